Source: an optimization exercise on an open RTL-to-GDS flow (aim: small area). Production flows keep margins and buffers that such runs may drop.
In this exercise RTL edits were held to simulation tests only and were not proved equivalent to the original.
Order is by start time. A run may have started before the one above it ended, and the first run may already hold edits.
The series may have gaps, and a smaller design here may also do less where the tests do not look.
Power and IR drop assume default switching activity.

==> flow/config.mk <==
export PLATFORM = sky130hd
export DESIGN_NAME = MIPS
export DESIGN_NICKNAME = MIPS
export VERILOG_FILES = /design/flow/design.v
export SDC_FILE = /design/flow/constraint.sdc
export NUM_CORES = 4
export LEC_CHECK = 0
export CAP_MARGIN = 20
export CORE_MARGIN = 2
export CORE_UTILIZATION = 40
export SETUP_SLACK_MARGIN = 0.4
export SLEW_MARGIN = 20
==> flow/constraint.sdc <==
create_clock -name core_clock -period 14.0 [get_ports {i_clk}]
set_input_delay 2.8000 -clock core_clock [delete_from_list [all_inputs] [get_ports {i_clk}]]
set_output_delay 2.8000 -clock core_clock [all_outputs]
set_load 0.01 [all_outputs]
==> flow/design.v <==
module program_counter(i_clk, i_arst, i_next_addr, o_curr_addr); 
input i_clk;
input i_arst;
input [31:0] i_next_addr;
output reg [31:0] o_curr_addr;
always @(posedge i_clk, posedge i_arst) 
	if(i_arst) begin
		o_curr_addr <= 32'd0;
	end else begin
		o_curr_addr <= i_next_addr;
	end
endmodule
module sign_extender(i_input16, o_output32);
input wire [15:0] i_input16;
output reg [31:0] o_output32;
always @*	 
begin
	o_output32[15:0] = i_input16[15:0];
	o_output32[31:16] = {16{i_input16[15]}};
end 
endmodule
module main_decoder(i_opcode, o_memto_reg, o_mem_write, o_branch_beq, o_branch_bne, o_jump, o_alu_src, o_reg_dst, o_reg_write);
input [5:0] i_opcode;
output reg o_memto_reg;
output reg o_mem_write;
output reg o_branch_beq;
output reg o_branch_bne;
output reg o_jump;
output reg o_alu_src;
output reg o_reg_dst;
output reg o_reg_write;
always @(i_opcode) begin
	o_reg_write = 1'bx;
	o_reg_dst = 1'bx;
	o_alu_src = 1'bx;
	o_branch_beq = 1'bx;
	o_branch_bne = 1'bx;
	o_mem_write = 1'bx;
	o_memto_reg = 1'bx;
	o_jump = 1'bx;
	casez(i_opcode)
		6'b000000:	 
			begin
				o_reg_write = 1'b1;	
				o_reg_dst = 1'b1;
				o_alu_src = 1'b0;
				o_branch_beq = 1'b0;
				o_branch_bne = 1'b0;
				o_mem_write = 1'b0;
				o_memto_reg = 1'b0;
				o_jump = 1'b0;
			end
		6'b100011:				 
			begin
				o_reg_write = 1'b1;
				o_reg_dst = 1'b0;
				o_alu_src = 1'b1;
				o_branch_beq = 1'b0;
				o_branch_bne = 1'b0;
				o_mem_write = 1'b0;
				o_memto_reg = 1'b1;
				o_jump = 1'b0;
			end
		6'b101011:				 
			begin
				o_reg_write = 1'b0;
				o_reg_dst = 1'bx;
				o_alu_src = 1'b1;
				o_branch_beq = 1'b0;
				o_branch_bne = 1'b0;
				o_mem_write = 1'b1;
				o_memto_reg = 1'bx;
				o_jump = 1'b0;
			end
		6'b000100:				 
			begin
				o_reg_write = 1'b0;
				o_reg_dst = 1'bx;
				o_alu_src = 1'b0;
				o_branch_beq = 1'b1;
				o_branch_bne = 1'b0;
				o_mem_write = 1'b0;
				o_memto_reg = 1'bx;
				o_jump = 1'b0;
			end
		6'b000101:				 
			begin
				o_reg_write = 1'b0;
				o_reg_dst = 1'bx;
				o_alu_src = 1'b0;
				o_branch_beq = 1'b0;
				o_branch_bne = 1'b1;
				o_mem_write = 1'b0;
				o_memto_reg = 1'bx;
				o_jump = 1'b0;
			end
		6'b001000:				 
			begin
				o_reg_write = 1'b1;
				o_reg_dst = 1'b0;
				o_alu_src = 1'b1;
				o_branch_beq = 1'b0;
				o_branch_bne = 1'b0;
				o_mem_write = 1'b0;
				o_memto_reg = 1'b0;
				o_jump = 1'b0;
			end
		6'b001010:				 
			begin
				o_reg_write = 1'b1;	 
				o_reg_dst = 1'b0;	 
				o_alu_src = 1'b1;	 
				o_branch_beq = 1'b0;	 
				o_branch_bne = 1'b0;
				o_mem_write = 1'b0;	 
				o_memto_reg = 1'b0;	 
				o_jump = 1'b0;		 
			end
		6'b001100:				 
			begin
				o_reg_write = 1'b1;
				o_reg_dst = 1'b0;
				o_alu_src = 1'b1;
				o_branch_beq = 1'b0;
				o_branch_bne = 1'b0;
				o_mem_write = 1'b0;
				o_memto_reg = 1'b0;
				o_jump = 1'b0;
			end
		6'b001101:				 
			begin
				o_reg_write = 1'b1;
				o_reg_dst = 1'b0;
				o_alu_src = 1'b1;
				o_branch_beq = 1'b0;
				o_branch_bne = 1'b0;
				o_mem_write = 1'b0;
				o_memto_reg = 1'b0;
				o_jump = 1'b0;
			end
		6'b001110:				 
			begin
				o_reg_write = 1'b1;
				o_reg_dst = 1'b0;
				o_alu_src = 1'b1;
				o_branch_beq = 1'b0;
				o_branch_bne = 1'b0;
				o_mem_write = 1'b0;
				o_memto_reg = 1'b0;
				o_jump = 1'b0;
			end
		6'b000010:				 
			begin
				o_reg_write = 1'b0;
				o_reg_dst = 1'bx;
				o_alu_src = 1'bx;
				o_branch_beq = 1'bx;
				o_branch_bne = 1'bx;
				o_mem_write = 1'b0;
				o_memto_reg = 1'bx;
				o_jump = 1'b1;
			end
		default:	
			begin
				o_reg_write = 1'bx;
				o_reg_dst = 1'bx;
				o_alu_src = 1'bx;
				o_branch_beq = 1'bx;
				o_branch_bne = 1'bx;
				o_mem_write = 1'bx;
				o_memto_reg = 1'bx;
				o_jump = 1'bx;
			end
	endcase
end
endmodule
module alu_decoder(i_opcode, i_funct, o_shift, o_alu_control);
input [5:0] i_opcode;		 
input [5:0] i_funct;		 
output reg o_shift;
output reg [3:0] o_alu_control;	 
always @(*) begin 
	o_alu_control = 4'bxxxx;	 
	o_shift = 1'bx;
	casez(i_opcode)
		6'b000000:	 
			begin
				casez(i_funct)
					6'b100000:	
						begin	
							o_alu_control = 4'b0010;  
							o_shift = 1'b0;
						end 
					6'b100010:	
						begin	
							o_alu_control = 4'b0110;  
							o_shift = 1'b0;
						end
					6'b100100:	
						begin
							o_alu_control = 4'b0000;  
							o_shift = 1'b0;
						end
					6'b100101:	
						begin	
							o_alu_control = 4'b0001;  
							o_shift = 1'b0;
						end
					6'b101010:	
						begin	
							o_alu_control = 4'b0111;  
							o_shift = 1'b0;
						end
					6'b100110:	
						begin	
							o_alu_control = 4'b0011;  
							o_shift = 1'b0;
						end
					6'b100111:	
						begin	
							o_alu_control = 4'b0100;  
							o_shift = 1'b0;
						end
					6'b000000:									 
						begin
							o_alu_control = 4'b1000;  
							o_shift = 1'b1;
						end
					6'b000010:
						begin
							o_alu_control = 4'b1001;  
							o_shift = 1'b1;
						end
					6'b000011:	
						begin
							o_alu_control = 4'b1010;  
							o_shift = 1'b1;
						end
					6'b000101:	
						begin
							o_alu_control = 4'b1011;  
							o_shift = 1'b1;
						end
					6'b001001:	
						begin
							o_alu_control = 4'b1100;  
							o_shift = 1'b1;
						end
					default: 	
						begin
							o_alu_control = 4'bxxxx;  
							o_shift = 1'bx;
						end
				endcase	
			end
		6'b100011:	 
			begin
				o_alu_control = 4'b0010;	 
				o_shift = 1'b0;
			end
		6'b101011:	 
			begin
				o_alu_control = 4'b0010;	 
				o_shift = 1'b0;
			end
		6'b000100:	 
			begin
				o_alu_control = 4'b0110;	 
				o_shift = 1'b0;
			end
		6'b000101:	 
			begin
				o_alu_control = 4'b0110;	 
				o_shift = 1'b0;
			end
		6'b001000:	 
			begin
				o_alu_control = 4'b0010;	 
				o_shift = 1'b0;
			end
		6'b001010:	 
			begin
				o_alu_control = 4'b0111;	 
				o_shift = 1'b0;
			end
		6'b001100:	 
			begin
				o_alu_control = 4'b0000;	 
				o_shift = 1'b0;
			end
		6'b001101:	 
			begin
				o_alu_control = 4'b0001;	 
				o_shift = 1'b0;
			end
		6'b001110:	 
			begin
				o_alu_control = 4'b0011;	 
				o_shift = 1'b0;
			end
		6'b000010:	 
			begin
				o_alu_control = 4'bxxxx;	 
				o_shift = 1'b0;
			end
		default:	 
			begin
				o_alu_control = 4'bxxxx;	 
				o_shift = 1'bx;
			end
	endcase
end
endmodule
module barrel_shifter(i_data, i_mode, i_shift_count, o_data);
input [31:0] i_data;
input [2:0] i_mode;
input [4:0] i_shift_count;
output reg [31:0] o_data;
wire [63:0] l_shifted = {i_data, i_data} << i_shift_count;
wire [63:0] r_shifted = {i_data, i_data} >> i_shift_count;
always @(*) begin
	case (i_mode)
		3'b000:
			begin
				o_data = l_shifted[31:0];				 
			end
		3'b001:
			begin
				o_data = r_shifted[63:32];				 
			end
		3'b010:	
			begin							 
				o_data = l_shifted[63:32];
			end
		3'b011:	
			begin							 
				o_data = r_shifted[31:0];
			end
		3'b100:
			begin
				o_data = $signed(i_data) >>> i_shift_count;	 
			end
		default:
			begin
				o_data = {32{1'bx}};	 
			end
	endcase
end
endmodule
module ALU(i_data_A, i_data_B, i_alu_control, o_zero_flag, o_result);
input [31:0] i_data_A;					 
input [31:0] i_data_B;					 
output reg [31:0] o_result;				 
input [3:0] i_alu_control;				 
output wire o_zero_flag;				 
assign o_zero_flag = ~|o_result;
reg [31:0] i_shifter_data;
reg [2:0] i_shift_mode;
reg [4:0] i_shift_cnt;
wire [31:0] o_shifted_data; 
barrel_shifter bs_inst(.i_data(i_shifter_data),
			.i_mode(i_shift_mode),
			.i_shift_count(i_shift_cnt),
			.o_data(o_shifted_data));
always @(*) begin
	i_shifter_data = {32{1'bx}};
	i_shift_mode = {3{1'bx}};
	i_shift_cnt = {5{1'bx}};
	casex(i_alu_control)
		4'b0010:	 
			begin
				o_result = i_data_A + i_data_B;
			end
		4'b0110:	 
			begin
				o_result = i_data_A - i_data_B;
			end
		4'b0000:	 
			begin
				o_result = i_data_A & i_data_B;
			end
		4'b0001:	 
			begin
				o_result = i_data_A | i_data_B;
			end
		4'b0111:	 
			begin
				o_result = i_data_A < i_data_B ? 32'h00000001 : 32'h00000000;	
			end
		4'b0011:	 
			begin
				o_result = i_data_A ^ i_data_B;
			end
		4'b0100:	 
			begin
				o_result = ~(i_data_A | i_data_B);
			end
		4'b1000:	 
			begin
				i_shifter_data = i_data_B;
				i_shift_mode = 3'b000;
				i_shift_cnt = i_data_A[4:0];	 
				o_result = o_shifted_data;		
			end
		4'b1001:	 
			begin
				i_shifter_data = i_data_B;
				i_shift_mode = 3'b001;
				i_shift_cnt = i_data_A[4:0];	
				o_result = o_shifted_data;	
			end
		4'b1010:	 
			begin
				i_shifter_data = i_data_B;
				i_shift_mode = 3'b100;
				i_shift_cnt = i_data_A[4:0];	
				o_result = o_shifted_data;	
			end
		4'b1011:	 
			begin
				i_shifter_data = i_data_B;
				i_shift_mode = 3'b011;
				i_shift_cnt = i_data_A[4:0];
				o_result = o_shifted_data;	
			end
		4'b1100:	 
			begin
				i_shifter_data = i_data_B;
				i_shift_mode = 3'b010;
				i_shift_cnt = i_data_A[4:0];	
				o_result = o_shifted_data;	
			end
		default:
			begin
				o_result = {32{1'bx}};	 
			end
	endcase
end
endmodule
module register_file(i_clk, i_we, i_arst, i_addr_1, i_addr_2, i_addr_3, i_wdata, o_rdata_1, o_rdata_2);
input i_clk;				 
input i_we;				 
input i_arst;
integer i;
input [4:0] i_addr_1;			 
input [4:0] i_addr_2;			 
input [4:0] i_addr_3;			 
input [31:0] i_wdata;			 
output [31:0] o_rdata_1;		 
output [31:0] o_rdata_2;		 
reg [31:0] registers[31:0];		 
assign o_rdata_1 = (i_addr_1 == 0) ? 32'd0 : registers[i_addr_1];	 
assign o_rdata_2 = (i_addr_2 == 0) ? 32'd0 : registers[i_addr_2];	 
always @(posedge i_clk or posedge i_arst)			 
	if(i_arst) begin
		for(i = 0; i < 32; i = i + 1) 
			registers[i] <= 32'd0;
	end else if(i_we) begin
		registers[i_addr_3] <= (i_addr_3 == 0) ? 32'd0 : i_wdata;
	end else begin
		for(i = 0; i < 32; i = i + 1) 
			registers[i] <= registers[i];	 
	end
endmodule
module MIPS(i_clk, i_arst, o_pc_cur, o_pc_next, i_instr, o_mem_addr, o_mem_wdata, o_mem_we, i_mem_rdata);
input i_clk;	 
input i_arst;	 
output wire [31:0] o_pc_cur;
output wire [31:0] o_pc_next;
input [31:0] i_instr;			 
output wire [31:0] o_mem_addr;		 
output wire [31:0] o_mem_wdata;		 
output wire o_mem_we;			 
input [31:0] i_mem_rdata;		 
wire MemtoReg;
wire MemWrite;
wire Branch_beq;
wire Branch_bne;
wire [3:0] ALUControl;
wire ALUSrc;
wire RegDst;
wire RegWrite;
wire Shift;
wire Jump;
wire Zero;						 
wire PCSrc;						 
assign PCSrc = (Branch_beq & Zero) | (Branch_bne & !Zero);
reg [31:0] pc_next;					 
wire [31:0] pc_current;					 
wire [31:0] pc_plus4;					 
wire [31:0] pc_branch;					 
wire [31:0] pc_jump;					 
wire [31:0] ROM_A;					 
wire [31:0] Instr;					 
assign ROM_A = pc_current;				 
	assign o_pc_cur = pc_current;
	assign o_pc_next = pc_next;
assign Instr = i_instr;					 
wire [31:0] sign_imm;					 
wire [31:0] shifted_sign_imm;					 
assign shifted_sign_imm = {sign_imm[29:0], 2'b00};	 
assign pc_plus4 = pc_current + 32'd4;			 
assign pc_branch = pc_plus4 + shifted_sign_imm;		 
assign pc_jump = {pc_plus4[31:28], Instr[25:0], 2'b00};	 
always @(*) begin
	casex(Jump)
		1'b0:
			begin
				casex(PCSrc)
					1'b0:
						begin
							pc_next = pc_plus4;
						end
					1'b1:	
						begin
							pc_next = pc_branch;
						end
				endcase
			end
		1'b1:	
			begin
				pc_next = pc_jump;
			end
	endcase
end
program_counter pc_inst(.i_clk(i_clk),			 
			.i_arst(i_arst),
			.i_next_addr(pc_next),
			.o_curr_addr(pc_current));
sign_extender sign_ext_inst(.i_input16(Instr[15:0]),	 
				.o_output32(sign_imm));	
main_decoder main_control_inst(.i_opcode(Instr[31:26]),  
				.o_memto_reg(MemtoReg),
				.o_mem_write(MemWrite),
				.o_branch_beq(Branch_beq),
				.o_branch_bne(Branch_bne),
				.o_jump(Jump),
				.o_alu_src(ALUSrc),
				.o_reg_dst(RegDst),
				.o_reg_write(RegWrite));
alu_decoder alu_control_inst(.i_opcode(Instr[31:26]),	 
				.i_funct(Instr[5:0]),
				.o_shift(Shift),
				.o_alu_control(ALUControl));
wire [4:0] REGF_A1;	
wire [4:0] REGF_A2;
reg [4:0] REGF_A3;
wire [31:0] REGF_WD3;
wire [31:0] REGF_RD1;
wire [31:0] REGF_RD2;
reg [31:0] result;		 
assign REGF_A1 = Instr[25:21];	 
assign REGF_A2 = Instr[20:16];	 
assign REGF_WD3 = result;
always @(*) begin
	casex(RegDst)
		1'b0:
			begin
				REGF_A3 = Instr[20:16];	 
			end
		1'b1:
			begin
				REGF_A3 = Instr[15:11];	 
			end
	endcase
end
register_file reg_file_inst(.i_clk(i_clk),		 
				.i_we(RegWrite),
				.i_arst(i_arst),
				.i_addr_1(REGF_A1),
				.i_addr_2(REGF_A2),
				.i_addr_3(REGF_A3),
				.i_wdata(REGF_WD3),
				.o_rdata_1(REGF_RD1),
				.o_rdata_2(REGF_RD2));
reg [31:0] srcA;
reg [31:0] srcB;
wire [31:0] alu_result;
always @(*) begin
	casex(Shift)
		1'b0:
			begin
				srcA = REGF_RD1;
			end
		1'b1:	
			begin
				srcA = {{27{1'b0}}, Instr[10:6]};
			end
	endcase
end
always @(*) begin
	casex(ALUSrc)
		1'b0:
			begin
				srcB = REGF_RD2;
			end
		1'b1:	
			begin
				srcB = sign_imm;
			end
	endcase
end
ALU alu_inst(.i_data_A(srcA),				 
		.i_data_B(srcB),
		.i_alu_control(ALUControl),
		.o_zero_flag(Zero),
		.o_result(alu_result));
wire [31:0] RAM_A;
wire [31:0] RAM_WD;
wire [31:0] RAM_RD;
assign RAM_A = alu_result;
assign RAM_WD = REGF_RD2;
assign o_mem_addr = RAM_A;
assign o_mem_wdata = RAM_WD;
assign o_mem_we = MemWrite;
assign RAM_RD = i_mem_rdata;
always @(*) begin
	casex(MemtoReg)
		1'b0: 
			begin
				result = alu_result;
			end
		1'b1:
			begin
				result = RAM_RD;
			end
	endcase
end
endmodule
==> flow/run.sh <==
#!/bin/bash
# synth_recipe.tcl (not shown) runs the flow's synth.tcl, then flattens the netlist and writes it again
# the make line also repeats each setting of config.mk as NAME=value (left out here)
make -C /OpenROAD-flow-scripts/flow DESIGN_CONFIG=/design/flow/config.mk WORK_HOME=/design/flow/orfs CLKGATE_MAP_FILE= SYNTH_SCRIPT=/design/flow/synth_recipe.tcl finish
==> results.txt, run 1 <==
- Maximum number of pins on one net before global-route repair: 180
- Largest vdd supply drop: 0.157 mV
- Worst Tran Pin Value: 1.18 ns
- F_max: 0.0724 GHz
- Proportion of power drawn by flip-flops and latches: 33.3%
- Switching Share: 44.0%
- Overall power consumption: 15.3 mW
- Main combinational cell family by area after synthesis: compound AO/OA/AOI/OAI gates
- Clock input transition at the sequential cells of the worst setup and hold paths: 0.06 ns
- Post-synthesis xor/xnor area fraction: 1.01%
- Min-delay worst type: reg -> reg
- Amount of wire on met3 after detailed routing: 60600 microns
- Die Y-Extent: 408 microns
- Number of design-rule violations left by the first detailed-router iteration: 13400
- Clk root buf: clkbuf_16
- Initial antenna violation count: 42
- Post-synthesis to final-layout area growth: 30.6%
- Logic gate share of total power: 45.8%
- Initial Util: 40.2%
- Placed cell areas: 79200 sq um
- Start point of the worst min-delay path: reg_file_inst.registers[15][29]
- Complex-gate fraction of the synthesized area: 26.8%
- Vias after detailed routing: 77700
- Crit path launch type: primary input
- Largest fanout on the critical path: 14
- Fraction of layout cells with a size suffix above 1: 24.4%
- CP max stage delay: 0.60 ns
- Vias/cell: 6.97
- Setup Total Neg Slack: 0 ns
- Routed wire length per instance: 39.9 microns
- Post-detailed-placement half-perimeter wirelength: 321000 microns
- Required time of the worst setup path: 11.20 ns
- Final nets: 9030
- Final min period: 13.81 ns
- Post-Synthesis Cells: 7808
- Wire length of the first global-routing pass: 604000 microns
- DRC Markers: 0
- DRT Wirelength: 445000 microns
- Highest Signal Layer: met5
- Outcome: complete, no violations
- Multiplexer share of the synthesized area: 4.65%
- Non-Filler Cell Area, Final: 85200 sq um
- Final critical-path share of the clock period: 98.6%
- Total overflow reported by the global router: 0
- Die span in x: 408 microns
- Vias in the first global route: 73100
- Wire length on met2: 179000 microns
- Setup clock skew after layout: 0.0799 ns
- Final Wtd Congestion: 1.13
- Cell count of the worst reg-to-reg path: 37
- Minimum setup slack among reg-to-reg paths: 6.07 ns
- Critical path's most frequent cell: buf_4
- Core area: 162000 sq um
- Overall fraction of global-route tracks in use: 51.7%
- Most used DFF post-synth: dfrtp_1
- Endpoint of the worst hold path: reg_file_inst.registers[15][29]
- Drt pass-1 iters: 9
- Critical Path AT: 11.01 ns
- Mapped Avg Cell Area: 8.35 sq um
- Power per cell area: 179 nW/um^2
- Final antenna-violating net count: 0
- Worst path slowest cell: a2111oi_1
- Sequential share of the synthesized area: 39.3%
- Number of violations of the max-capacitance limit: 0
- Category of the critical setup timing path: in -> out
- Critical register-to-register path startpoint: reg_file_inst.registers[8][0]
- Num rows: 148
- Number of port buffers: 194
- Worst Hold Path Cells: 2
- Slew Limit Fails: 0
- Fraction of power consumed by the clock network: 20.9%
- Arithmetic-cell share of the synthesized area counting full adders, half adders and majority gates: 2.49%
- Die area: 166000 sq um
- EDFF count, synth: 0
- Clock tree sinks: 1024
- Setup ws final: 0.195 ns
- Synthesized area: 65200 sq um
- Post-synthesis share of cell area spent on and, or, nand and nor gates: 20.5%
- Count of unique library cells instantiated by Yosys: 112
- Total clock buffers created by CTS: 113
- Worst slew margin relative to its limit: 20.5%
- Proportion of synthesized flip-flops having asynchronous set or reset: 100%
- Switching pwr: 6.71 mW
- Setup repair after global routing missed its margin: false
- Flop and latch count out of synthesis: 1024
- Final setup violating endpoints: 0
- Pre-CTS worst setup slack: -1.05 ns
- CTS Buffer Depth: 3
- Static Leakage: 40.0 nW
- Sum of routed wire segments on met1: 158000 microns
- Clock latency of the later-clocked register in the worst-skew pair: 0.85 ns
- Final hold violation count: 0
- I/O pin count: 195
- Crit path capture type: primary output
- Internal power consumption: 8.55 mW
- Terminus of the critical flop-to-flop path: pc_inst.o_curr_addr[27]
- Number of H-tree levels: 3
- Ys Warns: 9
- Clock tree from TritonCTS: built
[metrics by stage]
stage | hold slack [ns] | std cells | util [%]
2_1_floorplan | 0.455 | 7808 | -
3_3_place_gp | 0.480 | 10800 | 48.8
3_5_place_dp | 0.488 | 10800 | 48.8
4_1_cts | 0.502 | 11100 | 51.7
5_1_grt | 0.529 | 11100 | 52.4
6_report | 0.501 | 11100 | 52.4
[synthesized netlist by cell type, drive strengths merged (118+ instances only)]
cell / number / area [sq um]
a22oi: 519 / 3920
mux2i: 140 / 1420
nor2: 363 / 1370
buf: 145 / 801
clkbuf: 573 / 2150
ha: 124 / 1550
mux2: 141 / 1590
o21ai: 1063 / 5320
and3: 489 / 3060
inv: 137 / 514
a2111oi: 138 / 1210
dfrtp: 1024 / 25600
nand2: 1259 / 4730
a21oi: 251 / 1310
nand3: 118 / 591
[routing by layer]
layer | track usage (%) | up-vias
met4 | 42.7 | 28
li1 | - | 31000
met2 | 72.8 | 6870
met5 | 0 | -
met3 | 20.2 | 2272
met1 | 62.1 | 37500
[critical path, delay by kind of cell]
kind                   cells  cell delay (ns)
AOI/OAI and AO/OA         10             2.76
buffers and inverters     14             2.84
muxes                      1             0.21
and+or+nand+nor            8             2.34
[layout by cell type, fill, tap and decap left out, types with 44 or more instances in the layout]
master	Yosys	final
clkdlybuf4s50_1	0	154
and3_1	488	483
dfrtp_1	1024	1024
nand3_1	118	114
xnor2_1	46	46
a22oi_1	517	508
nor2_1	361	308
buf_12	1	99
mux2i_1	135	135
buf_6	10	50
or2_2	46	44
o22ai_1	91	90
a2111oi_0	137	97
nand2_1	1257	1224
a211oi_1	76	69
a21oi_1	240	228
mux2_2	138	139
buf_4	14	1273
clkbuf_16	0	118
nor3_1	103	89
inv_1	134	130
o21ai_0	1053	1035
nand4_1	111	111
ha_1	124	116
a221oi_1	70	56
[power groups by stage]
stage	logic, mW	clock network (mW)	registers (mW)
2_1_floorplan	3.15	0	4.47
3_3_place_gp	6.51	0	5.00
3_5_place_dp	6.55	0	4.99
4_1_cts	6.63	3.16	4.95
5_1_grt	7.34	3.29	5.07
6_report	7.00	3.18	5.08
[timing repair]
item	in CTS	in global routing
resized for setup	200	224
pin swaps	39	66
setup buffers	20	20
setup endpoints to repair	30	30
gates cloned	2	5
hold buffers	0	0
[final cells by class]
class | count | area [sq um]
fillers | 15500 | 77200
multi-input cells | 5927 | 38000
flip-flops and latches | 1024 | 25600
repair buffers | 1632 | 14300
clock buffers | 156 | 3180
well taps | 2175 | 2720
clock inverters | 51 | 707
inverters | 139 | 528
diodes | 38 | 95.1
[state kept, by name (all words and copies together) (netlist names)]
signal / cells
reg_file_inst.registers: 992
pc_inst.o_curr_addr: 32
[cell families after synthesis]
| kind of cell | count (synthesis) |
|---|---|
| AO/OA/AOI/OAI | 2658 |
| XOR/XNOR | 75 |
| adder cells (fa/ha/maj) | 128 |
| buffers and inverters | 857 |
| flip-flops | 1024 |
| multiplexers | 282 |
| AND/OR/NAND/NOR | 2784 |
[worst max path at each step]
stage | startpoint | end | slack (ns)
global route | i_instr[17] | o_pc_next[27] | 0.34
detailed placement | i_instr[24] | o_pc_next[27] | -1.05
CTS | i_instr[25] | o_pc_next[12] | 0.40
finish | i_instr[19] | o_pc_next[27] | 0.19
floorplan | i_arst | pc_inst.o_curr_addr[0] | -2.91
global placement | i_instr[24] | o_pc_next[28] | -1.11
==> inputs of run 2 (changes only) <==
==> flow/design.v (replaced) <==
module program_counter(i_clk, i_arst, i_imm, i_target, i_jump, i_taken, o_pc, o_pc_next);
input i_clk;
input i_arst;
input [29:0] i_imm;		 
input [25:0] i_target;		 
input i_jump;
input i_taken;
output reg [29:0] o_pc;
output [31:0] o_pc_next;	 
wire [29:0] pc_plus4 = o_pc + 30'd1;
wire [29:0] pc_branch = o_pc + i_imm + 30'd1;
wire [29:0] pc_next = i_jump ? {pc_plus4[29:26], i_target} :
		      i_taken ? pc_branch : pc_plus4;
assign o_pc_next = {pc_next, 2'b00};
always @(posedge i_clk, posedge i_arst)
	if (i_arst)
		o_pc <= 30'd0;
	else
		o_pc <= pc_next;
endmodule
module sign_extender(i_input16, o_output32);
input [15:0] i_input16;
output [31:0] o_output32;
assign o_output32 = {{16{i_input16[15]}}, i_input16};
endmodule
module main_decoder(i_opcode, o_reg_write, o_reg_dst, o_alu_src, o_memto_reg, o_mem_write,
			o_branch, o_branch_ne, o_jump);
input [5:0] i_opcode;
output o_reg_write;	 
output o_reg_dst;	 
output o_alu_src;	 
output o_memto_reg;	 
output o_mem_write;	 
output o_branch;	 
output o_branch_ne;	 
output o_jump;		 
wire mem = i_opcode[5];
wire imm = i_opcode[3];
assign o_reg_write = mem ? ~imm : (imm | ~(i_opcode[2] | i_opcode[1]));
assign o_reg_dst = ~imm & ~mem;
assign o_alu_src = imm | mem;
assign o_memto_reg = mem;
assign o_mem_write = mem & imm;
assign o_branch = ~mem & ~imm & i_opcode[2];
assign o_branch_ne = i_opcode[0];
assign o_jump = ~mem & ~imm & i_opcode[1];
endmodule
module alu_decoder(i_opcode, i_funct, o_sub, o_slt, o_logic, o_logic_sel,
			o_shift, o_shift_left, o_shift_rot, o_shift_arith);
input [5:0] i_opcode;
input [5:0] i_funct;
output o_sub;			 
output o_slt;			 
output o_logic;			 
output [1:0] o_logic_sel;	 
output o_shift;			 
output o_shift_left;		 
output o_shift_rot;		 
output o_shift_arith;		 
wire imm = i_opcode[3];
wire [2:0] f = imm ? i_opcode[2:0] : i_funct[2:0];
assign o_sub = ~i_opcode[5] & f[1];
assign o_slt = imm ? i_opcode[1] : i_funct[3];
assign o_logic = f[2];
assign o_logic_sel = f[1:0];
assign o_shift = ~imm & ~i_funct[5];
assign o_shift_left = i_funct[3] | ~(i_funct[2] | i_funct[1]);
assign o_shift_rot = i_funct[3] | i_funct[2];
assign o_shift_arith = i_funct[0];
endmodule
module barrel_shifter(i_data, i_shift_count, i_left, i_rot, i_arith, o_data);
input [31:0] i_data;
input [4:0] i_shift_count;
input i_left;		 
input i_rot;		 
input i_arith;		 
output [31:0] o_data;
wire [4:0] n = i_left ? (5'd0 - i_shift_count) : i_shift_count;
wire [31:0] r0 = n[0] ? {i_data[0], i_data[31:1]} : i_data;
wire [31:0] r1 = n[1] ? {r0[1:0], r0[31:2]} : r0;
wire [31:0] r2 = n[2] ? {r1[3:0], r1[31:4]} : r1;
wire [31:0] r3 = n[3] ? {r2[7:0], r2[31:8]} : r2;
wire [31:0] rotated = n[4] ? {r3[15:0], r3[31:16]} : r3;
wire [31:0] low = ~(32'hffffffff << i_shift_count);
wire fill = i_arith & i_data[31];
genvar i;
generate
	for (i = 0; i < 32; i = i + 1) begin : g_bit
		wire wrapped = ~i_rot & (i_left ? low[i] : low[31 - i]);
		assign o_data[i] = wrapped ? fill : rotated[i];
	end
endgenerate
endmodule
module ALU(i_a, i_b, i_rt, i_shamt, i_sub, i_slt, i_logic, i_logic_sel, i_shift, i_shift_left,
		i_shift_rot, i_shift_arith, o_sum, o_equal, o_result);
input [31:0] i_a;
input [31:0] i_b;
input [31:0] i_rt;			 
input [4:0] i_shamt;
input i_sub;
input i_slt;
input i_logic;
input [1:0] i_logic_sel;
input i_shift;
input i_shift_left;
input i_shift_rot;
input i_shift_arith;
output [31:0] o_sum;
output o_equal;
output [31:0] o_result;
wire carry;
assign {carry, o_sum} = {1'b0, i_a} + {1'b0, i_b ^ {32{i_sub}}} + {32'd0, i_sub};
wire [31:0] x = i_a ^ i_b;
assign o_equal = i_a == i_rt;
reg [31:0] logic_res;
always @(*)
	case (i_logic_sel)
		2'b00: logic_res = i_a & i_b;
		2'b01: logic_res = i_a | i_b;
		2'b10: logic_res = x;
		default: logic_res = ~(i_a | i_b);
	endcase
wire [31:0] shifted;
barrel_shifter bs_inst(.i_data(i_rt), .i_shift_count(i_shamt), .i_left(i_shift_left),
			.i_rot(i_shift_rot), .i_arith(i_shift_arith), .o_data(shifted));
assign o_result = i_shift ? shifted :
		  i_logic ? logic_res :
		  i_slt ? {31'd0, ~carry} : o_sum;
endmodule
module register_file(i_clk, i_arst, i_we, i_addr_1, i_addr_2, i_addr_3, i_wdata, o_rdata_1, o_rdata_2);
input i_clk;
input i_arst;
input i_we;
input [4:0] i_addr_1;
input [4:0] i_addr_2;
input [4:0] i_addr_3;
input [31:0] i_wdata;
output [31:0] o_rdata_1;
output [31:0] o_rdata_2;
reg [31:0] registers [1:31];
reg [31:1] valid;
wire [31:1] we;
wire [31:1] sel_1, sel_2;
wire [32*31-1:0] data;
genvar i;
generate
	for (i = 1; i < 32; i = i + 1) begin : g_reg
		assign we[i] = i_we & (i_addr_3 == i);
		always @(posedge i_clk)
			if (we[i])
				registers[i] <= i_wdata;
		assign sel_1[i] = valid[i] & (i_addr_1 == i);
		assign sel_2[i] = valid[i] & (i_addr_2 == i);
		assign data[32*(i-1) +: 32] = registers[i];
	end
endgenerate
always @(posedge i_clk, posedge i_arst)
	if (i_arst)
		valid <= 31'd0;
	else
		valid <= valid | we;
read_port rp1_inst(.i_sel(sel_1), .i_data(data), .o_data(o_rdata_1));
read_port rp2_inst(.i_sel(sel_2), .i_data(data), .o_data(o_rdata_2));
endmodule
module read_port(i_sel, i_data, o_data);
input [31:1] i_sel;
input [32*31-1:0] i_data;
output reg [31:0] o_data;
integer j;
always @(*) begin
	o_data = 32'd0;
	for (j = 1; j < 32; j = j + 1)
		o_data = o_data | ({32{i_sel[j]}} & i_data[32*(j-1) +: 32]);
end
endmodule
module MIPS(i_clk, i_arst, o_pc_cur, o_pc_next, i_instr, o_mem_addr, o_mem_wdata, o_mem_we, i_mem_rdata);
input i_clk;
input i_arst;
output wire [31:0] o_pc_cur;
output wire [31:0] o_pc_next;
input [31:0] i_instr;
output wire [31:0] o_mem_addr;
output wire [31:0] o_mem_wdata;
output wire o_mem_we;
input [31:0] i_mem_rdata;
wire [5:0] op = i_instr[31:26];
wire reg_write, reg_dst, alu_src, mem_to_reg, mem_write, branch, branch_ne, jump;
wire sub, slt, logic_op, shift;
wire [1:0] logic_sel;
wire shift_left, shift_rot, shift_arith;
main_decoder dec_inst(.i_opcode(op),
			.o_reg_write(reg_write), .o_reg_dst(reg_dst), .o_alu_src(alu_src),
			.o_memto_reg(mem_to_reg), .o_mem_write(mem_write),
			.o_branch(branch), .o_branch_ne(branch_ne), .o_jump(jump));
alu_decoder alu_dec_inst(.i_opcode(op), .i_funct(i_instr[5:0]),
			.o_sub(sub), .o_slt(slt), .o_logic(logic_op), .o_logic_sel(logic_sel),
			.o_shift(shift), .o_shift_left(shift_left), .o_shift_rot(shift_rot),
			.o_shift_arith(shift_arith));
wire [31:0] rs_data, rt_data, wdata;
wire [4:0] waddr = reg_dst ? i_instr[15:11] : i_instr[20:16];
register_file rf_inst(.i_clk(i_clk), .i_arst(i_arst), .i_we(reg_write),
			.i_addr_1(i_instr[25:21]), .i_addr_2(i_instr[20:16]), .i_addr_3(waddr),
			.i_wdata(wdata), .o_rdata_1(rs_data), .o_rdata_2(rt_data));
wire [31:0] sign_imm;
sign_extender sx_inst(.i_input16(i_instr[15:0]), .o_output32(sign_imm));
wire [31:0] src_b = alu_src ? sign_imm : rt_data;
wire [31:0] sum, alu_result;
wire equal;
ALU alu_inst(.i_a(rs_data), .i_b(src_b), .i_rt(rt_data), .i_shamt(i_instr[10:6]),
		.i_sub(sub), .i_slt(slt), .i_logic(logic_op), .i_logic_sel(logic_sel),
		.i_shift(shift), .i_shift_left(shift_left), .i_shift_rot(shift_rot),
		.i_shift_arith(shift_arith),
		.o_sum(sum), .o_equal(equal), .o_result(alu_result));
assign wdata = mem_to_reg ? i_mem_rdata : alu_result;
assign o_mem_addr = sum;
assign o_mem_wdata = rt_data;
assign o_mem_we = mem_write;
wire [29:0] pc;
wire taken = branch & (equal ^ branch_ne);
program_counter pc_inst(.i_clk(i_clk), .i_arst(i_arst), .i_imm(sign_imm[29:0]),
			.i_target(i_instr[25:0]), .i_jump(jump), .i_taken(taken), .o_pc(pc),
			.o_pc_next(o_pc_next));
assign o_pc_cur = {pc, 2'b00};
endmodule
==> flow/flow/run.sh (new file) <==
#!/bin/bash
# Own layout flow: the standard ORFS flow, with
#  - port buffers of the smallest buffer cell;
#  - clock tree without dummy loads.
# Each tool's output goes to the ORFS logs under orfs/logs; make's own output to flow_make.log.
set -euo pipefail
WORK=$(cd "$(dirname "$0")/.." && pwd)
cd "$WORK"

sed "s|log_cmd abc {\*}\$abc_args|log_cmd abc -script $WORK/flow/abc_area.script {*}[lrange \$abc_args 2 end]|" \
	"$FLOW_HOME/scripts/synth.tcl" > "$WORK/flow_synth_core.tcl"
grep -q "flow/abc_area.script" "$WORK/flow_synth_core.tcl"
sed "s|source \$::env(SCRIPTS_DIR)/synth.tcl|source $WORK/flow_synth_core.tcl|" \
	"$WORK/synth_recipe.tcl" > "$WORK/flow_synth.tcl"
grep -q "flow_synth_core.tcl" "$WORK/flow_synth.tcl"

export BUFFER_PORTS_ARGS="-buffer_cell sky130_fd_sc_hd__buf_1"
export CTS_ARGS="-sink_clustering_enable -repair_clock_nets -dont_use_dummy_load -buf_list {sky130_fd_sc_hd__clkbuf_4 sky130_fd_sc_hd__clkbuf_8}"

bash "$WORK/standard.sh" SYNTH_SCRIPT="$WORK/flow_synth.tcl" finish > "$WORK/flow_make.log" 2>&1
test -s "$WORK/out/final.def"
==> flow/flow/abc_area.script (new file) <==
strash
&get -n
&st
&syn2
&dch
&nf -a
&st
&dch
&nf -a
&put
topo
stime -c
buffer -c
upsize -c
dnsize -c
==> flow/standard.sh (new file) <==
#!/bin/bash
# synth_recipe.tcl (not shown) runs the flow's synth.tcl, then flattens the netlist and writes it again
# the make line also repeats each setting of config.mk as NAME=value (left out here)
make -C /OpenROAD-flow-scripts/flow DESIGN_CONFIG=/design/flow/config.mk WORK_HOME=/design/flow/orfs CLKGATE_MAP_FILE= SYNTH_SCRIPT=/design/flow/synth_recipe.tcl "${@:-finish}"
--- a/flow/config.mk
+++ b/flow/config.mk
@@ -7,6 +7,9 @@
 export LEC_CHECK = 0
 export CAP_MARGIN = 20
 export CORE_MARGIN = 2
-export CORE_UTILIZATION = 40
+export CORE_UTILIZATION = 55
+export GPL_TIMING_DRIVEN = 0
 export SETUP_SLACK_MARGIN = 0.4
 export SLEW_MARGIN = 20
+export SYNTH_HIERARCHICAL = 1
+export SYNTH_MINIMUM_KEEP_SIZE = 200
removed: flow/run.sh
==> results.txt, run 2 <==
- Flop and latch count out of synthesis: 1053
- Proportion of power drawn by flip-flops and latches: 46.6%
- Num rows: 115
- Final min period: 12.97 ns
- Clock tree sinks: 1053
- Worst path slowest cell: or3_1
- Initial Util: 55.2%
- Overall power consumption: 8.07 mW
- Max FFs per register: 992
- CP bufs+invs: 6
- Wire length of the first global-routing pass: 284000 microns
- Cell types with the largest area share after synthesis: edfxtp_1 (55%), a22oi_1 (7.4%), a221oi_1 (3.3%)
- F_max: 0.0771 GHz
- Area fraction of the dominant cell type after synthesis: 55.1%
- EDFF count, synth: 992
- Critical path's most frequent cell: buf_1
- Static Leakage: 20.5 nW
- Power per cell area: 135 nW/um^2
- Vias after detailed routing: 43000
- Logic gate share of total power: 26.8%
- Die span in x: 318 microns
- Fraction of power consumed by the clock network: 26.6%
- Die Y-Extent: 318 microns
- Category of the critical setup timing path: in -> out
- Quantity of hold-fixing buffers added after cts: 0
- Clock latency of the later-clocked register in the worst-skew pair: 0.84 ns
- Mapped Avg Cell Area: 12.7 sq um
- Switching pwr: 2.72 mW
- Worst slew margin relative to its limit: 22.4%
- Count of unique library cells instantiated by Yosys: 90
- Outcome: complete, no violations
- Ys Warns: 11
- Number of H-tree levels: 4
- Overall fraction of global-route tracks in use: 38.8%
- Fraction of layout cells with a size suffix above 1: 10.3%
- Total overflow reported by the global router: 0
- Most instantiated cells after synthesis: edfxtp_1 (992), a22oi_1 (535), nand4_1 (215)
- Maximum number of pins on one net before global-route repair: 32
- Met2 usage in global routing: 59.6%
- Critical Path AT: 10.17 ns
- Core area: 98000 sq um
- Largest fanout on the critical path: 10
- Dominant cell by count in the synthesized netlist: edfxtp_1
- Post-detailed-placement half-perimeter wirelength: 151000 microns
- Post-synthesis to final-layout area growth: 10.5%
- Synthesized area: 54100 sq um
- Cell taking the most area after synthesis: edfxtp_1
- Vias in the first global route: 41200
- DRT Wirelength: 201000 microns
- Crit path capture type: primary output
- Number of design-rule violations left by the first detailed-router iteration: 6991
- CP max stage delay: 0.78 ns
- Setup clock skew after layout: 0.0671 ns
- DRC Markers: 0
- Final Wtd Congestion: 1.02
- Total clock buffers created by CTS: 169
- Critical path, cell by cell: buf_1, nor2_1, and3_1, buf_4, a221oi_1, nand4_1, or3_1, o2bb2ai_1, or4_1, nor4_1, xor2_1, and3_1, clkbuf_1, inv_1, buf_1, a21oi_1, o21ai_0, a2bb2oi_1, buf_1
- Clock input transition at the sequential cells of the worst setup and hold paths: 0.06 ns
- Number of violations of the max-capacitance limit: 0
- Setup Total Neg Slack: 0 ns
- GRT Max-Usage Layer: met2
- Number of port buffers: 187
- Sequential share of the synthesized area: 57.9%
- Post-Synthesis Cells: 4255
- CTS Buffer Depth: 3
- Internal power consumption: 5.35 mW
- Largest Register: rf_inst.registers
- Final antenna-violating net count: 0
- Post-CTS setup repair buffer count: 0
- Vias/cell: 7.24
- Final hold violation count: 0
- Worst Tran Pin Value: 1.16 ns
- Drt pass-1 iters: 12
- CP delay by family, top: simple AND/OR/NAND/NOR gates
- Initial antenna violation count: 10
- Met1 Usage GRT: 50.3%
- Min-delay worst type: reg -> reg
- Met3 GRT Util: 9.62%
- Die area: 101000 sq um
- Count of cells resized by post-cts repair: 0
- Final setup violating endpoints: 0
- I/O pin count: 195
- Required time of the worst setup path: 11.20 ns
- Switching Share: 33.7%
- Clk root buf: clkbuf_8
- Final critical-path share of the clock period: 92.7%
- Slew Limit Fails: 0
- Most used DFF post-synth: edfxtp_1
- Final nets: 4850
- Registers with the most flip-flops: rf_inst.registers (992), rf_inst.valid (31), pc_inst.o_pc (30)
- Proportion of synthesized flip-flops having asynchronous set or reset: 5.79%
- Crit path launch type: primary input
- Most frequent cells in the layout: edfxtp_1 (992), a22oi_1 (535), nand4_1 (215)
- Setup repair after global routing missed its margin: false
- Most common library cell in the layout ignoring fill and taps: edfxtp_1
- Largest vdd supply drop: 0.0948 mV
- Routed wire length per instance: 33.8 microns
- Clock tree from TritonCTS: built
==> run 2: cell types whose count changed in the layout (fill, tap and decap cells not counted), moves of 154 or more <==
cell and delta:
and3_1 -410, a22o_1 +165, buf_4 -1251, clkbuf_8 +154
clkdlybuf4s50_1 -154, o21ai_0 -917, edfxtp_1 +992, dfrtp_1 -963
nand2_1 -1055, clkbuf_1 +157, buf_1 +193, nor2_1 -225
==> run 2: per-layer routing <==
metal | up-vias | wire [microns]
met3 | 580 | 23000
met1 | 21200 | 75400
met5 | - | 13
met4 | 2 | 12500
li1 | 18200 | -
met2 | 3011 | 90100
==> run 2: modules after synthesis (local to each module, per instance) <==
module | flops+latches | copies in the design
register_file | 1023 | 1
read_port | 0 | 2
ALU | 0 | 1
program_counter | 30 | 1
barrel_shifter | 0 | 1
MIPS | 0 | 1
==> run 2: worst paths after layout <==
| kind | start | to | slack, ns | cells after the start |
|---|---|---|---|---|
| max | i_instr[17] | o_pc_next[26] | 1.03 | 19 |
| min | rf_inst.valid[1] | rf_inst.valid[1] | 0.48 | 1 |
| max reg2reg | rf_inst.valid[27] | rf_inst.registers[5][30] | 6.30 | 20 |
| min reg2reg | rf_inst.valid[1] | rf_inst.valid[1] | 0.48 | 1 |
| max in group asynchronous | i_arst | rf_inst.valid[17] | 11.28 | 2 |
| min in group asynchronous | i_arst | pc_inst.o_pc[27] | 2.22 | 2 |
==> run 2: cell families after synthesis <==
| family | Yosys count | share of synthesized area (%) |
|---|---|---|
| AO/OA/AOI/OAI | 1552 | 21.8 |
| flip-flops | 1053 | 57.9 |
| AND/OR/NAND/NOR | 766 | 7.62 |
| buffers and inverters | 439 | 3.95 |
| multiplexers | 197 | 3.80 |
| adder cells (fa/ha/maj) | 135 | 3.15 |
| XOR/XNOR | 111 | 1.81 |
| other | 2 | 0.0139 |
==> run 2: worst reg2reg max path, stage by stage (launching register included) <==
cell and delay (ns):
dfrtp_1 0.39, and3_1 0.33, buf_6 0.24, a22o_1 0.20, a221oi_1 0.55, nand4_1 0.33
or3_1 0.60, mux2_2 0.39, xor2_1 0.17, ha_1 0.42, a21o_1 0.20, a21oi_1 0.13
o21ai_2 0.33, a41oi_1 0.25, o31a_1 0.45, o31ai_1 0.50, a21oi_1 0.20, xnor2_1 0.59
a211oi_1 0.18, a21oi_1 0.26, mux2_2 0.67
==> run 2: area by class of cell <==
cell class | count | area (sq um)
Fill cell | 8034 | 38200
Sequential cell | 1053 | 31300
Multi-Input combinational cell | 2765 | 20900
Clock buffer | 169 | 2330
Buffer | 306 | 1640
Tap cell | 1287 | 1610
Timing Repair Buffer | 221 | 1470
Inverter | 133 | 499
Antenna cell | 6 | 15.0
==> run 2: metrics by stage <==
stage / util [%] / std cells / worst slack, ns / area (sq um) / hold slack, ns
floorplan: - / 4257 / 4.26 / 54100 / 0.448
global placement: 57.6 / 5731 / 1.29 / 56400 / 0.464
detailed placement: 58.6 / 5765 / 1.34 / 57400 / 0.466
CTS: 61.0 / 5934 / 1.33 / 59700 / 0.484
global route: 61.0 / 5937 / 0.905 / 59800 / 0.503
finish: 61.0 / 5940 / 1.03 / 59800 / 0.482
==> run 2: power groups by stage <==
stage | logic, mW | registers [mW] | clock network, mW
CTS | 2.10 | 3.76 | 2.17
floorplan | 1.25 | 3.80 | 0
detailed placement | 2.09 | 3.82 | 0
global route | 2.28 | 3.77 | 2.29
finish | 2.17 | 3.76 | 2.14
global placement | 2.06 | 3.82 | 0
==> inputs of run 3 (changes only) <==
==> flow/flow/run.sh (replaced) <==
#!/bin/bash
# Own layout flow: the standard ORFS flow (standard.sh), with these changes:
#  - port buffers of the smallest buffer cell (buf_1);
#  - clock tree of clkbuf_4/clkbuf_8 without dummy loads.
# Each tool writes its full output to its own log under orfs/logs/; make's output goes to
# flow_make.log in the work folder.
set -euo pipefail
WORK=$(cd "$(dirname "$0")/.." && pwd)
cd "$WORK"

CORE="$WORK/flow_synth_core.tcl"
awk -v gates="$WORK/flow/read_port_gates.v" -v abcs="$WORK/flow/abc_area.script" '
	/^read_checkpoint .*1_1_yosys_canonicalize.rtlil/ {
		print; print "delete read_port"; print "read_verilog -overwrite " gates; n1++; next }
	/^  log_cmd abc \{\*\}\$abc_args$/ {
		print "  log_cmd abc -script " abcs " {*}[lrange $abc_args 2 end]"; n2++; next }
	{ print }
	END { if (n1 != 1 || n2 != 1) exit 1 }' "$FLOW_HOME/scripts/synth.tcl" > "$CORE"
sed "s|source \$::env(SCRIPTS_DIR)/synth.tcl|source $CORE|" "$WORK/synth_recipe.tcl" > "$WORK/flow_synth.tcl"
grep -q "flow_synth_core.tcl" "$WORK/flow_synth.tcl"

export BUFFER_PORTS_ARGS="-buffer_cell sky130_fd_sc_hd__buf_1"
export CTS_ARGS="-sink_clustering_enable -repair_clock_nets -dont_use_dummy_load -buf_list {sky130_fd_sc_hd__clkbuf_4 sky130_fd_sc_hd__clkbuf_8}"

bash "$WORK/standard.sh" SYNTH_SCRIPT="$WORK/flow_synth.tcl" ${FLOW_TARGET:-finish} > "$WORK/flow_make.log" 2>&1
[[ -n "${FLOW_TARGET:-}" ]] || test -s "$WORK/out/final.def"
==> flow/flow/abc_area.script (replaced) <==
strash
&get -n
&st
&syn2
&dch
&nf -a
&st
&dch
&nf -a
&put
topo
==> flow/flow/read_port_gates.v (new file) <==
// read_port mapped onto sky130_fd_sc_hd cells (read by the flow's synthesis in place of the
// RTL read_port of register.v). Per bit: ten a222oi_1 and one nand2_1 give eleven active-low
// terms, two nand4_1 and a nand3_1 merge them, and an or3_1 gives the bit.
module read_port(i_sel, i_data, o_data);
input [31:1] i_sel;
input [32*31-1:0] i_data;
output [31:0] o_data;
genvar b, g;
generate
	for (b = 0; b < 32; b = b + 1) begin : g_bit
		wire [10:0] n;
		wire [2:0] m;
		for (g = 0; g < 10; g = g + 1) begin : g_grp
			sky130_fd_sc_hd__a222oi_1 u_a (
				.A1(i_sel[3*g+1]), .A2(i_data[32*(3*g)+b]),
				.B1(i_sel[3*g+2]), .B2(i_data[32*(3*g+1)+b]),
				.C1(i_sel[3*g+3]), .C2(i_data[32*(3*g+2)+b]), .Y(n[g]));
		end
		sky130_fd_sc_hd__nand2_1 u_n (.A(i_sel[31]), .B(i_data[32*30+b]), .Y(n[10]));
		sky130_fd_sc_hd__nand4_1 u_m0 (.A(n[0]), .B(n[1]), .C(n[2]), .D(n[3]), .Y(m[0]));
		sky130_fd_sc_hd__nand4_1 u_m1 (.A(n[4]), .B(n[5]), .C(n[6]), .D(n[7]), .Y(m[1]));
		sky130_fd_sc_hd__nand3_1 u_m2 (.A(n[8]), .B(n[9]), .C(n[10]), .Y(m[2]));
		sky130_fd_sc_hd__or3_1 u_o (.A(m[0]), .B(m[1]), .C(m[2]), .X(o_data[b]));
	end
endgenerate
endmodule
--- a/flow/config.mk
+++ b/flow/config.mk
@@ -7,9 +7,7 @@
 export LEC_CHECK = 0
 export CAP_MARGIN = 20
 export CORE_MARGIN = 2
-export CORE_UTILIZATION = 55
+export CORE_UTILIZATION = 60
 export GPL_TIMING_DRIVEN = 0
 export SETUP_SLACK_MARGIN = 0.4
 export SLEW_MARGIN = 20
-export SYNTH_HIERARCHICAL = 1
-export SYNTH_MINIMUM_KEEP_SIZE = 200
==> results.txt, run 3 <==
- Number of design-rule violations left by the first detailed-router iteration: 11600
- Clk root buf: clkbuf_8
- CTS Buffer Depth: 3
- Crit path capture type: primary output
- Largest vdd supply drop: 0.119 mV
- DRC Markers: 0
- Complex-gate fraction of the synthesized area: 20.4%
- Area fraction of the dominant cell type after synthesis: 59.3%
- Initial antenna violation count: 11
- Static Leakage: 19.8 nW
- Wire length of the first global-routing pass: 292000 microns
- Placed cell areas: 56700 sq um
- Core area: 83300 sq um
- Post-synthesis to final-layout area growth: 17.6%
- Worst Hold Path Cells: 1
- Vias in the first global route: 42700
- Registers with the most flip-flops: rf_inst.registers (992), rf_inst.valid (31), pc_inst.o_pc (30)
- Most used DFF post-synth: edfxtp_1
- Critical Path AT: 10.18 ns
- Worst Tran Pin Value: 1.18 ns
- Setup repair after global routing missed its margin: false
- Initial Util: 60.3%
- Routed wire length per instance: 39.0 microns
- Cell count of the worst reg-to-reg path: 20
- Number of H-tree levels: 4
- Outcome: complete, no violations
- DRT Wirelength: 209000 microns
- Max FFs per register: 992
- Fraction of layout cells with a size suffix above 1: 11.4%
- Cell taking the most area after synthesis: edfxtp_1
- Die span in x: 293 microns
- Main combinational cell family by area after synthesis: compound AO/OA/AOI/OAI gates
- Final instance count without filler cells: 5353
- Die area: 86000 sq um
- Worst slew margin relative to its limit: 21.6%
- Min-delay worst type: reg -> reg
- Final hold violation count: 0
- Most common library cell in the layout ignoring fill and taps: edfxtp_1
- Total clock buffers created by CTS: 162
- Synthesized area: 50200 sq um
- Num rows: 106
- Category of the critical setup timing path: in -> out
- Total overflow reported by the global router: 0
- Cell types with the largest area share after synthesis: edfxtp_1 (59%), a222oi_1 (13%), ha_1 (3.3%)
- Mapped Avg Cell Area: 13.4 sq um
- Crit path launch type: primary input
- Post-detailed-placement half-perimeter wirelength: 141000 microns
- Clock tree sinks: 1053
- Dominant cell by count in the synthesized netlist: edfxtp_1
- F_max: 0.0770 GHz
- Slew Limit Fails: 0
- Proportion of synthesized flip-flops having asynchronous set or reset: 5.79%
- Non-Filler Cell Area, Final: 59000 sq um
- Final antenna-violating net count: 0
- Die Y-Extent: 293 microns
- Power per cell area: 133 nW/um^2
- Ys Warns: 5
- Setup clock skew after layout: 0.0957 ns
- Largest fanout on the critical path: 16
- Post-synthesis xor/xnor area fraction: 2.22%
- Post-Synthesis Cells: 3736
- Final Wtd Congestion: 1.02
- Final nets: 4465
- Quantity of hold-fixing buffers added after cts: 0
- Sequential share of the synthesized area: 62.4%
- Final setup violating endpoints: 0
- Overall fraction of global-route tracks in use: 47.6%
- Final critical-path share of the clock period: 92.7%
- Drt pass-1 iters: 17
- Number of violations of the max-capacitance limit: 0
- Largest Register: rf_inst.registers
- Vias after detailed routing: 44500
- Most frequent cells in the layout: edfxtp_1 (992), a222oi_1 (640), nand2_1 (304)
- I/O pin count: 195
- Flop and latch count out of synthesis: 1053
- Clock input transition at the sequential cells of the worst setup and hold paths: 0.06 ns
- Number of instances in the placed design: 5180
- Vias/cell: 8.31
- Arithmetic-cell share of the synthesized area counting full adders, half adders and majority gates: 3.35%
- Most instantiated cells after synthesis: edfxtp_1 (992), a222oi_1 (640), nand2_1 (304)
- Maximum number of pins on one net before global-route repair: 39
- EDFF count, synth: 992
- Count of unique library cells instantiated by Yosys: 56
- Post-CTS setup repair buffer count: 0
- Required time of the worst setup path: 11.20 ns
- Count of cells resized by post-cts repair: 0
- Clock tree from TritonCTS: built
- Clock latency of the later-clocked register in the worst-skew pair: 0.85 ns
- Multiplexer share of the synthesized area: 1.32%
- Filler cells: 5539
- Final min period: 12.98 ns
- Number of port buffers: 189
- Post-synthesis share of cell area spent on and, or, nand and nor gates: 9.63%
## run 3: changes by cell type in the layout (fill, tap and decap cells not counted), sizes merged, moves of 64 or more
cell    change
nand2     +135
a222oi    +576
clkinv     +90
inv       -133
a21oi      +64
a22oi     -533
a22o      -187
nand3      +76
mux2i      -77
clkbuf    -200
a221oi    -184
## run 3: through the flow
stage                     worst slack, ns   TNS, ns  hold slack, ns  utilization [%]  total power, mW
after floorplan                     0.993         0           0.449                -             4.87
after global placement              -4.90  -2940.71           0.466             62.8             5.55
after detailed placement             1.55         0           0.482             68.1             5.70
after CTS                            1.53         0           0.498             70.8             7.73
after global routing                0.978         0           0.521             70.8             8.05
final                                1.02         0           0.506             70.8             7.84
## run 3: cell type report
| class | instances | area [sq um] | share of cell area (%) |
|---|---|---|---|
| Antenna cell | 9 | 22.5 | 0.0382 |
| Buffer | 4 | 30.0 | 0.0509 |
| Clock buffer | 162 | 2230 | 3.78 |
| Inverter | 90 | 339 | 0.575 |
| Multi-Input combinational cell | 2592 | 19300 | 32.7 |
| Sequential cell | 1053 | 31300 | 53.1 |
| Tap cell | 1080 | 1350 | 2.29 |
| Timing Repair Buffer | 363 | 4430 | 7.51 |
## run 3: cell families after synthesis
family | Yosys count
AO/OA/AOI/OAI | 1279
flip-flops | 1053
AND/OR/NAND/NOR | 984
adder cells (fa/ha/maj) | 133
XOR/XNOR | 127
buffers and inverters | 94
multiplexers | 65
other | 1
## run 3: metal layers
metal  track usage (%)  vias up  wire [microns]
met1              58.4    21000           66100
li1                  -    17400               -
met5             0.510        -              79
met2              67.9     4856           86500
met3              20.1     1127           37400
met4              34.0       10           18700
## run 3: final timing paths
check,startpoint,end,slack (ns)
min,rf_inst.valid[27],rf_inst.valid[27],0.51
min in group asynchronous,i_arst,pc_inst.o_pc[14],2.01
max,i_instr[16],o_mem_addr[26],1.02
max reg2reg,rf_inst.valid[13],rf_inst.registers[16][0],5.91
max in group asynchronous,i_arst,rf_inst.valid[15],11.41
min reg2reg,rf_inst.valid[27],rf_inst.valid[27],0.51
## run 3: critical path, cell delays in order
cell and delay (ns):
buf_1 0.39, nor2b_1 0.50, nor2b_1 0.43, and3_2 0.67, a222oi_1 0.17, nand4_1 0.44, or3_1 0.51, mux2i_1 0.27
xnor2_1 0.30, clkinv_1 0.13, fa_1 0.48, nor2b_1 0.13, nor3_1 0.07, o31a_1 0.31, o21ai_0 0.33, a31oi_1 0.29
o31a_1 0.42, o31a_1 0.36, o31a_1 0.37, o31a_1 0.34, xnor2_1 0.27, buf_1 0.20
## run 3: where the power goes
part	switching (mW)	internal (mW)
sequential	0.0967	3.63
combinational	1.39	0.626
clock	1.08	1.02
total	2.56	5.27
==> inputs of run 4 (changes only) <==
--- a/flow/design.v
+++ b/flow/design.v
@@ -59,7 +59,7 @@
 output o_shift_arith;		 
 wire imm = i_opcode[3];
 wire [2:0] f = imm ? i_opcode[2:0] : i_funct[2:0];
-assign o_sub = ~i_opcode[5] & f[1];
+assign o_sub = ~i_opcode[5] & f[1] & ~f[2];	 
 assign o_slt = imm ? i_opcode[1] : i_funct[3];
 assign o_logic = f[2];
 assign o_logic_sel = f[1:0];
@@ -91,11 +91,13 @@
 	end
 endgenerate
 endmodule
-module ALU(i_a, i_b, i_rt, i_shamt, i_sub, i_slt, i_logic, i_logic_sel, i_shift, i_shift_left,
+module ALU(i_a, i_b, i_rt, i_rdata, i_load, i_shamt, i_sub, i_slt, i_logic, i_logic_sel, i_shift, i_shift_left,
 		i_shift_rot, i_shift_arith, o_sum, o_equal, o_result);
 input [31:0] i_a;
 input [31:0] i_b;
 input [31:0] i_rt;			 
+input [31:0] i_rdata;			 
+input i_load;				 
 input [4:0] i_shamt;
 input i_sub;
 input i_slt;
@@ -110,22 +112,23 @@
 output [31:0] o_result;
 wire carry;
 assign {carry, o_sum} = {1'b0, i_a} + {1'b0, i_b ^ {32{i_sub}}} + {32'd0, i_sub};
-wire [31:0] x = i_a ^ i_b;
 assign o_equal = i_a == i_rt;
-reg [31:0] logic_res;
-always @(*)
-	case (i_logic_sel)
-		2'b00: logic_res = i_a & i_b;
-		2'b01: logic_res = i_a | i_b;
-		2'b10: logic_res = x;
-		default: logic_res = ~(i_a | i_b);
-	endcase
+wire [31:0] p = i_a ^ i_b;
+wire [31:0] g = i_a & i_b;
 wire [31:0] shifted;
 barrel_shifter bs_inst(.i_data(i_rt), .i_shift_count(i_shamt), .i_left(i_shift_left),
 			.i_rot(i_shift_rot), .i_arith(i_shift_arith), .o_data(shifted));
-assign o_result = i_shift ? shifted :
-		  i_logic ? logic_res :
-		  i_slt ? {31'd0, ~carry} : o_sum;
+wire alu = ~i_load & ~i_shift;
+wire s_sh = ~i_load & i_shift;
+wire s_lg = alu & i_logic;
+wire s_sum = alu & ~i_logic & ~i_slt;
+wire s_slt = alu & ~i_logic & i_slt;
+wire t_g = s_lg & ~i_logic_sel[1];			 
+wire t_p = s_lg & (i_logic_sel[1] ^ i_logic_sel[0]);	 
+wire t_0 = s_lg & i_logic_sel[1] & i_logic_sel[0];	 
+assign o_result = ({32{i_load}} & i_rdata) | ({32{s_sh}} & shifted) |
+		  ({32{s_sum}} & o_sum) | {31'd0, s_slt & ~carry} |
+		  ({32{t_g}} & g) | ({32{t_p}} & p) | ({32{t_0}} & ~(p | g));
 endmodule
 module register_file(i_clk, i_arst, i_we, i_addr_1, i_addr_2, i_addr_3, i_wdata, o_rdata_1, o_rdata_2);
 input i_clk;
@@ -204,14 +207,13 @@
 wire [31:0] sign_imm;
 sign_extender sx_inst(.i_input16(i_instr[15:0]), .o_output32(sign_imm));
 wire [31:0] src_b = alu_src ? sign_imm : rt_data;
-wire [31:0] sum, alu_result;
+wire [31:0] sum;
 wire equal;
-ALU alu_inst(.i_a(rs_data), .i_b(src_b), .i_rt(rt_data), .i_shamt(i_instr[10:6]),
+ALU alu_inst(.i_a(rs_data), .i_b(src_b), .i_rt(rt_data), .i_rdata(i_mem_rdata), .i_load(mem_to_reg), .i_shamt(i_instr[10:6]),
 		.i_sub(sub), .i_slt(slt), .i_logic(logic_op), .i_logic_sel(logic_sel),
 		.i_shift(shift), .i_shift_left(shift_left), .i_shift_rot(shift_rot),
 		.i_shift_arith(shift_arith),
-		.o_sum(sum), .o_equal(equal), .o_result(alu_result));
-assign wdata = mem_to_reg ? i_mem_rdata : alu_result;
+		.o_sum(sum), .o_equal(equal), .o_result(wdata));
 assign o_mem_addr = sum;
 assign o_mem_wdata = rt_data;
 assign o_mem_we = mem_write;
--- a/flow/flow/run.sh
+++ b/flow/flow/run.sh
@@ -1,7 +1,8 @@
 #!/bin/bash
 # Own layout flow: the standard ORFS flow (standard.sh), with these changes:
 #  - port buffers of the smallest buffer cell (buf_1);
-#  - clock tree of clkbuf_4/clkbuf_8 without dummy loads.
+#  - the repair of slew and capacitance after placement uses small cells (flow/resize_pre.tcl);
+#  - clock tree of clkbuf_4 in clusters of up to 10 sinks, without dummy loads.
 # Each tool writes its full output to its own log under orfs/logs/; make's output goes to
 # flow_make.log in the work folder.
 set -euo pipefail
@@ -19,8 +20,10 @@
 sed "s|source \$::env(SCRIPTS_DIR)/synth.tcl|source $CORE|" "$WORK/synth_recipe.tcl" > "$WORK/flow_synth.tcl"
 grep -q "flow_synth_core.tcl" "$WORK/flow_synth.tcl"
 
+export PRE_RESIZE_TCL="$WORK/flow/resize_pre.tcl"
 export BUFFER_PORTS_ARGS="-buffer_cell sky130_fd_sc_hd__buf_1"
-export CTS_ARGS="-sink_clustering_enable -repair_clock_nets -dont_use_dummy_load -buf_list {sky130_fd_sc_hd__clkbuf_4 sky130_fd_sc_hd__clkbuf_8}"
+export CTS_ARGS="-sink_clustering_enable -repair_clock_nets -dont_use_dummy_load -buf_list {sky130_fd_sc_hd__clkbuf_4} -sink_clustering_size 10 -sink_clustering_max_diameter 50"
 
-bash "$WORK/standard.sh" SYNTH_SCRIPT="$WORK/flow_synth.tcl" ${FLOW_TARGET:-finish} > "$WORK/flow_make.log" 2>&1
+bash "$WORK/standard.sh" SYNTH_SCRIPT="$WORK/flow_synth.tcl" SYNTH_OPERATIONS_ARGS=-noshare ADDER_MAP_FILE= \
+	${FLOW_TARGET:-finish} > "$WORK/flow_make.log" 2>&1
 [[ -n "${FLOW_TARGET:-}" ]] || test -s "$WORK/out/final.def"
==> flow/flow/abc_area.script (replaced) <==
strash
&get -n
&st
&syn2
&dch -f
&nf -a -R 1000
&st
&syn2
&dch -f
&nf -a -R 1000
&st
&dch -f
&nf -a -R 1000
&put
topo
==> flow/flow/resize_pre.tcl (new file) <==
# Sourced by ORFS's resize step (PRE_RESIZE_TCL) before repair_design: fix slew and
# capacitance with small buffers and gates rather than the big buffers the repair
# otherwise picks. Later steps (timing repair after CTS and global route) may still
# use every cell.
set_dont_use {sky130_fd_sc_hd__buf_6 sky130_fd_sc_hd__buf_8 sky130_fd_sc_hd__buf_12
	sky130_fd_sc_hd__buf_16 sky130_fd_sc_hd__clkbuf_* sky130_fd_sc_hd__dlygate*
	sky130_fd_sc_hd__clkdly* sky130_fd_sc_hd__dlymetal* sky130_fd_sc_hd__bufbuf*
	sky130_fd_sc_hd__bufinv* sky130_fd_sc_hd__*_4 sky130_fd_sc_hd__*_8}
--- a/flow/config.mk
+++ b/flow/config.mk
@@ -7,7 +7,7 @@
 export LEC_CHECK = 0
 export CAP_MARGIN = 20
 export CORE_MARGIN = 2
-export CORE_UTILIZATION = 60
+export CORE_UTILIZATION = 50
 export GPL_TIMING_DRIVEN = 0
-export SETUP_SLACK_MARGIN = 0.4
+export SETUP_SLACK_MARGIN = 0.3
 export SLEW_MARGIN = 20
==> results.txt, run 4 <==
- Core area: 96400 sq um
- CP max stage delay: 0.76 ns
- Clock input transition at the sequential cells of the worst setup and hold paths: 0.09 ns
- Largest fanout on the critical path: 19
- Die area: 99600 sq um
- CP bufs+invs: 5
- Number of H-tree levels: 4
- Die Y-Extent: 316 microns
- Post-detailed-placement half-perimeter wirelength: 145000 microns
- Logic gate share of total power: 25.1%
- Maximum number of pins on one net before global-route repair: 40
- Most used DFF post-synth: edfxtp_1
- Fraction of power consumed by the clock network: 20.0%
- Final min period: 13.50 ns
- Worst Tran Pin Value: 1.08 ns
- Mapped Avg Cell Area: 13.7 sq um
- Overall fraction of global-route tracks in use: 40.2%
- Final antenna-violating net count: 0
- Vias/cell: 7.84
- Number of port buffers: 189
- Total clock buffers created by CTS: 131
- Total overflow reported by the global router: 0
- Clock latency of the later-clocked register in the worst-skew pair: 1.09 ns
- Ys Warns: 4
- Number of violations of the max-capacitance limit: 0
- Min-delay worst type: reg -> reg
- Drt pass-1 iters: 14
- Worst path slowest cell: or3_1
- Crit path capture type: primary output
- Max FFs per register: 992
- Initial Util: 50.4%
- Clock tree sinks: 1053
- I/O pin count: 195
- Largest Register: rf_inst.registers
- Outcome: complete, no violations
- Die span in x: 316 microns
- Proportion of synthesized flip-flops having asynchronous set or reset: 5.79%
- F_max: 0.0741 GHz
- Required time of the worst setup path: 11.20 ns
- Proportion of power drawn by flip-flops and latches: 54.8%
- Critical Path AT: 10.70 ns
- CP delay by family, top: compound AO/OA/AOI/OAI gates
- Post-Synthesis Cells: 3532
- Vias in the first global route: 39900
- Final setup violating endpoints: 0
- Fraction of layout cells with a size suffix above 1: 12.0%
- EDFF count, synth: 992
- Slew Limit Fails: 0
- Registers with the most flip-flops: rf_inst.registers (992), rf_inst.valid (31), pc_inst.o_pc (30)
- Switching Share: 33.8%
- Num rows: 114
- DRT Wirelength: 205000 microns
- Count of unique library cells instantiated by Yosys: 58
- Most instantiated cells after synthesis: edfxtp_1 (992), a222oi_1 (643), nand2_1 (277)
- Worst Hold Slack: 0.487 ns
- Area fraction of the dominant cell type after synthesis: 61.3%
- Post-synthesis to final-layout area growth: 9.77%
- Final Wtd Congestion: 0.985
- Category of the critical setup timing path: in -> out
- Routed wire length per instance: 38.4 microns
- Number of design-rule violations left by the first detailed-router iteration: 9922
- Worst slew margin relative to its limit: 27.5%
- Largest vdd supply drop: 0.0813 mV
- Power per cell area: 132 nW/um^2
- Most frequent cells in the layout: edfxtp_1 (992), a222oi_1 (643), nand2_1 (272)
- Switching pwr: 2.38 mW
- Wire length of the first global-routing pass: 284000 microns
- Final nets: 4120
- Final hold violation count: 0
- Clock tree from TritonCTS: built
- Setup ws final: 0.497 ns
- Static Leakage: 17.5 nW
- Flop and latch count out of synthesis: 1053
- Initial antenna violation count: 8
- Internal power consumption: 4.67 mW
- Crit path launch type: primary input
- CTS Buffer Depth: 3
- Cell taking the most area after synthesis: edfxtp_1
- Most common library cell in the layout ignoring fill and taps: edfxtp_1
- Dominant cell by count in the synthesized netlist: edfxtp_1
- Sequential share of the synthesized area: 64.5%
- Setup repair after global routing missed its margin: true
- Vias after detailed routing: 41800
- Clk root buf: clkbuf_4
- Synthesized area: 48600 sq um
- Cell types with the largest area share after synthesis: edfxtp_1 (61%), a222oi_1 (13%), dfrtp_1 (3.1%)
- DRC Markers: 0
- Setup clock skew after layout: 0.177 ns
- Final critical-path share of the clock period: 96.5%
- Pre-CTS worst setup slack: -1.36 ns
==> run 4: cell types whose count changed after synthesis, moves of 24 or more <==
cell      before  now
mux2i_1       55   96
nand2_1      304  277
ha_1         131    0
nand3_1       93  121
a21oi_1      255  174
clkinv_1      90   32
nand2b_1       7   31
==> run 4: power by group through the flow <==
| stage | Clock (mW) | Combinational [mW] | Sequential [mW] |
|---|---|---|---|
| after floorplan | 0 | 0.970 | 3.92 |
| after global placement | 0 | 1.64 | 3.94 |
| after detailed placement | 0 | 1.69 | 3.93 |
| after CTS | 1.42 | 1.70 | 3.86 |
| after global routing | 1.54 | 1.87 | 3.88 |
| final | 1.41 | 1.77 | 3.86 |
==> run 4: cells by family (layout without fill, tap and decap cells) <==
kind of cell    count (synthesis)  after routing  share of synthesized area (%)
simple gates                 1044           1044                           10.9
compound gates               1167           1167                           19.8
flops                        1053           1053                           64.5
mux                           109            109                           2.35
xor+xnor                      119            119                           2.15
buf+inv                        36            553                          0.309
other cells                     1              8                        0.00772
fa+ha+maj                       3              3                         0.0618
==> run 4: path summary, 6_finish.rpt <==
check                            startpoint                       to  slack (ns)  cells after the start
min in group asynchronous            i_arst         pc_inst.o_pc[27]        1.71                      2
max in group asynchronous            i_arst         pc_inst.o_pc[14]       11.09                      3
hold / removal             pc_inst.o_pc[29]         pc_inst.o_pc[29]        0.49                      1
setup reg to reg           rf_inst.valid[8]  rf_inst.registers[4][0]        5.44                     27
hold reg to reg            pc_inst.o_pc[29]         pc_inst.o_pc[29]        0.49                      1
setup / recovery                i_instr[20]           o_mem_addr[31]        0.50                     28
==> run 4: area by class of cell <==
cell class	count	area, sq um
multi-input combinational	2446	17500
timing repair buffer	386	1770
fill	8033	43100
inverter	32	121
tap	1276	1600
sequential	1053	31300
buffer	4	30.0
antenna	4	10.0
clock buffer	131	983
==> run 4: metrics by stage <==
stage | instance area [sq um] | setup TNS (ns) | util, % | power [mW] | std cells
after floorplan | 48600 | 0 | - | 4.89 | 3535
after global placement | 50900 | -2556.20 | 52.8 | 5.58 | 5000
after detailed placement | 52100 | -8.51 | 54.0 | 5.63 | 5194
after CTS | 53200 | 0 | 55.1 | 6.99 | 5325
after global routing | 53300 | 0 | 55.3 | 7.29 | 5331
final | 53300 | 0 | 55.3 | 7.05 | 5332
==> run 4: worst register-to-register path: stages, from the launching register on <==
cell	delay, ns
dfrtp_1	0.41
and3_2	0.38
clkbuf_4	0.41
a222oi_1	0.40
nand4_1	0.38
or3_1	0.76
mux2i_1	0.38
a22oi_1	0.10
o21ai_0	0.17
nand2_1	0.12
clkinv_1	0.09
a221oi_1	0.08
a211oi_1	0.34
a31oi_2	0.18
a21o_1	0.29
o21ai_4	0.30
a21oi_2	0.21
a21oi_1	0.27
a31oi_2	0.25
nor4_1	0.42
a211oi_2	0.08
buf_4	0.18
nor3_2	0.29
a41oi_1	0.29
or3_1	0.44
nand2_1	0.13
nand4_1	0.51
buf_2	0.46
==> run 4: routing by layer <==
| metal | global-route usage [%] | share of wire (%) | up-vias | wire [microns] |
|---|---|---|---|---|
| li1 | - | - | 16800 | - |
| met1 | 50.5 | 34 | 20400 | 69100 |
| met2 | 60.0 | 43 | 3831 | 89000 |
| met3 | 12.4 | 15 | 742 | 30600 |
| met4 | 27.2 | 7.8 | 6 | 16000 |
| met5 | 0 | 0.018 | - | 37 |
==> run 4: timing repair <==
item,4_1_cts,5_1_grt
buffers inserted,0,2
gates resized for setup,24,20
setup endpoints to repair,11,7
gates cloned,0,0
hold buffers,0,0
endpoints found under the hold margin,0,0
pin swaps,1,2
==> inputs of run 5 (changes only) <==
--- a/flow/design.v
+++ b/flow/design.v
@@ -7,8 +7,15 @@
 input i_taken;
 output reg [29:0] o_pc;
 output [31:0] o_pc_next;	 
-wire [29:0] pc_plus4 = o_pc + 30'd1;
-wire [29:0] pc_branch = o_pc + i_imm + 30'd1;
+wire [16:0] lo_plus4 = {1'b0, o_pc[15:0]} + 17'd1;
+wire [16:0] lo_branch = {1'b0, o_pc[15:0]} + {1'b0, i_imm[15:0]} + 17'd1;
+wire [13:0] hi = o_pc[29:16];
+wire [13:0] hi_inc = hi + 14'd1;
+wire [13:0] hi_dec = hi - 14'd1;
+wire [13:0] hi_plus4 = lo_plus4[16] ? hi_inc : hi;
+wire [13:0] hi_branch = (lo_branch[16] == i_imm[15]) ? hi : lo_branch[16] ? hi_inc : hi_dec;
+wire [29:0] pc_plus4 = {hi_plus4, lo_plus4[15:0]};
+wire [29:0] pc_branch = {hi_branch, lo_branch[15:0]};
 wire [29:0] pc_next = i_jump ? {pc_plus4[29:26], i_target} :
 		      i_taken ? pc_branch : pc_plus4;
 assign o_pc_next = {pc_next, 2'b00};
@@ -112,9 +119,9 @@
 output [31:0] o_result;
 wire carry;
 assign {carry, o_sum} = {1'b0, i_a} + {1'b0, i_b ^ {32{i_sub}}} + {32'd0, i_sub};
-assign o_equal = i_a == i_rt;
 wire [31:0] p = i_a ^ i_b;
 wire [31:0] g = i_a & i_b;
+assign o_equal = ~|p;
 wire [31:0] shifted;
 barrel_shifter bs_inst(.i_data(i_rt), .i_shift_count(i_shamt), .i_left(i_shift_left),
 			.i_rot(i_shift_rot), .i_arith(i_shift_arith), .o_data(shifted));
--- a/flow/flow/run.sh
+++ b/flow/flow/run.sh
@@ -2,7 +2,7 @@
 # Own layout flow: the standard ORFS flow (standard.sh), with these changes:
 #  - port buffers of the smallest buffer cell (buf_1);
 #  - the repair of slew and capacitance after placement uses small cells (flow/resize_pre.tcl);
-#  - clock tree of clkbuf_4 in clusters of up to 10 sinks, without dummy loads.
+#  - clock tree of clkbuf_4 in clusters of up to 8 sinks, without dummy loads.
 # Each tool writes its full output to its own log under orfs/logs/; make's output goes to
 # flow_make.log in the work folder.
 set -euo pipefail
@@ -22,7 +22,7 @@
 
 export PRE_RESIZE_TCL="$WORK/flow/resize_pre.tcl"
 export BUFFER_PORTS_ARGS="-buffer_cell sky130_fd_sc_hd__buf_1"
-export CTS_ARGS="-sink_clustering_enable -repair_clock_nets -dont_use_dummy_load -buf_list {sky130_fd_sc_hd__clkbuf_4} -sink_clustering_size 10 -sink_clustering_max_diameter 50"
+export CTS_ARGS="-sink_clustering_enable -repair_clock_nets -dont_use_dummy_load -buf_list {sky130_fd_sc_hd__clkbuf_4} -sink_clustering_size 8 -sink_clustering_max_diameter 40"
 
 bash "$WORK/standard.sh" SYNTH_SCRIPT="$WORK/flow_synth.tcl" SYNTH_OPERATIONS_ARGS=-noshare ADDER_MAP_FILE= \
 	${FLOW_TARGET:-finish} > "$WORK/flow_make.log" 2>&1
==> results.txt, run 5 <==
- Outcome: complete, no violations
- Most instantiated cells after synthesis: edfxtp_1 (992), a222oi_1 (640), nand2_1 (266)
- Ys Warns: 4
- Clock input transition at the sequential cells of the worst setup and hold paths: 0.08 ns
- CP bufs+invs: 3
- Post-synthesis to final-layout area growth: 10.5%
- Cell taking the most area after synthesis: edfxtp_1
- Most common library cell in the layout ignoring fill and taps: edfxtp_1
- Synthesized area: 48200 sq um
- Critical Path AT: 10.96 ns
- Final hold violation count: 0
- Crit path launch type: primary input
- DRC Markers: 0
- Final critical-path share of the clock period: 98.3%
- Switching pwr: 2.36 mW
- Total overflow reported by the global router: 0
- Most used DFF post-synth: edfxtp_1
- Initial Util: 50.6%
- Overall fraction of global-route tracks in use: 40.3%
- Largest vdd supply drop: 0.0815 mV
- GRT Max-Usage Layer: met2
- Mapped Avg Cell Area: 14.0 sq um
- Worst slew margin relative to its limit: 21.6%
- Area fraction of the dominant cell type after synthesis: 61.8%
- Total clock buffers created by CTS: 165
- Die span in x: 315 microns
- I/O pin count: 195
- Power per cell area: 134 nW/um^2
- Post-Synthesis Cells: 3442
- Post-detailed-placement half-perimeter wirelength: 142000 microns
- Proportion of synthesized flip-flops having asynchronous set or reset: 5.79%
- Worst Tran Pin Value: 1.18 ns
- F_max: 0.0726 GHz
- Clk root buf: clkbuf_4
- Category of the critical setup timing path: in -> out
- Vias/cell: 7.89
- Non-Filler Cell Area, Final: 53300 sq um
- Most frequent cells in the layout: edfxtp_1 (992), a222oi_1 (640), nand2_1 (263)
- Proportion of power drawn by flip-flops and latches: 54.1%
- CP delay by family, top: simple AND/OR/NAND/NOR gates
- Final Wtd Congestion: 0.978
- Setup repair after global routing missed its margin: true
- Dominant cell by count in the synthesized netlist: edfxtp_1
- DRT Wirelength: 204000 microns
- Worst path slowest cell: buf_2
- Initial antenna violation count: 3
- Met2 usage in global routing: 60.6%
- Flop and latch count out of synthesis: 1053
- Number of design-rule violations left by the first detailed-router iteration: 9862
- Registers with the most flip-flops: rf_inst.registers (992), rf_inst.valid (31), pc_inst.o_pc (30)
- Placed cell areas: 51800 sq um
- Core area: 95300 sq um
- Final min period: 13.76 ns
- Met1 Usage GRT: 51.2%
- Fraction of layout cells with a size suffix above 1: 13.4%
- Required time of the worst setup path: 11.20 ns
- Routed wire length per instance: 38.7 microns
- Wire length of the first global-routing pass: 283000 microns
- Num rows: 113
- Largest fanout on the critical path: 18
- Internal power consumption: 4.77 mW
- Count of unique library cells instantiated by Yosys: 59
- Clock latency of the later-clocked register in the worst-skew pair: 1.17 ns
- Number of violations of the max-capacitance limit: 0
- Maximum number of pins on one net before global-route repair: 44
- Static Leakage: 17.5 nW
- Vias after detailed routing: 41600
- Max FFs per register: 992
- Final nets: 4071
- Final antenna-violating net count: 0
- Clock tree sinks: 1053
- Switching Share: 33.1%
- Sequential share of the synthesized area: 64.9%
- Met3 GRT Util: 12.1%
- CTS Buffer Depth: 3
- Drt pass-1 iters: 15
- Number of H-tree levels: 4
- Setup clock skew after layout: 0.160 ns
- Die Y-Extent: 315 microns
- Clock tree from TritonCTS: built
- Crit path capture type: primary output
- Number of port buffers: 189
- EDFF count, synth: 992
- Setup Total Neg Slack: 0 ns
- Filler cells: 7834
- CP max stage delay: 0.66 ns
- Cell types with the largest area share after synthesis: edfxtp_1 (62%), a222oi_1 (13%), dfrtp_1 (3.2%)
- Vias in the first global route: 39400
- Fraction of power consumed by the clock network: 21.9%
- Logic gate share of total power: 24.0%
- Final setup violating endpoints: 0
- Largest Register: rf_inst.registers
- Min-delay worst type: reg -> reg
- Die area: 98900 sq um
- Slew Limit Fails: 0
-- run 5: worst paths after layout --
path / startpoint / end / slack [ns] / cells past startpoint
max: i_instr[22] / o_mem_addr[31] / 0.24 / 29
min: pc_inst.o_pc[29] / pc_inst.o_pc[29] / 0.50 / 1
max reg2reg: rf_inst.valid[8] / rf_inst.registers[22][31] / 5.43 / 27
min reg2reg: pc_inst.o_pc[29] / pc_inst.o_pc[29] / 0.50 / 1
max in group asynchronous: i_arst / pc_inst.o_pc[18] / 11.10 / 3
min in group asynchronous: i_arst / rf_inst.valid[27] / 1.68 / 2
-- run 5: power by group through the flow --
| stage | Combinational [mW] | Clock [mW] | Sequential (mW) |
|---|---|---|---|
| 6_report | 1.71 | 1.56 | 3.86 |
| 5_1_grt | 1.80 | 1.70 | 3.87 |
| 4_1_cts | 1.66 | 1.56 | 3.86 |
| 2_1_floorplan | 0.949 | 0 | 3.91 |
| 3_5_place_dp | 1.65 | 0 | 3.93 |
| 3_3_place_gp | 1.59 | 0 | 3.93 |
-- run 5: cell type report --
type / instances / area (sq um) / area share (%)
multi-input cells: 2368 / 17200 / 32.2
inverters: 20 / 76.3 / 0.143
repair buffers: 393 / 1860 / 3.48
well taps: 1265 / 1580 / 2.97
plain buffers: 4 / 30.0 / 0.0563
clock buffers: 165 / 1240 / 2.32
diodes: 6 / 15.0 / 0.0282
flip-flops and latches: 1053 / 31300 / 58.8
-- run 5: per-stage QoR --
stage / util (%) / std cells / power [mW] / hold slack (ns) / worst slack [ns]
floorplan: - / 3445 / 4.86 / 0.449 / 0.578
CTS: 55.8 / 5263 / 7.08 / 0.492 / 0.341
detailed placement: 54.3 / 5097 / 5.57 / 0.473 / -0.689
global placement: 53.0 / 4899 / 5.51 / 0.464 / -5.30
global route: 55.9 / 5271 / 7.37 / 0.512 / -0.0120
finish: 55.9 / 5274 / 7.13 / 0.496 / 0.235
-- run 5: cell families after synthesis --
| family | after synthesis | share of synthesized area (%) |
|---|---|---|
| AOI/OAI and AO/OA | 1077 | 18.8 |
| DFF | 1053 | 64.9 |
| and+or+nand+nor | 1050 | 11.0 |
| xor gates and xnor gates | 118 | 2.14 |
| muxes | 115 | 2.81 |
| buffers and inverters | 24 | 0.218 |
| adders and majority gates | 4 | 0.0830 |
| other | 1 | 0.00778 |
-- run 5: what timing repair did --
item	4_1_cts	5_1_grt
buffers inserted	1	5
pin swaps	1	0
endpoints found under the setup margin	11	12
hold buffers	0	0
gates resized for setup	51	11
-- run 5: metal layers --
layer	part of all wire, %	vias up
met4	7.5	0
met2	44	4098
met1	33	20200
li1	-	16600
met3	16	773
met5	0	-
==> inputs of run 6 (changes only) <==
==> flow/flow/abc_area.script (replaced) <==
strash
&get -n
&st
&dc2
&syn2
&dch -f
&nf -a -R 1000
&st
&dc2
&dch -f
&nf -a -R 1000
&st
&dch -f
&nf -a -R 1000
&put
topo
==> results.txt, run 6 <==
- Met3 GRT Util: 14.6%
- Post-Synthesis Cells: 3346
- Worst slew margin relative to its limit: 21.2%
- Proportion of synthesized flip-flops having asynchronous set or reset: 5.79%
- Final Wtd Congestion: 0.962
- Initial antenna violation count: 9
- Area fraction of the dominant cell type after synthesis: 62.4%
- Die Y-Extent: 313 microns
- Number of design-rule violations left by the first detailed-router iteration: 10700
- Vias after detailed routing: 41100
- Max FFs per register: 992
- Die span in x: 313 microns
- Worst path slowest cell: buf_2
- Largest fanout on the critical path: 21
- Most frequent cells in the layout: edfxtp_1 (992), a222oi_1 (640), nand2_1 (292)
- Quantity of hold-fixing buffers added after cts: 0
- Fraction of layout cells with a size suffix above 1: 16.0%
- I/O pin count: 195
- Static Leakage: 17.9 nW
- CP bufs+invs: 4
- Power per cell area: 133 nW/um^2
- Dominant cell by count in the synthesized netlist: edfxtp_1
- Overall power consumption: 7.16 mW
- GRT Max-Usage Layer: met2
- Drt pass-1 iters: 14
- Number of port buffers: 189
- Final min period: 13.67 ns
- CTS Buffer Depth: 3
- Outcome: complete, no violations
- Most common library cell in the layout ignoring fill and taps: edfxtp_1
- CP max stage delay: 0.72 ns
- Core area: 94900 sq um
- Final hold violation count: 0
- Min-delay worst type: reg -> reg
- Setup repair after global routing missed its margin: true
- Crit path capture type: primary output
- Count of unique library cells instantiated by Yosys: 52
- Clock tree from TritonCTS: built
- F_max: 0.0731 GHz
- Final antenna-violating net count: 0
- Setup Total Neg Slack: 0 ns
- Setup clock skew after layout: 0.110 ns
- Routed wire length per instance: 39.6 microns
- Met2 usage in global routing: 59.2%
- Post-detailed-placement half-perimeter wirelength: 145000 microns
- Critical path's most frequent cell: o21ai_2
- DRT Wirelength: 207000 microns
- Final critical-path share of the clock period: 97.7%
- Number of violations of the max-capacitance limit: 0
- DRC Markers: 0
- Vias/cell: 7.86
- Critical Path AT: 10.87 ns
- Cell taking the most area after synthesis: edfxtp_1
- Total clock buffers created by CTS: 170
- Slew Limit Fails: 0
- Ys Warns: 4
- CP delay by family, top: simple AND/OR/NAND/NOR gates
- Mapped Avg Cell Area: 14.3 sq um
- Registers with the most flip-flops: rf_inst.registers (992), rf_inst.valid (31), pc_inst.o_pc (30)
- Crit path launch type: primary input
- Total overflow reported by the global router: 0
- Met1 Usage GRT: 53.1%
- Clk root buf: clkbuf_4
- Post-synthesis to final-layout area growth: 13.1%
- Maximum number of pins on one net before global-route repair: 43
- Initial Util: 50.3%
- Die area: 98000 sq um
- Sequential share of the synthesized area: 65.6%
- EDFF count, synth: 992
- Overall fraction of global-route tracks in use: 41.2%
- Clock tree sinks: 1053
- Synthesized area: 47800 sq um
- Largest Register: rf_inst.registers
- Largest vdd supply drop: 0.0876 mV
- Final nets: 4025
- Number of H-tree levels: 4
- Num rows: 113
- Vias in the first global route: 39000
- Cell types with the largest area share after synthesis: edfxtp_1 (62%), a222oi_1 (13%), dfrtp_1 (3.2%)
- Most instantiated cells after synthesis: edfxtp_1 (992), a222oi_1 (640), nand2_1 (295)
- Final setup violating endpoints: 0
- Most used DFF post-synth: edfxtp_1
- Worst Tran Pin Value: 1.18 ns
- Clock input transition at the sequential cells of the worst setup and hold paths: 0.09 ns
- Category of the critical setup timing path: in -> out
- Clock latency of the later-clocked register in the worst-skew pair: 1.18 ns
- Required time of the worst setup path: 11.20 ns
- Flop and latch count out of synthesis: 1053
- Wire length of the first global-routing pass: 285000 microns
[run 6: cell types whose count changed after synthesis, moves of 12 or more]
cell	previous run	this run
nor2_1	165	125
nand2_1	266	295
a21oi_1	150	124
xor2_1	27	50
nor2b_1	36	14
o21ai_0	124	104
o22ai_1	25	6
nand2b_1	36	24
[run 6: cell type report]
class | count | area [sq um]
Antenna cell | 13 | 32.5
Buffer | 4 | 30.0
Clock buffer | 170 | 1280
Fill cell | 7753 | 40900
Inverter | 19 | 72.6
Multi-Input combinational cell | 2273 | 17200
Sequential cell | 1053 | 31300
Tap cell | 1265 | 1580
Timing Repair Buffer | 438 | 2530
[run 6: cell families (layout without fill, tap and decap cells)]
family          after synthesis  in the layout  share of synthesized area, %
buf+inv                      23            631                         0.212
fa+ha+maj                    10             10                         0.210
xor+xnor                    143            143                          2.62
flops                      1053           1053                          65.6
mux                         116            116                          2.72
compound gates              999            999                          18.0
simple gates               1001           1001                          10.6
other cells                   1             17                       0.00785
[run 6: through the flow]
step | hold slack (ns) | setup slack [ns] | cells | cell area, sq um | util (%)
6_report | 0.510 | 0.328 | 5235 | 54000 | 56.9
5_1_grt | 0.525 | 0.165 | 5232 | 54000 | 56.9
4_1_cts | 0.501 | 0.303 | 5209 | 53700 | 56.6
3_5_place_dp | 0.477 | -3.03 | 4998 | 51300 | 54.1
3_3_place_gp | 0.466 | -5.28 | 4803 | 50100 | 52.8
2_1_floorplan | 0.449 | 0.762 | 3349 | 47800 | -
[run 6: power breakdown]
group	internal, mW	switching [mW]
Combinational	0.483	1.23
Clock	0.553	1.03
Sequential	3.77	0.0931
Total	4.80	2.36
[run 6: path summary, 6_finish.rpt]
check | slack [ns] | from | cells after the start | to
hold / removal | 0.51 | rf_inst.valid[31] | 1 | rf_inst.valid[31]
max in group asynchronous | 11.08 | i_arst | 3 | pc_inst.o_pc[26]
setup / recovery | 0.33 | i_instr[25] | 39 | o_mem_addr[31]
min in group asynchronous | 1.68 | i_arst | 2 | rf_inst.valid[16]
setup reg to reg | 5.01 | rf_inst.valid[10] | 43 | rf_inst.registers[19][31]
hold reg to reg | 0.51 | rf_inst.valid[31] | 1 | rf_inst.valid[31]
[run 6: per-layer routing]
| metal | share of wire [%] | vias up |
|---|---|---|
| met4 | 7.3 | 12 |
| met3 | 17 | 741 |
| met5 | 0.077 | - |
| li1 | - | 16300 |
| met1 | 34 | 20000 |
| met2 | 42 | 4119 |
[run 6: worst register-to-register path, delay by kind of cell (launching register included)]
kind / cells / cell delay, ns
AOI/OAI and AO/OA: 14 / 2.56
and+or+nand+nor: 19 / 3.20
DFF: 1 / 0.41
xor gates and xnor gates: 2 / 0.28
adders and majority gates: 4 / 1.33
muxes: 1 / 0.20
buffers and inverters: 3 / 0.49
[run 6: repair_timing]
item | 4_1_cts | 5_1_grt
pin swaps | 38 | 32
resized for setup | 227 | 31
buffers inserted | 41 | 12
endpoints found under the setup margin | 69 | 8
==> inputs of run 7 (changes only) <==
==> flow/flow/abc_area.script (replaced) <==
strash
&get -n
&st
&syn2
&dch -f
&nf -a -R 1000
&st
&syn2
&dch -f
&nf -a -R 1000
&st
&dch -f
&nf -a -R 1000
&put
topo
--- a/flow/config.mk
+++ b/flow/config.mk
@@ -9,5 +9,5 @@
 export CORE_MARGIN = 2
 export CORE_UTILIZATION = 50
 export GPL_TIMING_DRIVEN = 0
-export SETUP_SLACK_MARGIN = 0.3
+export SETUP_SLACK_MARGIN = 0.6
 export SLEW_MARGIN = 20
==> results.txt, run 7 <==
- Final antenna-violating net count: 0
- Most instantiated cells after synthesis: edfxtp_1 (992), a222oi_1 (640), nand2_1 (266)
- Crit path capture type: primary output
- Final nets: 4071
- Number of H-tree levels: 4
- Proportion of power drawn by flip-flops and latches: 54.0%
- Logic gate share of total power: 24.3%
- Initial antenna violation count: 10
- F_max: 0.0755 GHz
- DRT Wirelength: 202000 microns
- Max FFs per register: 992
- Setup repair after global routing missed its margin: false
- CP max stage delay: 0.55 ns
- Fraction of power consumed by the clock network: 21.8%
- Worst Tran Pin Value: 1.22 ns
- Overall power consumption: 7.14 mW
- Routed wire length per instance: 38.3 microns
- Vias/cell: 7.82
- Flop and latch count out of synthesis: 1053
- Outcome: complete, no violations
- Cell types with the largest area share after synthesis: edfxtp_1 (62%), a222oi_1 (13%), dfrtp_1 (3.2%)
- Met1 Usage GRT: 50.2%
- Largest Register: rf_inst.registers
- Final min period: 13.25 ns
- Switching Share: 33.1%
- Die area: 98900 sq um
- DRC Markers: 0
- Post-detailed-placement half-perimeter wirelength: 141000 microns
- Static Leakage: 17.5 nW
- Start point of the worst min-delay path: rf_inst.valid[20]
- I/O pin count: 195
- Met2 usage in global routing: 59.7%
- Worst path slowest cell: and3_2
- Met3 GRT Util: 13.6%
- Clock input transition at the sequential cells of the worst setup and hold paths: 0.06 ns
- Internal power consumption: 4.78 mW
- Final critical-path share of the clock period: 94.6%
- Final Wtd Congestion: 0.972
- Number of design-rule violations left by the first detailed-router iteration: 10100
- Required time of the worst setup path: 11.20 ns
- Category of the critical setup timing path: in -> out
- Registers with the most flip-flops: rf_inst.registers (992), rf_inst.valid (31), pc_inst.o_pc (30)
- Terminus of the critical flop-to-flop path: rf_inst.registers[21][29]
- Number of instances in the placed design: 5088
- Synthesized area: 48200 sq um
- Final instance count without filler cells: 5278
- Fraction of layout cells with a size suffix above 1: 13.9%
- Largest vdd supply drop: 0.0880 mV
- Most common library cell in the layout ignoring fill and taps: edfxtp_1
- Sequential share of the synthesized area: 64.9%
- Switching pwr: 2.36 mW
- Vias after detailed routing: 41300
- Endpoint of the worst hold path: rf_inst.valid[20]
- Count of unique library cells instantiated by Yosys: 59
- Crit path launch type: primary input
- CTS Buffer Depth: 3
- Initial Util: 50.6%
- Minimum setup slack among reg-to-reg paths: 5.80 ns
- Core area: 95300 sq um
- Final hold violation count: 0
- Largest fanout on the critical path: 21
- Overall fraction of global-route tracks in use: 39.7%
- Clock tree sinks: 1053
- Post-synthesis to final-layout area growth: 10.9%
- Total overflow reported by the global router: 0
- Die Y-Extent: 315 microns
- Placed cell areas: 51700 sq um
- Ys Warns: 4
- Final setup violating endpoints: 0
- Clock latency of the later-clocked register in the worst-skew pair: 1.21 ns
- Maximum number of pins on one net before global-route repair: 42
- Area fraction of the dominant cell type after synthesis: 61.8%
- Most used DFF post-synth: edfxtp_1
- Clock tree from TritonCTS: built
- Total clock buffers created by CTS: 163
- Post-Synthesis Cells: 3442
- Cell taking the most area after synthesis: edfxtp_1
- Vias in the first global route: 38800
- Critical Path AT: 10.45 ns
- Dominant cell by count in the synthesized netlist: edfxtp_1
- Wire length of the first global-routing pass: 278000 microns
- Number of violations of the max-capacitance limit: 0
- Quantity of hold-fixing buffers added after cts: 0
- Most frequent cells in the layout: edfxtp_1 (992), a222oi_1 (640), nand2_1 (264)
- Num rows: 113
- GRT Max-Usage Layer: met2
- Setup clock skew after layout: 0.152 ns
- Mapped Avg Cell Area: 14.0 sq um
- Worst Hold Slack: 0.490 ns
- Critical register-to-register path startpoint: rf_inst.valid[4]
- Worst Hold Path Cells: 1
- Clk root buf: clkbuf_4
- EDFF count, synth: 992
- Worst slew margin relative to its limit: 18.3%
- Min-delay worst type: reg -> reg
- Cell count of the worst reg-to-reg path: 26
- Slew Limit Fails: 0
- Die span in x: 315 microns
- Non-Filler Cell Area, Final: 53500 sq um
- Proportion of synthesized flip-flops having asynchronous set or reset: 5.79%
- Power per cell area: 134 nW/um^2
- Number of port buffers: 189
- Drt pass-1 iters: 14
- Setup Total Neg Slack: 0 ns
[run 7: how the worst max path moves through the flow]
stage | start | slack [ns] | end | depth (start not counted)
final | i_instr[18] | 0.75 | o_mem_addr[31] | 31
after floorplan | i_instr[31] | 1.52 | o_mem_addr[31] | 23
after CTS | i_instr[23] | 0.37 | o_mem_addr[31] | 29
after global placement | i_instr[31] | -4.10 | o_mem_addr[31] | 23
after detailed placement | i_instr[16] | -0.55 | o_mem_addr[31] | 30
after global routing | i_instr[18] | 0.60 | o_mem_addr[31] | 30
[run 7: routing by layer]
metal	vias to the layer above	wire length (microns)
li1	16600	-
met1	20000	68000
met2	3946	88100
met3	737	31900
met4	6	14100
met5	-	38
[run 7: area by class of cell]
class                      instances  area, sq um
fill                            7873        41800
sequential                      1053        31300
multi-input combinational       2368        17300
timing repair buffer             395         1940
tap                             1265         1580
clock buffer                     163         1220
inverter                          20         76.3
buffer                             4         30.0
antenna                           10         25.0
[run 7: cells by family after synthesis]
kind of cell	share of synthesized area, %
adders and majority gates	0.0830
xor gates and xnor gates	2.14
other	0.00778
AOI/OAI and AO/OA	18.8
DFF	64.9
and+or+nand+nor	11.0
buffers and inverters	0.218
muxes	2.81
[run 7: critical path, delay by kind of cell]
kind,cells,cell delay (ns)
AND/OR/NAND/NOR,14,3.91
AO/OA/AOI/OAI,10,1.98
buffers and inverters,4,1.12
multiplexers,2,0.33
XOR/XNOR,1,0.25
[run 7: timing repair]
| action | 4_1_cts | 5_1_grt |
|---|---|---|
| pin swaps | 2 | 13 |
| setup buffers | 1 | 15 |
| gates cloned | 0 | 0 |
| resized for setup | 41 | 66 |
| setup endpoints to repair | 23 | 34 |
[run 7: stage by stage]
stage	util [%]	setup WS, ns
after CTS	55.7	0.366
after global placement	53.0	-4.10
after detailed placement	54.3	-0.552
final	56.1	0.752
after floorplan	-	1.52
after global routing	56.1	0.604
[run 7: power groups by stage]
stage	registers (mW)	logic (mW)	clock network [mW]
4_1_cts	3.86	1.65	1.56
5_1_grt	3.87	1.83	1.68
2_1_floorplan	3.91	0.949	0
3_3_place_gp	3.92	1.59	0
3_5_place_dp	3.93	1.64	0
6_report	3.86	1.73	1.56
==> inputs of run 8 (changes only) <==
--- a/flow/flow/run.sh
+++ b/flow/flow/run.sh
@@ -2,7 +2,7 @@
 # Own layout flow: the standard ORFS flow (standard.sh), with these changes:
 #  - port buffers of the smallest buffer cell (buf_1);
 #  - the repair of slew and capacitance after placement uses small cells (flow/resize_pre.tcl);
-#  - clock tree of clkbuf_4 in clusters of up to 8 sinks, without dummy loads.
+#  - clock tree of clkbuf_4 in clusters of up to 9 sinks, without dummy loads.
 # Each tool writes its full output to its own log under orfs/logs/; make's output goes to
 # flow_make.log in the work folder.
 set -euo pipefail
@@ -22,7 +22,7 @@
 
 export PRE_RESIZE_TCL="$WORK/flow/resize_pre.tcl"
 export BUFFER_PORTS_ARGS="-buffer_cell sky130_fd_sc_hd__buf_1"
-export CTS_ARGS="-sink_clustering_enable -repair_clock_nets -dont_use_dummy_load -buf_list {sky130_fd_sc_hd__clkbuf_4} -sink_clustering_size 8 -sink_clustering_max_diameter 40"
+export CTS_ARGS="-sink_clustering_enable -repair_clock_nets -dont_use_dummy_load -buf_list {sky130_fd_sc_hd__clkbuf_4} -sink_clustering_size 9 -sink_clustering_max_diameter 40"
 
 bash "$WORK/standard.sh" SYNTH_SCRIPT="$WORK/flow_synth.tcl" SYNTH_OPERATIONS_ARGS=-noshare ADDER_MAP_FILE= \
 	${FLOW_TARGET:-finish} > "$WORK/flow_make.log" 2>&1
--- a/flow/config.mk
+++ b/flow/config.mk
@@ -5,9 +5,9 @@
 export SDC_FILE = /design/flow/constraint.sdc
 export NUM_CORES = 4
 export LEC_CHECK = 0
-export CAP_MARGIN = 20
+export CAP_MARGIN = 10
 export CORE_MARGIN = 2
 export CORE_UTILIZATION = 50
 export GPL_TIMING_DRIVEN = 0
 export SETUP_SLACK_MARGIN = 0.6
-export SLEW_MARGIN = 20
+export SLEW_MARGIN = 10
==> results.txt, run 8 <==
- Ys Warns: 4
- Fraction of layout cells with a size suffix above 1: 12.9%
- Cell types with the largest area share after synthesis: edfxtp_1 (62%), a222oi_1 (13%), dfrtp_1 (3.2%)
- CP bufs+invs: 4
- Pre-CTS worst setup slack: -0.608 ns
- Largest Register: rf_inst.registers
- Total clock buffers created by CTS: 155
- Registers with the most flip-flops: rf_inst.registers (992), rf_inst.valid (31), pc_inst.o_pc (30)
- Overall fraction of global-route tracks in use: 39.8%
- Crit path launch type: primary input
- Highest Signal Layer: met5
- Area fraction of the dominant cell type after synthesis: 61.8%
- Clock tree from TritonCTS: built
- Maximum number of pins on one net before global-route repair: 42
- Post-detailed-placement half-perimeter wirelength: 140000 microns
- F_max: 0.0749 GHz
- Sequential share of the synthesized area: 64.9%
- Most frequent cells in the layout: edfxtp_1 (992), a222oi_1 (640), nand2_1 (266)
- Largest vdd supply drop: 0.0920 mV
- Dominant cell by count in the synthesized netlist: edfxtp_1
- Slew Limit Fails: 0
- Final setup violating endpoints: 0
- Routed wire length per instance: 38.4 microns
- Static Leakage: 17.4 nW
- CP max stage delay: 0.53 ns
- Number of design-rule violations left by the first detailed-router iteration: 9526
- Setup ws final: 0.646 ns
- Total overflow reported by the global router: 0
- Worst slew margin relative to its limit: 14.0%
- Synthesized area: 48200 sq um
- Final instance count without filler cells: 5257
- Final critical-path share of the clock period: 95.4%
- EDFF count, synth: 992
- Initial antenna violation count: 9
- Vias after detailed routing: 41300
- Largest fanout on the critical path: 23
- Flop and latch count out of synthesis: 1053
- Die Y-Extent: 315 microns
- Setup clock skew after layout: 0.147 ns
- Die area: 98900 sq um
- Final nets: 4046
- Critical Path AT: 10.55 ns
- Post-synthesis to final-layout area growth: 10.6%
- Count of unique library cells instantiated by Yosys: 59
- Clock tree sinks: 1053
- Filler cells: 7873
- Num rows: 113
- Post-Route Utilization: 56.0%
- Number of violations of the max-capacitance limit: 0
- Min-delay worst type: reg -> reg
- Worst path slowest cell: or3_1
- Vias in the first global route: 38700
- Crit path capture type: primary output
- Overall power consumption: 7.10 mW
- Final antenna-violating net count: 0
- I/O pin count: 195
- Amount of wire on met3 after detailed routing: 31500 microns
- Mapped Avg Cell Area: 14.0 sq um
- Max FFs per register: 992
- Drt pass-1 iters: 13
- Number of H-tree levels: 4
- DRC Markers: 0
- Power per cell area: 133 nW/um^2
- Proportion of synthesized flip-flops having asynchronous set or reset: 5.79%
- Wire length on met2: 88600 microns
- Most common library cell in the layout ignoring fill and taps: edfxtp_1
- Final Wtd Congestion: 0.972
- Final hold violation count: 0
- Setup repair after global routing missed its margin: false
- Vias/cell: 7.86
- Most instantiated cells after synthesis: edfxtp_1 (992), a222oi_1 (640), nand2_1 (266)
- Quantity of hold-fixing buffers added after cts: 0
- Final min period: 13.35 ns
- Initial Util: 50.6%
- Number of port buffers: 189
- Clock latency of the later-clocked register in the worst-skew pair: 1.16 ns
- Core area: 95300 sq um
- Number of instances in the placed design: 5074
- CP delay by family, top: simple AND/OR/NAND/NOR gates
- Sum of routed wire segments on met1: 67600 microns
- DRT Wirelength: 202000 microns
- Wire length of the first global-routing pass: 279000 microns
- CTS Buffer Depth: 3
- Required time of the worst setup path: 11.20 ns
- Outcome: complete, no violations
- Cell taking the most area after synthesis: edfxtp_1
- Worst Tran Pin Value: 1.29 ns
- Most used DFF post-synth: edfxtp_1
- Die span in x: 315 microns
- Clk root buf: clkbuf_4
- Clock input transition at the sequential cells of the worst setup and hold paths: 0.07 ns
- Category of the critical setup timing path: in -> out
- Post-Synthesis Cells: 3442
[run 8: cell counts after synthesis]
Identical to the previous run, type by type.
[run 8: metal layers]
layer	vias to the layer above	GRT usage, %
li1	16500	-
met1	20200	49.7
met2	3922	59.7
met3	715	14.4
met4	6	23.7
met5	-	0.338
[run 8: kinds of logic after synthesis]
| kind of cell | count (synthesis) | synth area share [%] |
|---|---|---|
| other | 1 | 0.00778 |
| and+or+nand+nor | 1050 | 11.0 |
| adders and majority gates | 4 | 0.0830 |
| buffers and inverters | 24 | 0.218 |
| xor gates and xnor gates | 118 | 2.14 |
| muxes | 115 | 2.81 |
| DFF | 1053 | 64.9 |
| AOI/OAI and AO/OA | 1077 | 18.8 |
[run 8: report_power, final]
| part | internal, mW | switching (mW) | total [mW] |
|---|---|---|---|
| Clock | 0.507 | 1.01 | 1.51 |
| Sequential | 3.76 | 0.0951 | 3.86 |
| Combinational | 0.480 | 1.25 | 1.73 |
[run 8: area by class of cell]
type	instances	area (sq um)	area share, %
multi-input cells	2368	17200	32.3
clock buffers	155	1160	2.18
repair buffers	378	1870	3.51
flip-flops and latches	1053	31300	58.7
inverters	20	76.3	0.143
plain buffers	4	30.0	0.0563
diodes	14	35.0	0.0657
well taps	1265	1580	2.97
[run 8: path summary, 6_finish.rpt]
kind / startpoint / endpoint / slack [ns] / cells after the start
max: i_instr[18] / o_mem_addr[31] / 0.65 / 31
min: rf_inst.valid[12] / rf_inst.valid[12] / 0.49 / 1
max reg2reg: rf_inst.valid[8] / rf_inst.registers[20][31] / 5.34 / 27
min reg2reg: rf_inst.valid[12] / rf_inst.valid[12] / 0.49 / 1
max in group asynchronous: i_arst / pc_inst.o_pc[1] / 11.01 / 3
min in group asynchronous: i_arst / rf_inst.valid[6] / 1.68 / 2
[run 8: repair_timing]
item / CTS / global route
gates resized for setup: 62 / 47
setup buffers: 4 / 8
pin swaps: 4 / 8
endpoints found under the setup margin: 24 / 12
hold endpoints to repair: 0 / 0
cloned: 0 / 0
[run 8: through the flow]
stage	TNS [ns]	hold WS [ns]	instance area [sq um]
5_1_grt	0	0.510	53300
2_1_floorplan	0	0.449	48200
3_5_place_dp	-1.30	0.474	51600
3_3_place_gp	-1020.71	0.463	50500
4_1_cts	0	0.489	53000
6_report	0	0.490	53300
[run 8: worst reg2reg max path, stage by stage, from the launching register on]
cell	delay, ns
dfrtp_1	0.42
and3_2	0.39
buf_4	0.37
a222oi_1	0.34
nand4_1	0.42
or3_1	0.66
mux2i_2	0.36
xnor2_1	0.20
nor2_1	0.08
o21ai_2	0.28
and3_1	0.23
a211oi_2	0.06
or3_1	0.53
nor2_4	0.25
a21oi_2	0.12
or2_0	0.30
o21a_1	0.30
a21oi_1	0.21
o21ai_2	0.07
buf_4	0.17
a211oi_2	0.28
nor3_4	0.11
or3_1	0.38
o211ai_1	0.17
nor2b_1	0.21
nor2_1	0.07
xnor2_1	0.24
a221o_1	0.99
==> inputs of run 9 (changes only) <==
--- a/flow/config.mk
+++ b/flow/config.mk
@@ -9,5 +9,5 @@
 export CORE_MARGIN = 2
 export CORE_UTILIZATION = 50
 export GPL_TIMING_DRIVEN = 0
-export SETUP_SLACK_MARGIN = 0.6
+export SETUP_SLACK_MARGIN = 0.45
 export SLEW_MARGIN = 10
==> results.txt, run 9 <==
- Registers with the most flip-flops: rf_inst.registers (992), rf_inst.valid (31), pc_inst.o_pc (30)
- Die span in x: 315 microns
- Number of H-tree levels: 4
- Ys Warns: 4
- Sequential share of the synthesized area: 64.9%
- I/O pin count: 195
- Crit path depth: 30
- Dominant cell by count in the synthesized netlist: edfxtp_1
- Cell types with the largest area share after synthesis: edfxtp_1 (62%), a222oi_1 (13%), dfrtp_1 (3.2%)
- CP delay by family, top: simple AND/OR/NAND/NOR gates
- Cell taking the most area after synthesis: edfxtp_1
- Number of violations of the max-capacitance limit: 0
- Main combinational cell family by area after synthesis: compound AO/OA/AOI/OAI gates
- Slew Limit Fails: 0
- Most instantiated cells after synthesis: edfxtp_1 (992), a222oi_1 (640), nand2_1 (266)
- Post-Route Utilization: 55.9%
- Initial antenna violation count: 7
- Power per cell area: 133 nW/um^2
- Cell count of the worst reg-to-reg path: 27
- Crit path launch type: primary input
- Most frequent cells in the layout: edfxtp_1 (992), a222oi_1 (640), nand2_1 (266)
- Synthesized area: 48200 sq um
- Die Y-Extent: 315 microns
- Final min period: 13.42 ns
- Final antenna-violating net count: 0
- Worst setup startpoint: i_instr[18]
- Vias in the first global route: 39100
- Largest Register: rf_inst.registers
- Vias/cell: 7.90
- CTS Buffer Depth: 3
- Count of unique library cells instantiated by Yosys: 59
- Most used DFF post-synth: edfxtp_1
- Number of design-rule violations left by the first detailed-router iteration: 10300
- Arithmetic-cell share of the synthesized area counting full adders, half adders and majority gates: 0.0830%
- Core area: 95300 sq um
- Placed cell areas: 51700 sq um
- Non-Filler Cell Area, Final: 53300 sq um
- Worst path slowest cell: buf_4
- Routed wire length per instance: 39.1 microns
- Minimum setup slack among reg-to-reg paths: 5.21 ns
- Crit path capture type: primary output
- Post-Synthesis Cells: 3442
- Critical register-to-register path startpoint: rf_inst.valid[8]
- Required time of the worst setup path: 11.20 ns
- Drt pass-1 iters: 11
- Fraction of layout cells with a size suffix above 1: 12.7%
- Post-synthesis xor/xnor area fraction: 2.14%
- Clk root buf: clkbuf_4
- Overall fraction of global-route tracks in use: 40.4%
- Final setup violating endpoints: 0
- Number of port buffers: 189
- Terminus of the critical flop-to-flop path: rf_inst.registers[19][31]
- Max FFs per register: 992
- Clock tree from TritonCTS: built
- Num rows: 113
- Final nets: 4047
- Post-detailed-placement half-perimeter wirelength: 141000 microns
- Overall power consumption: 7.09 mW
- Maximum number of pins on one net before global-route repair: 45
- Multiplexer share of the synthesized area: 2.81%
- Initial Util: 50.6%
- Most common library cell in the layout ignoring fill and taps: edfxtp_1
- Largest fanout on the critical path: 23
- Category of the critical setup timing path: in -> out
- DRC Markers: 0
- Area fraction of the dominant cell type after synthesis: 61.8%
- Total clock buffers created by CTS: 155
- Mapped Avg Cell Area: 14.0 sq um
- Worst Hold Slack: 0.491 ns
- Proportion of synthesized flip-flops having asynchronous set or reset: 5.79%
- CP max stage delay: 0.52 ns
- Post-synthesis share of cell area spent on and, or, nand and nor gates: 11.0%
- Largest vdd supply drop: 0.0830 mV
- Complex-gate fraction of the synthesized area: 18.8%
- Clock input transition at the sequential cells of the worst setup and hold paths: 0.08 ns
- Clock latency of the later-clocked register in the worst-skew pair: 1.14 ns
- Worst Tran Pin Value: 1.30 ns
- Wire length of the first global-routing pass: 283000 microns
- Die area: 98900 sq um
- DRT Wirelength: 206000 microns
- Last element of the critical path: o_mem_addr[31]
- Static Leakage: 17.4 nW
- Worst slew margin relative to its limit: 13.2%
- Quantity of hold-fixing buffers added after cts: 0
- Setup repair after global routing missed its margin: false
- Vias after detailed routing: 41500
- Outcome: complete, no violations
- Final hold violation count: 0
- Setup clock skew after layout: 0.134 ns
- EDFF count, synth: 992
- Critical Path AT: 10.62 ns
- Final Wtd Congestion: 0.978
- Total overflow reported by the global router: 0
- Min-delay worst type: reg -> reg
- Clock tree sinks: 1053
- CP bufs+invs: 3
- F_max: 0.0745 GHz
- Flop and latch count out of synthesis: 1053
- Final critical-path share of the clock period: 95.9%
- Post-synthesis to final-layout area growth: 10.5%
==> run 9: changes by cell type in the layout (fill, tap and decap cells not counted), sizes merged <==
cell    before  now
buf        375  373
clkbuf     162  165
diode       14   12
==> run 9: final cells by class <==
cell class | count | area [sq um]
buffer | 4 | 30.0
tap | 1265 | 1580
fill | 7926 | 42000
antenna | 12 | 30.0
clock buffer | 155 | 1160
timing repair buffer | 379 | 1890
multi-input combinational | 2368 | 17200
sequential | 1053 | 31300
inverter | 20 | 76.3
==> run 9: report_power, final <==
part | leakage [nW] | switching [mW] | internal (mW) | total [mW]
Sequential | 9.64 | 0.0957 | 3.76 | 3.86
Clock | 0.713 | 1.00 | 0.507 | 1.51
Combinational | 7.06 | 1.24 | 0.473 | 1.72
Total | 17.4 | 2.34 | 4.74 | 7.09
==> run 9: logic make-up (layout without fill, tap and decap cells) <==
logic type                 count (synthesis)  in the layout
xor gates and xnor gates                 118            118
and+or+nand+nor                         1050           1050
buffers and inverters                     24            558
AOI/OAI and AO/OA                       1077           1077
DFF                                     1053           1053
other                                      1             16
muxes                                    115            115
adders and majority gates                  4              4
==> run 9: repair_timing <==
action | 4_1_cts | 5_1_grt
buffers inserted | 1 | 9
gates resized for setup | 51 | 45
endpoints found under the setup margin | 16 | 21
pin swaps | 1 | 5
==> run 9: per-stage QoR <==
stage / instances / setup WS, ns / setup TNS [ns]
floorplan: 3445 / 0.578 / 0
global placement: 4899 / -5.30 / -2101.57
detailed placement: 5077 / -0.708 / -1.34
CTS: 5233 / 0.501 / 0
global route: 5251 / 0.458 / 0
finish: 5256 / 0.577 / 0
==> run 9: worst reg2reg max path, stage by stage (launching register included) <==
cell	delay [ns]
dfrtp_1	0.42
and3_2	0.41
buf_2	0.43
a222oi_1	0.39
nand4_1	0.49
or3_1	0.64
nand2b_1	0.16
nand2_1	0.06
a21oi_1	0.14
a31oi_1	0.10
maj3_1	0.41
maj3_1	0.37
a211oi_2	0.39
or3_1	0.29
nor2_1	0.14
a21oi_2	0.27
or2_0	0.24
o21a_1	0.27
a21oi_1	0.10
o21ai_2	0.31
a211oi_1	0.11
nor3_2	0.42
or3_1	0.19
o211ai_1	0.14
nor2b_1	0.18
nor2_1	0.13
xnor2_1	0.16
a221o_1	0.99
==> run 9: routing by layer <==
metal	routed length [microns]	track usage, %	vias to the layer above
li1	-	-	16500
met1	69500	51.3	20200
met2	89000	59.9	4046
met3	31700	12.6	765
met4	15400	26.1	8
met5	92	0.338	-
==> run 9: worst min path at each step <==
stage / start / end / slack (ns) / cells past startpoint
after CTS: rf_inst.valid[23] / rf_inst.valid[23] / 0.49 / 1
after floorplan: rf_inst.valid[10] / rf_inst.valid[10] / 0.45 / 1
after global routing: rf_inst.valid[21] / rf_inst.valid[21] / 0.51 / 1
final: pc_inst.o_pc[29] / pc_inst.o_pc[29] / 0.49 / 1
after global placement: rf_inst.valid[12] / rf_inst.valid[12] / 0.46 / 1
after detailed placement: rf_inst.valid[23] / rf_inst.valid[23] / 0.47 / 1
==> inputs of run 10 (changes only) <==
--- a/flow/config.mk
+++ b/flow/config.mk
@@ -5,9 +5,9 @@
 export SDC_FILE = /design/flow/constraint.sdc
 export NUM_CORES = 4
 export LEC_CHECK = 0
-export CAP_MARGIN = 10
+export CAP_MARGIN = 0
 export CORE_MARGIN = 2
 export CORE_UTILIZATION = 50
 export GPL_TIMING_DRIVEN = 0
 export SETUP_SLACK_MARGIN = 0.45
-export SLEW_MARGIN = 10
+export SLEW_MARGIN = 0
==> results.txt, run 10 <==
- Worst path slowest cell: or3_4
- Required time of the worst setup path: 11.20 ns
- Wire length of the first global-routing pass: 282000 microns
- Ys Warns: 4
- I/O pin count: 195
- Post-Synthesis Cells: 3442
- Number of H-tree levels: 4
- Total overflow reported by the global router: 0
- Drt pass-1 iters: 14
- Initial Util: 50.6%
- Worst slew margin relative to its limit: 8.79%
- Pre-CTS worst setup slack: -0.725 ns
- Number of port buffers: 189
- Most used DFF post-synth: edfxtp_1
- Most instantiated cells after synthesis: edfxtp_1 (992), a222oi_1 (640), nand2_1 (266)
- Initial antenna violation count: 6
- Die Y-Extent: 315 microns
- Cell taking the most area after synthesis: edfxtp_1
- Mapped Avg Cell Area: 14.0 sq um
- Cell count of the worst reg-to-reg path: 28
- Post-synthesis to final-layout area growth: 10.2%
- Core area: 95300 sq um
- Filler cells: 7893
- Cell types with the largest area share after synthesis: edfxtp_1 (62%), a222oi_1 (13%), dfrtp_1 (3.2%)
- Area fraction of the dominant cell type after synthesis: 61.8%
- Largest fanout on the critical path: 17
- EDFF count, synth: 992
- Count of unique library cells instantiated by Yosys: 59
- Clock input transition at the sequential cells of the worst setup and hold paths: 0.07 ns
- CTS Buffer Depth: 3
- Clock latency of the later-clocked register in the worst-skew pair: 1.14 ns
- Final hold violation count: 0
- Vias/cell: 7.88
- Crit path capture type: primary output
- Most common library cell in the layout ignoring fill and taps: edfxtp_1
- Outcome: complete, no violations
- Setup ws final: 0.518 ns
- Worst Tran Pin Value: 1.37 ns
- Registers with the most flip-flops: rf_inst.registers (992), rf_inst.valid (31), pc_inst.o_pc (30)
- Final nets: 4017
- Quantity of hold-fixing buffers added after cts: 0
- Sequential share of the synthesized area: 64.9%
- DRC Markers: 0
- Critical Path AT: 10.68 ns
- Number of instances in the placed design: 5051
- Largest Register: rf_inst.registers
- DRT Wirelength: 204000 microns
- Die area: 98900 sq um
- Number of violations of the max-capacitance limit: 0
- Critical path's most frequent cell: a21oi_1
- Category of the critical setup timing path: in -> out
- Num rows: 113
- Routed wire length per instance: 39.1 microns
- Number of design-rule violations left by the first detailed-router iteration: 9983
- Vias after detailed routing: 41200
- Min-delay worst type: reg -> reg
- Largest vdd supply drop: 0.0753 mV
- F_max: 0.0742 GHz
- Setup repair after global routing missed its margin: false
- Final instance count without filler cells: 5224
- Final Wtd Congestion: 0.978
- Synthesized area: 48200 sq um
- Flop and latch count out of synthesis: 1053
- Clock tree sinks: 1053
- Power per cell area: 133 nW/um^2
- CP max stage delay: 0.62 ns
- Setup clock skew after layout: 0.155 ns
- Total clock buffers created by CTS: 153
- Fraction of layout cells with a size suffix above 1: 12.1%
- Worst Hold Path Cells: 1
- Final min period: 13.48 ns
- Placed cell areas: 51500 sq um
- Final setup violating endpoints: 0
- Clock tree from TritonCTS: built
- Max FFs per register: 992
- Setup Total Neg Slack: 0 ns
- Clk root buf: clkbuf_4
- Crit path launch type: primary input
- Die span in x: 315 microns
- Final antenna-violating net count: 0
- Maximum number of pins on one net before global-route repair: 47
- Most frequent cells in the layout: edfxtp_1 (992), a222oi_1 (640), nand2_1 (266)
- Static Leakage: 17.2 nW
- Final critical-path share of the clock period: 96.3%
- Post-detailed-placement half-perimeter wirelength: 138000 microns
- Slew Limit Fails: 0
- Post-Route Utilization: 55.8%
- Vias in the first global route: 39300
- Non-Filler Cell Area, Final: 53100 sq um
- Proportion of synthesized flip-flops having asynchronous set or reset: 5.79%
- Dominant cell by count in the synthesized netlist: edfxtp_1
- Overall fraction of global-route tracks in use: 40.2%
==> run 10: cell types whose count changed in the layout (fill, tap and decap cells not counted), sizes merged <==
cell / change
diode: -2
clkbuf: -4
buf: -26
==> run 10: critical path, delay by kind of cell <==
family / cells / cell delay [ns]
adder cells (fa/ha/maj): 2 / 0.78
multiplexers: 1 / 0.32
AO/OA/AOI/OAI: 10 / 2.30
XOR/XNOR: 1 / 0.16
AND/OR/NAND/NOR: 13 / 3.43
buffers and inverters: 3 / 0.85
==> run 10: what timing repair did <==
action                     in CTS  in global routing
setup endpoints to repair      14                 21
setup buffers                   0                  9
resized for setup              49                 69
pin swaps                       0                  6
==> run 10: power breakdown <==
group	total, mW	internal, mW	switching, mW
Clock	1.50	0.500	1.00
Combinational	1.72	0.472	1.25
Sequential	3.86	3.77	0.0950
==> run 10: cell type report <==
cell class | count | area, sq um | share of cell area, %
plain buffers | 4 | 30.0 | 0.0565
diodes | 10 | 25.0 | 0.0471
repair buffers | 351 | 1740 | 3.28
flip-flops and latches | 1053 | 31300 | 58.9
clock buffers | 153 | 1150 | 2.16
well taps | 1265 | 1580 | 2.98
inverters | 20 | 76.3 | 0.144
multi-input cells | 2368 | 17200 | 32.4
==> run 10: final timing paths <==
path                              startpoint                   endpoint  slack, ns
min                        rf_inst.valid[29]          rf_inst.valid[29]       0.49
max in group asynchronous             i_arst           pc_inst.o_pc[18]      10.98
min reg2reg                rf_inst.valid[29]          rf_inst.valid[29]       0.49
max reg2reg                 rf_inst.valid[8]  rf_inst.registers[22][31]       5.05
max                              i_instr[16]             o_mem_addr[31]       0.52
min in group asynchronous             i_arst           pc_inst.o_pc[23]       1.64
==> run 10: through the flow <==
step / hold WS (ns) / total power [mW]
final: 0.487 / 7.08
after global routing: 0.519 / 7.32
after CTS: 0.489 / 7.01
after detailed placement: 0.474 / 5.57
after global placement: 0.464 / 5.51
after floorplan: 0.449 / 4.86
==> run 10: cells by family after synthesis <==
group           Yosys count  share of synthesized area (%)
compound gates         1077                           18.8
xor+xnor                118                           2.14
fa+ha+maj                 4                         0.0830
buf+inv                  24                          0.218
flops                  1053                           64.9
mux                     115                           2.81
other cells               1                        0.00778
simple gates           1050                           11.0
==> run 10: layer usage <==
metal | GRT usage (%) | wire (microns) | up-vias
li1 | - | - | 16500
met1 | 51.0 | 68600 | 20000
met2 | 59.3 | 88100 | 3992
met3 | 12.2 | 31200 | 750
met4 | 27.4 | 16100 | 4
met5 | 0.193 | 23 | -
==> inputs of run 11 (changes only) <==
==> flow/config.mk (replaced) <==
export PLATFORM = sky130hd
export DESIGN_NAME = MIPS
export DESIGN_NICKNAME = MIPS
export VERILOG_FILES = /design/flow/design.v
export SDC_FILE = /design/flow/constraint.sdc
export NUM_CORES = 4
export LEC_CHECK = 0
export CAP_MARGIN = 10
export CORE_MARGIN = 2
export CORE_UTILIZATION = 45
export GPL_TIMING_DRIVEN = 0
export SETUP_SLACK_MARGIN = 0.45
export SLEW_MARGIN = 10
==> results.txt, run 11 <==
- Synthesized area: 48200 sq um
- Total overflow reported by the global router: 0
- Critical path's most frequent cell: or3_1
- Clock tree from TritonCTS: built
- Wire length of the first global-routing pass: 277000 microns
- Vias/cell: 7.59
- Met2 usage in global routing: 50.5%
- Count of unique library cells instantiated by Yosys: 59
- Endpoint of the worst hold path: pc_inst.o_pc[29]
- I/O pin count: 195
- Main combinational cell family by area after synthesis: compound AO/OA/AOI/OAI gates
- EDFF count, synth: 992
- Final nets: 4047
- Initial antenna violation count: 10
- Multiplexer share of the synthesized area: 2.81%
- Minimum setup slack among reg-to-reg paths: 5.20 ns
- Met3 GRT Util: 10.5%
- Area fraction of the dominant cell type after synthesis: 61.8%
- Critical Path AT: 10.96 ns
- Final critical-path share of the clock period: 98.3%
- GRT Max-Usage Layer: met2
- Required time of the worst setup path: 11.20 ns
- Num rows: 120
- Drt pass-1 iters: 15
- Final min period: 13.76 ns
- Die area: 110000 sq um
- Final antenna-violating net count: 0
- Number of H-tree levels: 4
- Post-Synthesis Cells: 3442
- Most frequent cells in the layout: edfxtp_1 (992), a222oi_1 (640), nand2_1 (266)
- Worst slew margin relative to its limit: 14.6%
- Flop and latch count out of synthesis: 1053
- Final setup violating endpoints: 0
- Die Y-Extent: 331 microns
- Vias in the first global route: 37500
- Clock input transition at the sequential cells of the worst setup and hold paths: 0.07 ns
- Critical register-to-register path startpoint: rf_inst.valid[22]
- Worst Hold Path Cells: 1
- Cell taking the most area after synthesis: edfxtp_1
- Total clock buffers created by CTS: 160
- Post-detailed-placement half-perimeter wirelength: 138000 microns
- Area occupied by multi-input gates: 17200 sq um
- Core area: 107000 sq um
- Outcome: complete, no violations
- Proportion of synthesized flip-flops having asynchronous set or reset: 5.79%
- Overall fraction of global-route tracks in use: 35.1%
- CP max stage delay: 0.63 ns
- Overall power consumption: 7.12 mW
- CTS Buffer Depth: 3
- Clock tree sinks: 1053
- Number of instances in the placed design: 5214
- Met1 Usage GRT: 47.1%
- Largest fanout on the critical path: 20
- Setup clock skew after layout: 0.133 ns
- DRT Wirelength: 200000 microns
- Fraction of layout cells with a size suffix above 1: 12.9%
- Cell types with the largest area share after synthesis: edfxtp_1 (62%), a222oi_1 (13%), dfrtp_1 (3.2%)
- Slew Limit Fails: 0
- Most common library cell in the layout ignoring fill and taps: edfxtp_1
- Clk root buf: clkbuf_4
- Sequential cell area in the final layout: 31300 sq um
- Largest vdd supply drop: 0.0833 mV
- Min-delay worst type: reg -> reg
- Final hold violation count: 0
- Worst path slowest cell: or3_1
- Vias after detailed routing: 41000
- Arithmetic-cell share of the synthesized area counting full adders, half adders and majority gates: 0.0830%
- Static Leakage: 17.4 nW
- Maximum number of pins on one net before global-route repair: 38
- Category of the critical setup timing path: in -> out
- DRC Markers: 0
- Most used DFF post-synth: edfxtp_1
- Dominant cell by count in the synthesized netlist: edfxtp_1
- Number of violations of the max-capacitance limit: 0
- F_max: 0.0727 GHz
- Clock latency of the later-clocked register in the worst-skew pair: 1.16 ns
- Most instantiated cells after synthesis: edfxtp_1 (992), a222oi_1 (640), nand2_1 (266)
- Post-synthesis xor/xnor area fraction: 2.14%
- Final Wtd Congestion: 0.992
- Terminus of the critical flop-to-flop path: rf_inst.registers[25][31]
- Cell count of the worst reg-to-reg path: 26
- Worst Hold Slack: 0.490 ns
- Crit path launch type: primary input
- Max FFs per register: 992
- Die span in x: 331 microns
- Ys Warns: 4
- Final instance count without filler cells: 5393
- Post-synthesis share of cell area spent on and, or, nand and nor gates: 11.0%
- Quantity of hold-fixing buffers added after cts: 0
- Setup repair after global routing missed its margin: true
- Post-synthesis to final-layout area growth: 10.8%
- Filler cells: 9211
- Initial Util: 45.2%
- Complex-gate fraction of the synthesized area: 18.8%
- Largest Register: rf_inst.registers
- Crit path capture type: primary output
- Start point of the worst min-delay path: pc_inst.o_pc[29]
- Number of design-rule violations left by the first detailed-router iteration: 9860
- Number of port buffers: 189
- Mapped Avg Cell Area: 14.0 sq um
- Worst Tran Pin Value: 1.28 ns
- Power per cell area: 133 nW/um^2
- Registers with the most flip-flops: rf_inst.registers (992), rf_inst.valid (31), pc_inst.o_pc (30)
- Sequential share of the synthesized area: 64.9%
- Routed wire length per instance: 37.1 microns
-- run 11: timing repair --
action / 4_1_cts / 5_1_grt
setup endpoints to repair: 11 / 14
pin swaps: 1 / 1
buffers inserted: 1 / 3
resized for setup: 65 / 11
-- run 11: worst max-delay path: cells and delay by family --
kind | cells | cell delay, ns
AND/OR/NAND/NOR | 14 | 4.32
AO/OA/AOI/OAI | 9 | 2.10
buffers and inverters | 3 | 0.83
multiplexers | 1 | 0.31
XOR/XNOR | 2 | 0.55
-- run 11: where the power goes --
group          switching, mW  internal [mW]
clock                   1.02          0.522
combinational           1.25          0.482
sequential            0.0935           3.76
total                   2.36           4.77
-- run 11: worst max path at each step --
stage | start | depth (start not counted) | to | slack (ns)
floorplan | i_instr[31] | 23 | o_mem_addr[31] | 0.58
global placement | i_instr[31] | 25 | o_mem_addr[31] | -5.40
detailed placement | i_instr[16] | 30 | o_mem_addr[31] | -1.00
CTS | i_instr[19] | 29 | o_mem_addr[31] | 0.46
global route | i_instr[18] | 30 | o_mem_addr[31] | 0.09
finish | i_instr[19] | 29 | o_mem_addr[31] | 0.24
-- run 11: kinds of logic (layout without fill, tap and decap cells) --
| logic type | after synthesis | in the layout |
|---|---|---|
| compound gates | 1077 | 1077 |
| flops | 1053 | 1053 |
| simple gates | 1050 | 1050 |
| xor+xnor | 118 | 118 |
| mux | 115 | 115 |
| buf+inv | 24 | 558 |
| fa+ha+maj | 4 | 4 |
| other cells | 1 | 15 |
-- run 11: per-stage QoR --
stage | setup TNS, ns | utilization, % | cell area (sq um) | worst slack, ns
3_5_place_dp | -2.55 | 48.6 | 51800 | -1.00
5_1_grt | 0 | 50.1 | 53400 | 0.0856
3_3_place_gp | -1897.27 | 47.6 | 50700 | -5.40
2_1_floorplan | 0 | - | 48200 | 0.578
4_1_cts | 0 | 49.9 | 53200 | 0.463
6_report | 0 | 50.1 | 53400 | 0.238
-- run 11: cell type report --
cell class,instances,share of cell area (%)
timing repair buffer,374,3.40
antenna,11,0.0515
tap,1403,3.29
sequential,1053,58.6
buffer,4,0.0562
clock buffer,160,2.25
multi-input combinational,2368,32.2
inverter,20,0.143
-- run 11: layer usage --
layer,share of wire (%),vias up
met5,0.019,-
met4,6.9,6
met3,16,668
met2,42,3846
met1,35,19900
li1,-,16500

## static timing again, ports no longer ideal
Ports are ideal in the flow. The routed layouts listed here were re-timed in OpenROAD. Step 1, drivers: a clkbuf_16 drives i_clk and a buf_2 each remaining input, both assumed. Step 2 also shifts input and output timing later by t, the mid clock arrival at the registers, as if the neighbouring blocks saw the same clock. Slacks: ideal ports / drivers / drivers and shift; pairs: ideal ports / drivers.
run | t (ns) | setup WS [ns] | latest minus earliest clock arrival (ns) | worst slew at a driven data input, ns
run 1 | 0.900 | 0.195 / 0.166 / 0.166 | 0.080 / 0.080 | 0.09
run 2 | 0.877 | 1.029 / 0.997 / 0.997 | 0.067 / 0.067 | 0.08
run 3 | 0.873 | 1.019 / 0.993 / 0.993 | 0.096 / 0.095 | 0.05
run 4 | 1.082 | 0.497 / 0.457 / 0.457 | 0.177 / 0.176 | 0.06
run 5 | 1.159 | 0.235 / 0.212 / 0.212 | 0.160 / 0.160 | 0.07
run 6 | 1.195 | 0.328 / 0.296 / 0.296 | 0.110 / 0.110 | 0.14
run 7 | 1.198 | 0.752 / 0.722 / 0.722 | 0.152 / 0.152 | 0.06
run 8 | 1.154 | 0.646 / 0.619 / 0.619 | 0.147 / 0.147 | 0.06
run 9 | 1.147 | 0.577 / 0.552 / 0.552 | 0.134 / 0.133 | 0.07
run 10 | 1.132 | 0.518 / 0.489 / 0.489 | 0.155 / 0.155 | 0.06
run 11 | 1.165 | 0.238 / 0.211 / 0.211 | 0.133 / 0.133 | 0.09
After both steps every run listed still meets setup and hold. For run 4, which loses most, drivers alone change the setup slack by -0.040 ns; drivers and shift together by -0.040 ns.
